This design comes from an exercise in tuning for small area on the open sky130 flow, not from production work.
At most, simulation tests tie the RTL to the original design; equivalence was not proved.
Order is by start time. A run may have started before the one above it ended, and the first run may already hold edits.
The series may have gaps, and a smaller design here may also do less where the tests do not look.
Only the layout flow was run in run 4; the RTL was not checked for function there.
The clock cells of run 9 come from the design's own scripts or RTL, not from TritonCTS.
No driver is modelled on the clock port, so clock power and skew are understated where the tree is cut down; a real chip needs a root buffer or a tree.
No activity file was given, so power comes from the tool's default toggle rates.

**design/flow/config.mk**
```make
export PLATFORM = sky130hd
export DESIGN_NAME = top_led_controller
export DESIGN_NICKNAME = top_led_controller
export VERILOG_FILES = /design/flow/design.v
export SDC_FILE = /design/flow/constraint.sdc
export NUM_CORES = 4
export LEC_CHECK = 0
export CAP_MARGIN = 20
export CORE_MARGIN = 2
export CORE_UTILIZATION = 40
export SLEW_MARGIN = 20
```
**design/flow/constraint.sdc**
```tcl
create_clock -name core_clock -period 10.0 [get_ports {clk}]
set_input_delay 2.0000 -clock core_clock [delete_from_list [all_inputs] [get_ports {clk}]]
set_output_delay 2.0000 -clock core_clock [all_outputs]
set_load 0.01 [all_outputs]
```
**design/flow/design.v**
```verilog
module cnt_decimal_0_30 (
    input  wire        clk,
    input  wire        rst,          
    input  wire        key_s2,       
    output reg [7:0]   cnt_out       
);
parameter DIV_CNT_MAX = 22'd5_000_000;
reg [21:0] div_cnt;
reg        tick;      
always @(posedge clk or posedge rst) begin
    if (rst) begin
        div_cnt <= 22'd0;
        tick    <= 1'b0;
    end else begin
        if (div_cnt == DIV_CNT_MAX - 1'b1) begin
            div_cnt <= 22'd0;
            tick    <= 1'b1;
        end else begin
            div_cnt <= div_cnt + 1'b1;
            tick    <= 1'b0;
        end
    end
end
reg run_flag;       
reg prev_key_s2;
always @(posedge clk or posedge rst) begin
    if (rst) begin
        run_flag    <= 1'b1;
        prev_key_s2 <= 1'b0;
    end else begin
        prev_key_s2 <= key_s2;
        if (key_s2 & ~prev_key_s2) begin
            run_flag <= ~run_flag;
        end else begin
            run_flag <= run_flag;
        end
    end
end
always @(posedge clk or posedge rst) begin
    if (rst) begin
        cnt_out <= 8'h00;
    end else if (tick == 1'b1 && run_flag == 1'b1) begin
        if (cnt_out == 8'h30) begin
            cnt_out <= 8'h00;
        end else begin
            if (cnt_out[3:0] == 4'h9) begin
                cnt_out[3:0] <= 4'h0;
                cnt_out[7:4] <= cnt_out[7:4] + 1'b1;
            end else begin
                cnt_out[3:0] <= cnt_out[3:0] + 1'b1;
            end
        end
    end else begin
        cnt_out <= cnt_out;
    end
end
endmodule
module cnt_s3_no_debounce (
    input  wire        clk,
    input  wire        rst,          
    input  wire        key_s3,       
    output reg [7:0]   cnt_out       
);
reg prev_key_s3;
always @(posedge clk or posedge rst) begin
    if (rst) begin
        prev_key_s3 <= 1'b0;
    end else begin
        prev_key_s3 <= key_s3;
    end
end
wire key_s3_rise;
assign key_s3_rise = key_s3 & ~prev_key_s3;
always @(posedge clk or posedge rst) begin
    if (rst) begin
        cnt_out <= 8'h00;
    end else if (key_s3_rise == 1'b1) begin
        if (cnt_out[3:0] == 4'h9) begin
            cnt_out[3:0] <= 4'h0;
            if (cnt_out[7:4] == 4'h9) begin
                cnt_out[7:4] <= 4'h0;
            end else begin
                cnt_out[7:4] <= cnt_out[7:4] + 4'b1;
            end
        end else begin
            cnt_out[3:0] <= cnt_out[3:0] + 4'b1;
        end
    end else begin
        cnt_out <= cnt_out;
    end
end
endmodule
module cnt_s3_with_debounce (
    input  wire        clk,
    input  wire        rst,          
    input  wire        key_s3_rise,  
    output reg [7:0]   cnt_out       
);
always @(posedge clk or posedge rst) begin
    if (rst) begin
        cnt_out <= 8'h00;
    end else if (key_s3_rise == 1'b1) begin
        if (cnt_out[3:0] == 4'h9) begin
            cnt_out[3:0] <= 4'h0;
            if (cnt_out[7:4] == 4'h9) begin
                cnt_out[7:4] <= 4'h0;
            end else begin
                cnt_out[7:4] <= cnt_out[7:4] + 4'b1;
            end
        end else begin
            cnt_out[3:0] <= cnt_out[3:0] + 4'b1;
        end
    end else begin
        cnt_out <= cnt_out;
    end
end
endmodule
module key_debounce_15ms (
    input  wire        clk,
    input  wire        rst,          
    input  wire        key_in,       
    output reg         key_out,
    output reg         rise_pulse,
    output reg         fall_pulse
);
parameter DEBOUNCE_CNT_MAX = 21'd1_500_000;
reg [2:0]  sync_key;          
reg [20:0] debounce_cnt;
reg        prev_key_out;
always @(posedge clk or posedge rst) begin
    if (rst) begin
        sync_key[0] <= 1'b0;
        sync_key[1] <= 1'b0;
        sync_key[2] <= 1'b0;
    end else begin
        sync_key[0] <= key_in;
        sync_key[1] <= sync_key[0];
        sync_key[2] <= sync_key[1];
    end
end
always @(posedge clk or posedge rst) begin
    if (rst) begin
        debounce_cnt <= 21'd0;
    end else if (sync_key[2] != key_out) begin
        if (debounce_cnt < DEBOUNCE_CNT_MAX) begin
            debounce_cnt <= debounce_cnt + 1'b1;
        end else begin
            debounce_cnt <= debounce_cnt;
        end
    end else begin
        debounce_cnt <= 21'd0;
    end
end
always @(posedge clk or posedge rst) begin
    if (rst) begin
        key_out <= 1'b0;
    end else if (debounce_cnt == DEBOUNCE_CNT_MAX) begin
        key_out <= sync_key[2];
    end else begin
        key_out <= key_out;
    end
end
always @(posedge clk or posedge rst) begin
    if (rst) begin
        prev_key_out <= 1'b0;
        rise_pulse   <= 1'b0;
        fall_pulse   <= 1'b0;
    end else begin
        prev_key_out <= key_out;
        rise_pulse <= key_out & ~prev_key_out;
        fall_pulse <= ~key_out & prev_key_out;
    end
end
endmodule
module led_ctrl_unit (
    input  wire        clk,
    input  wire        rst,          
    input  wire        display_en,   
    input  wire [31:0] display,      
    output reg [7:0]   led_en,       
    output reg [7:0]   led_cx        
);
reg [16:0]  div_cnt;
reg         div_clk;
always @(posedge clk or posedge rst) begin
    if (rst) begin
        div_cnt <= 17'd0;
        div_clk <= 1'b0;
    end else if (div_cnt == 17'd99_999) begin
        div_cnt <= 17'd0;
        div_clk <= ~div_clk;
    end else begin
        div_cnt <= div_cnt + 1'b1;
        div_clk <= div_clk;
    end
end
reg [2:0]  bit_cnt;
wire       div_clk_rise = (div_cnt == 17'd99_999) & ~div_clk;
always @(posedge clk or posedge rst) begin
    if (rst) begin
        bit_cnt <= 3'd0;
    end else if (div_clk_rise) begin
        if (bit_cnt == 3'd7) begin
            bit_cnt <= 3'd0;
        end else begin
            bit_cnt <= bit_cnt + 3'd1;
        end
    end
end
function [7:0] seg_table;
    input [3:0] d;
    begin
        case (d)
            4'd0: seg_table = 8'h03;
            4'd1: seg_table = 8'h9F;
            4'd2: seg_table = 8'h25;
            4'd3: seg_table = 8'h0D;
            4'd4: seg_table = 8'h99;
            4'd5: seg_table = 8'h49;
            4'd6: seg_table = 8'h41;
            4'd7: seg_table = 8'h1F;
            4'd8: seg_table = 8'h01;
            4'd9: seg_table = 8'h09;
            default: seg_table = 8'hFF;
        endcase
    end
endfunction
always @(posedge clk or posedge rst) begin
    if (rst) begin
        led_en <= 8'h00;
        led_cx <= 8'hFD;
    end else if (display_en == 1'b0) begin
        led_en <= 8'hFF;
        led_cx <= 8'hFF;
    end else begin
        case (bit_cnt)
            3'd7: led_en <= 8'h7F;
            3'd6: led_en <= 8'hBF;
            3'd5: led_en <= 8'hDF;
            3'd4: led_en <= 8'hEF;
            3'd3: led_en <= 8'hF7;
            3'd2: led_en <= 8'hFB;
            3'd1: led_en <= 8'hFD;
            3'd0: led_en <= 8'hFE;
            default: led_en <= 8'hFF;
        endcase
        case (bit_cnt)
            3'd7: led_cx <= seg_table(display[31:28]);
            3'd6: led_cx <= seg_table(display[27:24]);
            3'd5: led_cx <= seg_table(display[23:20]);
            3'd4: led_cx <= seg_table(display[19:16]);
            3'd3: led_cx <= seg_table(display[15:12]);
            3'd2: led_cx <= seg_table(display[11:8]);
            3'd1: led_cx <= seg_table(display[7:4]);
            3'd0: led_cx <= seg_table(display[3:0]);
            default: led_cx <= 8'hFF;
        endcase
    end
end
endmodule
module top_led_controller (
    input  wire        clk,          
    input  wire        rst,          
    input  wire        key_s2,       
    input  wire        key_s3,       
    input  wire        sw0,          
    output wire [7:0]  led_en,       
    output wire [7:0]  led_cx        
);
parameter STUDENT_ID_TEN = 4'h5;
parameter STUDENT_ID_ONE = 4'h0;
wire [7:0]  cnt_s3_no_deb_out;
wire [7:0]  cnt_s3_deb_out;
wire [7:0]  cnt_dec_0_30_out;
wire        key_s3_deb_rise;
wire [31:0] display;
wire        key_s2_deb_out;
assign display = {
    STUDENT_ID_TEN,                                   
    STUDENT_ID_ONE,                                   
    cnt_s3_no_deb_out[7:4], cnt_s3_no_deb_out[3:0],   
    cnt_s3_deb_out[7:4], cnt_s3_deb_out[3:0],         
    cnt_dec_0_30_out[7:4], cnt_dec_0_30_out[3:0]      
};
led_ctrl_unit u_led_ctrl_unit (
    .clk(clk),
    .rst(rst),
    .display_en(sw0),
    .display(display),
    .led_en(led_en),
    .led_cx(led_cx)
);
key_debounce_15ms u_key_debounce_15ms_for_key_3 (
    .clk(clk),
    .rst(rst),
    .key_in(key_s3),
    .key_out(),
    .rise_pulse(key_s3_deb_rise),
    .fall_pulse()
);
key_debounce_15ms u_key_debounce_15ms_for_key_2 (
    .clk(clk),
    .rst(rst),
    .key_in(key_s2),
    .key_out(key_s2_deb_out),
    .rise_pulse(),
    .fall_pulse()
);
cnt_s3_no_debounce u_cnt_s3_no_debounce (
    .clk(clk),
    .rst(rst),
    .key_s3(key_s3),
    .cnt_out(cnt_s3_no_deb_out)
);
cnt_s3_with_debounce u_cnt_s3_with_debounce (
    .clk(clk),
    .rst(rst),
    .key_s3_rise(key_s3_deb_rise),
    .cnt_out(cnt_s3_deb_out)
);
cnt_decimal_0_30 u_cnt_decimal_0_30 (
    .clk(clk),
    .rst(rst),
    .key_s2(key_s2_deb_out),
    .cnt_out(cnt_dec_0_30_out)
);
endmodule
```
**design/flow/run.sh**
```bash
#!/bin/bash
# synth_recipe.tcl (not shown) runs the flow's synth.tcl, then flattens the netlist and writes it again
# the make line also repeats each setting of config.mk as NAME=value (left out here)
make -C /OpenROAD-flow-scripts/flow DESIGN_CONFIG=/design/flow/config.mk WORK_HOME=/design/flow/orfs CLKGATE_MAP_FILE= SYNTH_SCRIPT=/design/flow/synth_recipe.tcl finish
```
==> impl_results.md, run 1 <==
- Outcome: timing/DRC/antenna clean
- Switch share: a little over a quarter
- Hold path startpoint: u_key_debounce_15ms_for_key_2.sync_key[1]
- Critical path buffers and inverters: 1
- Final HPWL DP: ~11000 um
- Crit share post-route: between 30% and 40%
- Resize count post-CTS: 0
- Ys async rst share: 100%
- Vias in the first global route: around 5500
- Layout cells sized above 1: under 10%
- I/O Pins: 21
- Synth Area per Inst: around 9.3 um^2
- Cell variety after synth: 60
- Count of flip-flops with a built-in enable after synthesis: 0
- Final Hold Viols: 0
- Starting density of the core: around 40%
- Area Overhead vs Synth: 13.6%
- Drc violations: 0
- Crit path cell chain: clkdlybuf4s50_1
- Gpl congestion: about 0.83
- Diode count: 0
- Die Span Y: 144 um
- Die area: approximately 21000 um^2
- Non-Filler Instances: approximately 1100
- GR Util All Layers: approximately 17%
- Slew headroom: between 30 and 40%
- Skew final: roughly 0.010 ns
- Synth top area share: 41.6%
- Vias per cell: 5.25
- Top cells by count, synth: 130 x dfrtp_1, 84 x nor2_1, 73 x nand2_1, 54 x o21ai_0, 50 x a21oi_1
- Leading area contributor after synthesis: dfrtp_1
- PortBufs: 19
- Vias post-DR: roughly 5900
- Final Setup Violations: 0
- Leakage: 0.00374 uW
- Rows: 51
- CTS max path bufs: 2
- R2r worst-path depth: 5
- WHS Endpoint: u_key_debounce_15ms_for_key_2.sync_key[2]
- Overflow after GRT: 0
- Clock network power share: 46.3%
- Setup TNS: 0 ns
- CP endpoint kind: primary output
- Post-CTS Setup Bufs: 0
- P_int: 1040 uW
- Reg2Reg Launch Point: u_key_debounce_15ms_for_key_2.debounce_cnt[16]
- # clock sinks: 137
- CP Launch Type: register
- Drt pass-1 iters: 5
- Minimum clock period: approximately 3.5 ns
- Sequential-to-total area share from yosys stat: between 40% and 50%
- R2R Setup Slk: 7.66 ns
- CORE AREA: between 15000 and 20000 um^2
- Synthesized net count: roughly 890
- Max Cap Viol: 0
- Placed insts: approximately 1100
- Predominant post-synthesis flop cell: dfrtp_1
- Inserted Clock Buffers: 17
- Top delay family on crit path: flip-flops
- Reg clk slew, reported paths: 0.06 ns
- WL/cell: approximately 14 um
- CP max-delay cell: dfstp_2
- CP required: roughly 8 ns
- TritonCTS clock tree: built
- H-tree depth: 4
- Width of the die: approximately 140 um
- Worst-Margin Slew: slightly above 0.9 ns
- Setup CP Type: reg2out
- Final wirelength: 15800 um
- RSZ-0062 raised after global routing: no
- Combinational share of power: a little over a tenth
- Hold Buf Count CTS: 0
- Peak VDD IR: 0.120 mV
- Crit path max fanout: 1
- Largest cells by area after synthesis: dfrtp_1 42%, ha_1 7.8%, nor2_1 4.0%
- Initial antenna violation count: 0
- Hold Path Depth: 0
- First-pass GRT wire length: between 20000 and 30000 um
- Cell Area, Synth: 7820 um^2
- Clk root buf: clkbuf_16
- Arr. time, crit path: 1.48 ns
- Most common cell in the netlist: dfrtp_1
- Pwr dens: ~160 nW/um^2
- Ys Warns: 6
- Worst skew pair latency: around 0.42 ns
- Slew Limit Fails: 0
- Worst Hold Margin: roughly 0.37 ns
- ANT nets after route: 0
- Fill count: ~1900
- Largest net degree at the start of global routing: 71
- P_sw: 390 uW
- Fmax: approximately 290 MHz
- Crit Reg-Reg Endpoint: u_key_debounce_15ms_for_key_2.debounce_cnt[4]
- Nets@finish: 906
- DR iter-0 viols: around 410
- Worst hold path type: reg2reg
- Slowest stage delay, CP: roughly 0.53 ns
- Synthesized flop and latch total: around 140
- Cells after Synth: roughly 840
- Sequential power share: 43.1%
kinds of logic (layout without fill, tap and decap cells):
family          count (synthesis)  after routing  share of synthesized area (%)
simple gates                  335            335                           22.4
mux                            11             11                           1.52
other cells                     1              1                         0.0480
compound gates                174            174                           13.6
xor+xnor                       65             65                           7.28
buf+inv                        65             93                           3.30
flops                         137            137                           44.0
fa+ha+maj                      49             49                           7.84
worst max path at each step:
stage | start | end | slack, ns | depth (start not counted)
final | u_led_ctrl_unit.led_cx[6] | led_cx[6] | 6.52 | 1
after global routing | rst | u_led_ctrl_unit.div_cnt[13] | 6.33 | 3
after global placement | rst | u_led_ctrl_unit.div_cnt[11] | 6.06 | 3
after detailed placement | rst | u_led_ctrl_unit.div_cnt[12] | 6.05 | 3
after floorplan | rst | u_cnt_decimal_0_30.cnt_out[0] | 4.34 | 1
after CTS | u_led_ctrl_unit.led_cx[6] | led_cx[6] | 6.50 | 1
metal layers:
layer	part of all wire, %	routed length, um	GRT usage, %
met1	52	8240	24.6
met2	43	6790	24.0
met3	3.6	570	3.80
met4	1.4	218	4.75
met5	0	0	0
power groups by stage:
stage                     Combinational [uW]  Clock, uW  Sequential, uW
after global placement                   150          0             626
after global routing                     177        706             623
after CTS                                153        679             617
final                                    151        663             617
after floorplan                          130          0             605
after detailed placement                 152          0             626
sequential cells by signal (all words and copies together) (netlist names), 3 cells and up:
| signal | count |
|---|---|
| u_led_ctrl_unit.div_cnt | 17 |
| u_cnt_s3_no_debounce.cnt_out | 8 |
| u_cnt_decimal_0_30.cnt_out | 8 |
| u_key_debounce_15ms_for_key_3.debounce_cnt | 21 |
| u_led_ctrl_unit.bit_cnt | 3 |
| u_key_debounce_15ms_for_key_3.sync_key | 3 |
| u_led_ctrl_unit.led_en | 8 |
| u_led_ctrl_unit.led_cx | 7 |
| u_key_debounce_15ms_for_key_2.sync_key | 3 |
| u_key_debounce_15ms_for_key_2.debounce_cnt | 21 |
| u_cnt_decimal_0_30.div_cnt | 22 |
| u_cnt_s3_with_debounce.cnt_out | 8 |
stage by stage:
| stage | utilization, % | worst slack [ns] | cell area, um^2 | power (uW) |
|---|---|---|---|---|
| after floorplan | - | 4.34 | 7820 | 735 |
| after global placement | 42.7 | 6.06 | 8250 | 776 |
| after detailed placement | 42.7 | 6.05 | 8250 | 778 |
| after CTS | 45.9 | 6.50 | 8880 | 1450 |
| after global routing | 45.9 | 6.33 | 8880 | 1510 |
| final | 45.9 | 6.52 | 8880 | 1430 |
area by class of cell:
class | instances | area, um^2 | area share [%]
Multi-Input combinational cell | 635 | 4120 | 46.4
Inverter | 39 | 151 | 1.70
Clock inverter | 14 | 189 | 2.13
Timing Repair Buffer | 22 | 213 | 2.39
Clock buffer | 18 | 439 | 4.94
Tap cell | 265 | 332 | 3.73
Sequential cell | 137 | 3440 | 38.7
layout by cell type (no fill, tap or decap), types with 3 or more instances in the layout:
cell,count
dfrtp_1,130
nor2_1,84
nand2_1,73
o21ai_0,54
a21oi_1,50
ha_1,49
nand3_1,38
inv_1,38
xor2_1,33
xnor2_1,32
nand4_1,24
clkdlybuf4s50_1,19
clkbuf_16,17
nor3_1,14
and3_1,14
or3_1,12
o211ai_1,12
nor4_1,11
nand2b_1,10
nor2b_1,10
or4_1,9
and4_1,8
o221ai_1,8
mux2i_1,7
o31ai_1,7
a21o_1,7
dfstp_2,7
o21a_1,6
nand3b_1,6
a211oi_1,6
o2111ai_1,5
nor3b_1,5
inv_6,5
a31o_2,4
o22ai_1,4
clkinv_4,4
nor4b_2,3
mux2_2,3
bufinv_16,3
buf_4,3
==> run 2, diff against run 1 <==
==> design/flow/design.v (replaced) <==
module cnt_decimal_0_30 (
    input  wire        clk,
    input  wire        rst,          
    input  wire        key_s2,       
    output wire [7:0]  cnt_out       
);
localparam [19:0] TERM = 20'b01111000101011110100;
localparam [19:0] PRE2 = 20'b01111100010101111010;
reg [19:0] div;
wire       tick = (div == TERM);
always @(posedge clk or posedge rst) begin
    if (rst) div <= PRE2;
    else     div <= {div[18:0], div[19] ^ div[2] ^ tick};
end
reg run_flag;
reg prev_key_s2;
always @(posedge clk or posedge rst) begin
    if (rst)
        run_flag <= 1'b1;
    else if (key_s2 & ~prev_key_s2)
        run_flag <= ~run_flag;
end
always @(posedge clk) prev_key_s2 <= key_s2;
reg [1:0] tens;
reg [3:0] ones;
assign cnt_out = {2'b00, tens, ones};
function [4:0] bcd_inc;
    input [3:0] q;
    input       en;
    reg         e0;
    begin
        e0 = en & q[0];
        bcd_inc[0] = q[0] ^ en;
        bcd_inc[1] = q[1] ^ (e0 & ~q[3]);
        bcd_inc[2] = q[2] ^ (e0 & q[1]);
        bcd_inc[3] = q[3] ^ (e0 & (q[3] | (q[1] & q[2])));
        bcd_inc[4] = e0 & q[3];
    end
endfunction
wire       step   = tick & run_flag;
wire       wrap   = step & tens[1] & tens[0];
wire [4:0] ones_n = bcd_inc(ones, step & ~wrap);
always @(posedge clk or posedge rst) begin
    if (rst) begin
        tens <= 2'd0;
        ones <= 4'd0;
    end else begin
        tens <= {tens[1] ^ ((ones_n[4] & tens[0]) | wrap), tens[0] ^ (ones_n[4] | wrap)};
        ones <= ones_n[3:0];
    end
end
endmodule
module cnt_s3_no_debounce (
    input  wire        clk,
    input  wire        rst,          
    input  wire        inc,          
    output reg [7:0]   cnt_out       
);
function [4:0] bcd_inc;
    input [3:0] q;
    input       en;
    reg         e0;
    begin
        e0 = en & q[0];
        bcd_inc[0] = q[0] ^ en;
        bcd_inc[1] = q[1] ^ (e0 & ~q[3]);
        bcd_inc[2] = q[2] ^ (e0 & q[1]);
        bcd_inc[3] = q[3] ^ (e0 & (q[3] | (q[1] & q[2])));
        bcd_inc[4] = e0 & q[3];
    end
endfunction
wire [4:0] ones_n = bcd_inc(cnt_out[3:0], inc);
wire [4:0] tens_n = bcd_inc(cnt_out[7:4], ones_n[4]);
always @(posedge clk or posedge rst) begin
    if (rst) cnt_out <= 8'h00;
    else     cnt_out <= {tens_n[3:0], ones_n[3:0]};
end
endmodule
module cnt_s3_with_debounce (
    input  wire        clk,
    input  wire        rst,          
    input  wire        inc,          
    output reg [7:0]   cnt_out       
);
function [4:0] bcd_inc;
    input [3:0] q;
    input       en;
    reg         e0;
    begin
        e0 = en & q[0];
        bcd_inc[0] = q[0] ^ en;
        bcd_inc[1] = q[1] ^ (e0 & ~q[3]);
        bcd_inc[2] = q[2] ^ (e0 & q[1]);
        bcd_inc[3] = q[3] ^ (e0 & (q[3] | (q[1] & q[2])));
        bcd_inc[4] = e0 & q[3];
    end
endfunction
wire [4:0] ones_n = bcd_inc(cnt_out[3:0], inc);
wire [4:0] tens_n = bcd_inc(cnt_out[7:4], ones_n[4]);
always @(posedge clk or posedge rst) begin
    if (rst) cnt_out <= 8'h00;
    else     cnt_out <= {tens_n[3:0], ones_n[3:0]};
end
endmodule
module key_debounce_15ms (
    input  wire        clk,
    input  wire        rst,          
    input  wire        key_in,       
    output reg         key_out,
    output reg         rise_pulse,
    output wire        raw_rise
);
localparam [20:0] START = 21'b011000101000111001100;
reg [3:0]  sync_key;
localparam [20:0] MASK = 21'h155555;
reg [20:0] cnt_s;
wire [20:0] cnt = cnt_s ^ MASK;
reg        prev_key_out;
wire differ = sync_key[3] ^ key_out;
wire at_max = &cnt[20:1];
assign raw_rise = sync_key[0] & ~sync_key[1];
always @(posedge clk or posedge rst) begin
    if (rst) begin
        sync_key     <= 4'd0;
        key_out      <= 1'b0;
        rise_pulse   <= 1'b0;
    end else begin
        sync_key     <= {sync_key[2:0], key_in};
        if (at_max)
            key_out  <= sync_key[3];
        rise_pulse   <= key_out & ~prev_key_out;
    end
end
always @(posedge clk) begin
    cnt_s        <= (differ ? {cnt[19:0], (cnt[20] ^ cnt[1]) | at_max} : START) ^ MASK;
    prev_key_out <= key_out;
end
endmodule
module led_ctrl_unit (
    input  wire        clk,
    input  wire        rst,          
    input  wire        display_en,   
    input  wire [31:0] display,      
    output wire [7:0]  led_en,       
    output wire [7:0]  led_cx        
);
localparam [17:0] TERM = 18'b000010111111010001;
localparam [17:0] INIT = 18'b110000111000111001;
reg [17:0] div;
wire       step = (div == TERM);
always @(posedge clk or posedge rst) begin
    if (rst) div <= INIT;
    else     div <= {div[16:0], div[17] ^ div[6] ^ step};
end
reg [2:0] bit_cnt;
always @(posedge clk or posedge rst) begin
    if (rst)       bit_cnt <= 3'd0;
    else         bit_cnt <= bit_cnt ^ {step & bit_cnt[1] & bit_cnt[0], step & bit_cnt[0], step};
end
reg rst_q;
reg en_q;
always @(posedge clk or posedge rst) begin
    if (rst) rst_q <= 1'b1;
    else     rst_q <= 1'b0;
end
always @(posedge clk) en_q <= display_en;
function [7:0] seg_table;
    input [3:0] d;
    begin
        case (d)
            4'd0: seg_table = 8'h03;
            4'd1: seg_table = 8'h9F;
            4'd2: seg_table = 8'h25;
            4'd3: seg_table = 8'h0D;
            4'd4: seg_table = 8'h99;
            4'd5: seg_table = 8'h49;
            4'd6: seg_table = 8'h41;
            4'd7: seg_table = 8'h1F;
            4'd8: seg_table = 8'h01;
            4'd9: seg_table = 8'h09;
            default: seg_table = 8'hFF;
        endcase
    end
endfunction
wire [7:0] sel = 8'h01 << bit_cnt;
reg  [3:0] digit;
integer i;
always @(*) begin
    digit = 4'd0;
    for (i = 0; i < 8; i = i + 1)
        digit = digit | ({4{sel[i]}} & display[4*i +: 4]);
end
assign led_en = rst_q ? 8'h00 : (en_q ? ~sel : 8'hFF);
assign led_cx = rst_q ? 8'hFD : (en_q ? seg_table(digit) : 8'hFF);
endmodule
module top_led_controller (
    input  wire        clk,          
    input  wire        rst,          
    input  wire        key_s2,       
    input  wire        key_s3,       
    input  wire        sw0,          
    output wire [7:0]  led_en,       
    output wire [7:0]  led_cx        
);
parameter STUDENT_ID_TEN = 4'h5;
parameter STUDENT_ID_ONE = 4'h0;
wire [7:0]  cnt_s3_no_deb_out;
wire [7:0]  cnt_s3_deb_out;
wire [7:0]  cnt_dec_0_30_out;
wire        key_s3_deb_rise;
wire        key_s3_raw_rise;
wire        key_s2_deb_out;
wire [31:0] display = {
    STUDENT_ID_TEN, STUDENT_ID_ONE,
    cnt_s3_no_deb_out, cnt_s3_deb_out, cnt_dec_0_30_out
};
led_ctrl_unit u_led_ctrl_unit (
    .clk(clk), .rst(rst), .display_en(sw0), .display(display),
    .led_en(led_en), .led_cx(led_cx)
);
key_debounce_15ms u_key_debounce_15ms_for_key_3 (
    .clk(clk), .rst(rst), .key_in(key_s3),
    .key_out(), .rise_pulse(key_s3_deb_rise), .raw_rise(key_s3_raw_rise)
);
key_debounce_15ms u_key_debounce_15ms_for_key_2 (
    .clk(clk), .rst(rst), .key_in(key_s2),
    .key_out(key_s2_deb_out), .rise_pulse(), .raw_rise()
);
cnt_s3_no_debounce u_cnt_s3_no_debounce (
    .clk(clk), .rst(rst), .inc(key_s3_raw_rise), .cnt_out(cnt_s3_no_deb_out)
);
cnt_s3_with_debounce u_cnt_s3_with_debounce (
    .clk(clk), .rst(rst), .inc(key_s3_deb_rise), .cnt_out(cnt_s3_deb_out)
);
cnt_decimal_0_30 u_cnt_decimal_0_30 (
    .clk(clk), .rst(rst), .key_s2(key_s2_deb_out), .cnt_out(cnt_dec_0_30_out)
);
endmodule
==> design/flow/flow/run.sh (new file) <==
#!/bin/bash
set -euo pipefail
bash standard.sh \
  "BUFFER_PORTS_ARGS=-buffer_cell sky130_fd_sc_hd__buf_1" \
  "CTS_ARGS=-sink_clustering_enable -repair_clock_nets -buf_list sky130_fd_sc_hd__clkbuf_4 -dont_use_dummy_load" \
  finish > standard.log 2>&1
==> design/flow/standard.sh (new file) <==
#!/bin/bash
# synth_recipe.tcl (not shown) runs the flow's synth.tcl, then flattens the netlist and writes it again
# the make line also repeats each setting of config.mk as NAME=value (left out here)
make -C /OpenROAD-flow-scripts/flow DESIGN_CONFIG=/design/flow/config.mk WORK_HOME=/design/flow/orfs CLKGATE_MAP_FILE= SYNTH_SCRIPT=/design/flow/synth_recipe.tcl "${@:-finish}"
--- a/design/flow/config.mk
+++ b/design/flow/config.mk
@@ -7,5 +7,5 @@
 export LEC_CHECK = 0
 export CAP_MARGIN = 20
 export CORE_MARGIN = 2
-export CORE_UTILIZATION = 40
+export CORE_UTILIZATION = 60
 export SLEW_MARGIN = 20
removed: design/flow/run.sh
==> impl_results.md, run 2 <==
- Drt pass-1 iters: 4 (-1)
- Worst skew pair latency: 0.49 ns (+0.07 ns)
- Setup TNS: 0 ns (unchanged)
- CORE AREA: 6870 um^2 (-64%)
- Reg2Reg Launch Point: u_cnt_decimal_0_30.div[13]
- Ys async rst share: 62.8% (-37 points)
- Most common cell in the netlist: dfrtp_1
- Post-CTS Setup Bufs: 0 (unchanged)
- Largest net degree at the start of global routing: 77 (+8.5%)
- Commonest cells after routing, fill and taps aside: 53 x dfrtp_1, 45 x dfxtp_1, 34 x nor2_1
- Gpl congestion: 0.789 (-4.5%)
- CP endpoint kind: primary output
- Starting density of the core: 62.6% (+22 points)
- Synth Area per Inst: 12.7 um^2 (+36%)
- Crit path cell chain: mux4_2, mux2i_1, ha_1, inv_1, a21boi_0, o21ai_0, buf_1
- Inserted Clock Buffers: 17 (unchanged)
- Synthesized flop and latch total: 121 (-12%)
- Top delay family on crit path: multiplexers
- Resize count post-CTS: 0 (unchanged)
- Skew final: 0.0482 ns (+0.0378 ns)
- Final HPWL DP: 4110 um (-62%)
- Initial antenna violation count: 0 (unchanged)
- Slew headroom: 32.8% (-4.8 points)
- Crit Reg-Reg Endpoint: u_cnt_decimal_0_30.tens[1]
- Count of flip-flops with a built-in enable after synthesis: 0 (unchanged)
- Max Cap Viol: 0 (unchanged)
- Hold path startpoint: u_key_debounce_15ms_for_key_2.cnt_s[9]
- Vias in the first global route: 2331 (-58%)
- Die area: 7860 um^2 (-62%)
- Synthesized net count: 354 (-60%)
- PortBufs: 19 (unchanged)
- Hold Path Depth: 1 (+1)
- Cell variety after synth: 54 (-10%)
- ANT nets after route: 0 (unchanged)
- Sequential-to-total area share from yosys stat: 65.8% (+22 points)
- CTS max path bufs: 2 (unchanged)
- Overflow after GRT: 0 (unchanged)
- Worst hold path type: reg2reg
- I/O Pins: 21 (unchanged)
- First-pass GRT wire length: 10600 um (-62%)
- CP required: 8.00 ns (about the same)
- Minimum clock period: 4.89 ns (+1.41 ns)
- Hold Buf Count CTS: 0 (unchanged)
- Clk root buf: clkbuf_4
- Layout cells sized above 1: 15.6% (+8.3 points)
- Die Span Y: 88.7 um (-38%)
- TritonCTS clock tree: built
- Crit path max fanout: 16 (+15)
- Critical path buffers and inverters: 2 (+1)
- Cell area after placement: 4440 um^2 (-46%)
- Top cells by count, synth: 53 x dfrtp_1, 45 x dfxtp_1, 34 x nor2_1, 26 x nand2_1, 23 x dfstp_2
- Fmax: 205 MHz (-29%)
- Leakage: 0.00192 uW (-49%)
- Cell Area, Synth: 4300 um^2 (-45%)
- Slowest stage delay, CP: 0.72 ns (+0.19 ns)
- Rows: 30 (-41%)
- R2r worst-path depth: 8 (+3)
- Setup CP Type: reg2out
- Final instance area: 4570 um^2 (-49%)
- Synth top area share: 30.8% (-11 points)
- Most common cell after layout, fill and taps aside: dfrtp_1
- WL/cell: 13.2 um (-5.9%)
- Area Overhead vs Synth: 6.14%
- Drc violations: 0 (unchanged)
- Nets@finish: 384 (-58%)
- Largest cells by area after synthesis: dfrtp_1 31%, dfxtp_1 21%, dfstp_2 14%
- Vias post-DR: 2376 (-60%)
- DR iter-0 viols: 70 (-83%)
- Reg clk slew, reported paths: 0.12 ns (+0.06 ns)
- Leading area contributor after synthesis: dfrtp_1
- Predominant post-synthesis flop cell: dfrtp_1
- Diode count: 0 (unchanged)
- GR Util All Layers: 18.1% (+1.5 points)
- WHS Endpoint: u_key_debounce_15ms_for_key_2.cnt_s[10]
- R2R Setup Slk: 7.75 ns (+0.09 ns)
- Width of the die: 88.7 um (-38%)
- Peak VDD IR: 0.126 mV (+5.1%)
- Final Setup Violations: 0 (unchanged)
- Final Hold Viols: 0 (unchanged)
- Ys Warns: 5 (-1)
- Vias per cell: 5.14 (-2.1%)
- H-tree depth: 4 (unchanged)
- Outcome: timing/DRC/antenna clean
- Slew Limit Fails: 0 (unchanged)
- Crit share post-route: 48.9% (+14 points)
- Pwr dens: 173 nW/um^2 (+7.2%)
- Worst-Margin Slew: 1.00 ns (+0.0732 ns)
- Arr. time, crit path: 2.89 ns (+1.41 ns)
- Cells after Synth: 338 (-60%)
- Top flop regs: u_key_debounce_15ms_for_key_2.cnt_s (21), u_key_debounce_15ms_for_key_3.cnt_s (21), u_cnt_decimal_0_30.div (20)
- CP Launch Type: register
- # clock sinks: 121 (-12%)
- Final wirelength: 6090 um (-62%)
- CP max-delay cell: dfrtp_1
- RSZ-0062 raised after global routing: no
run 2: how the worst max path moves through the flow:
stage | from | endpoint | slack [ns] | cells after the start
after floorplan | u_led_ctrl_unit.bit_cnt[0] | led_cx[6] | 5.96 | 8
after global placement | u_led_ctrl_unit.bit_cnt[0] | led_cx[6] | 5.67 | 7
after detailed placement | u_led_ctrl_unit.bit_cnt[0] | led_cx[6] | 5.56 | 7
after CTS | u_led_ctrl_unit.bit_cnt[0] | led_cx[6] | 5.05 | 7
after global routing | u_led_ctrl_unit.bit_cnt[0] | led_cx[6] | 4.85 | 7
final | u_led_ctrl_unit.bit_cnt[0] | led_cx[6] | 5.11 | 7
run 2: area by class of cell:
| type | instances | area (um^2) |
|---|---|---|
| clock buffers | 17 | 128 |
| fillers | 549 | 2300 |
| inverters | 7 | 27.5 |
| multi-input cells | 201 | 1380 |
| flip-flops and latches | 121 | 2830 |
| well taps | 96 | 120 |
| repair buffers | 20 | 78.8 |
run 2: kinds of logic after synthesis:
family                     share of synthesized area (%)
xor gates and xnor gates                            4.28
buffers and inverters                               2.09
DFF                                                 65.8
and+or+nand+nor                                     14.7
muxes                                               4.65
AOI/OAI and AO/OA                                   5.06
other                                              0.175
adders and majority gates                           3.20
run 2: layer usage:
metal  track usage (%)  vias to the layer above  routed length (um)
met5                 0                        -                   0
met4              7.85                        0                  91
met3              6.16                        9                 193
met2              26.5                       30                2710
met1              24.7                     1139                3100
li1                  -                     1198                   -
run 2: where the power goes:
part           total [uW]  leakage (uW)  switching (uW)  internal, uW
sequential            531       0.00132            19.2           512
combinational        42.4      0.000514            20.7          21.8
clock                 215     0.0000782             137          77.8
total                 788       0.00192             177           612
run 2: through the flow:
stage,utilization [%],setup WS [ns],hold WS (ns),instances,total power [uW]
2_1_floorplan,-,5.96,0.331,338,571
3_3_place_gp,64.6,5.67,0.332,445,584
3_5_place_dp,64.6,5.56,0.336,445,585
4_1_cts,66.5,5.05,0.331,462,799
5_1_grt,66.5,4.85,0.351,462,833
6_report,66.5,5.11,0.331,462,788
==> run 3, diff against run 2 <==
--- a/design/flow/config.mk
+++ b/design/flow/config.mk
@@ -7,5 +7,6 @@
 export LEC_CHECK = 0
 export CAP_MARGIN = 20
 export CORE_MARGIN = 2
-export CORE_UTILIZATION = 60
+export CORE_UTILIZATION = 75
+export PLACE_DENSITY = 0.85
 export SLEW_MARGIN = 20
==> impl_results.md, run 3 <==
- Outcome: timing/DRC/antenna clean
- Top flop regs: u_key_debounce_15ms_for_key_2.cnt_s (21), u_key_debounce_15ms_for_key_3.cnt_s (21), u_cnt_decimal_0_30.div (20)
- Non-Filler Instances: 438 (-5.2%)
- Slew Limit Fails: 0 (unchanged)
- PortBufs: 19 (unchanged)
- P_int: 612 uW (about the same)
- CP max-delay cell: dfrtp_1
- Placed insts: 421 (-5.4%)
- Max Cap Viol: 0 (unchanged)
- Top delay family on crit path: flip-flops
- Resize count post-CTS: 0 (unchanged)
- Cells after Synth: 338 (unchanged)
- CP Launch Type: register
- Worst skew pair latency: 0.49 ns (about the same)
- Inserted Clock Buffers: 17 (unchanged)
- Gpl congestion: 0.715 (-9.3%)
- Synth top area share: 30.8% (unchanged)
- Switch share: 22.6% (+0.22 points)
- Worst hold path type: reg2reg
- P_sw: 179 uW (+1.3%)
- Cell area after placement: 4410 um^2 (-0.68%)
- Predominant post-synthesis flop cell: dfrtp_1
- Layout cells sized above 1: 15.8% (+0.27 points)
- DR iter-0 viols: 157 (+120%)
- Width of the die: 79.7 um (-10%)
- Synthesized flop and latch total: 121 (unchanged)
- Commonest cells after routing, fill and taps aside: 53 x dfrtp_1, 45 x dfxtp_1, 34 x nor2_1
- Starting density of the core: 78.1% (+15 points)
- Count of flip-flops with a built-in enable after synthesis: 0 (unchanged)
- Clock network power share: 27.1% (about the same)
- Crit path cell chain: mux4_2, inv_2, o21ai_2, clkinv_2, ha_1, or2_2, a31oi_1, buf_1
- Drt pass-1 iters: 5 (+1)
- GR Util All Layers: 24.0% (+5.9 points)
- Cell variety after synth: 54 (unchanged)
- Ys Warns: 5 (unchanged)
- Slew headroom: 33.6% (+0.78 points)
- Overflow after GRT: 0 (unchanged)
- WL/cell: 15.1 um (+15%)
- Diode count: 0 (unchanged)
- R2R Setup Slk: 7.68 ns (-0.07 ns)
- Sequential power share: 67.3% (about the same)
- Largest cells by area after synthesis: dfrtp_1 31%, dfxtp_1 21%, dfstp_2 14%
- Skew final: 0.0427 ns (-0.00542 ns)
- Nets@finish: 384 (unchanged)
- Vias post-DR: 2536 (+6.7%)
- CP required: 8.00 ns (about the same)
- Clk root buf: clkbuf_4
- Pwr dens: 174 nW/um^2 (+0.81%)
- Crit share post-route: 49.0% (+0.12 points)
- Die Span Y: 79.7 um (-10%)
- Sequential-to-total area share from yosys stat: 65.8% (unchanged)
- Final wirelength: 6630 um (+9.0%)
- Rows: 27 (-10%)
- Vias per cell: 5.79 (+13%)
- RSZ-0062 raised after global routing: no
- Reg clk slew, reported paths: 0.09 ns (-0.03 ns)
- Largest net degree at the start of global routing: 77 (unchanged)
- Final HPWL DP: 4350 um (+5.9%)
- Peak VDD IR: 0.137 mV (+8.5%)
- H-tree depth: 4 (unchanged)
- # clock sinks: 121 (unchanged)
- Drc violations: 0 (unchanged)
- Most common cell after layout, fill and taps aside: dfrtp_1
- Combinational share of power: 5.6% (+0.2 points)
- Setup CP Type: reg2out
- TritonCTS clock tree: built
- CTS max path bufs: 2 (unchanged)
- CP endpoint kind: primary output
- CORE AREA: 5510 um^2 (-20%)
- Top cells by count, synth: 53 x dfrtp_1, 45 x dfxtp_1, 34 x nor2_1, 26 x nand2_1, 23 x dfstp_2
- Critical path buffers and inverters: 3 (+1)
- Leading area contributor after synthesis: dfrtp_1
- Initial antenna violation count: 0 (unchanged)
- Ys async rst share: 62.8% (unchanged)
- Setup TNS: 0 ns (unchanged)
- ANT nets after route: 0 (unchanged)
- Cell Area, Synth: 4300 um^2 (unchanged)
- Final Setup Violations: 0 (unchanged)
- Slowest stage delay, CP: 0.72 ns (about the same)
- Vias in the first global route: 2457 (+5.4%)
- Area Overhead vs Synth: 5.61%
- Fmax: 204 MHz (-0.25%)
- Synth Area per Inst: 12.7 um^2 (unchanged)
- Post-CTS Setup Bufs: 0 (unchanged)
- Die area: 6360 um^2 (-19%)
- Hold Buf Count CTS: 0 (unchanged)
- I/O Pins: 21 (unchanged)
- Most common cell in the netlist: dfrtp_1
- Final Hold Viols: 0 (unchanged)
- Worst Hold Margin: 0.354 ns (+0.0224 ns)
- Final core occ: 82.5% (+16 points)
- Arr. time, crit path: 2.90 ns (about the same)
- Minimum clock period: 4.90 ns (+0.0124 ns)
- Crit path max fanout: 16 (unchanged)
- Final instance area: 4540 um^2 (-0.49%)
- First-pass GRT wire length: 11300 um (+6.7%)
- Worst-Margin Slew: 0.989 ns (-0.0116 ns)
- Synthesized net count: 354 (unchanged)
- Leakage: 0.00192 uW (+0.23%)
-- run 3: cell types whose count changed in the layout (fill, tap and decap cells not counted) --
cell     delta
xnor2_2     +1
xnor2_1     -1
-- run 3: worst paths after layout --
check / to / from / depth (start not counted)
max reg2reg: u_cnt_decimal_0_30.tens[1] / u_cnt_decimal_0_30.div[13] / 8
min in group asynchronous: u_cnt_decimal_0_30.div[0] / rst / 3
max in group asynchronous: u_cnt_decimal_0_30.tens[0] / rst / 3
max: led_cx[2] / u_led_ctrl_unit.bit_cnt[0] / 8
min: u_key_debounce_15ms_for_key_3.sync_key[3] / u_key_debounce_15ms_for_key_3.sync_key[2] / 0
min reg2reg: u_key_debounce_15ms_for_key_3.sync_key[3] / u_key_debounce_15ms_for_key_3.sync_key[2] / 0
-- run 3: per-layer routing --
metal / track usage (%) / vias to the layer above / part of all wire, %
met2: 35.6 / 64 / 47
met3: 6.79 / 11 / 4.4
met5: 0 / - / 0
met4: 12.5 / 0 / 1.5
li1: - / 1213 / -
met1: 32.5 / 1248 / 47
-- run 3: logic make-up (layout without fill, tap and decap cells) --
family	after synthesis	in the layout	synth area share, %
other	2	2	0.175
XOR/XNOR	21	21	4.28
AND/OR/NAND/NOR	118	118	14.7
AO/OA/AOI/OAI	33	33	5.06
flip-flops	121	121	65.8
multiplexers	16	16	4.65
buffers and inverters	16	44	2.09
adder cells (fa/ha/maj)	11	11	3.20
-- run 3: metrics by stage --
step                      setup slack, ns  power, uW
after floorplan                      5.96        571
after global placement               5.67        582
after detailed placement             5.59        586
after CTS                            5.07        799
after global routing                 4.89        823
final                                5.10        791
-- run 3: power groups by stage --
stage               clock network [uW]  registers [uW]  logic (uW)
floorplan                            0             535        36.5
global placement                     0             540        42.0
detailed placement                   0             541        44.9
CTS                                222             532        45.3
global route                       238             535        49.6
finish                             214             532        44.2
-- run 3: final cells by class --
class	instances	area, um^2
fillers	327	963
multi-input cells	201	1390
inverters	7	27.5
flip-flops and latches	121	2830
clock buffers	17	128
repair buffers	20	78.8
well taps	72	90.1
-- run 3: worst reg2reg max path, delay by kind of cell, from the launching register on --
kind                       cells  cell delay (ns)
and+or+nand+nor                4             1.14
DFF                            1             0.39
AOI/OAI and AO/OA              2             0.33
adders and majority gates      1             0.24
muxes                          1             0.09
==> run 4, diff against run 3 <==
--- a/design/flow/design.v
+++ b/design/flow/design.v
@@ -1,17 +1,18 @@
 module cnt_decimal_0_30 (
     input  wire        clk,
     input  wire        rst,          
+    input  wire        init,         
     input  wire        key_s2,       
     output wire [7:0]  cnt_out       
 );
 localparam [19:0] TERM = 20'b01111000101011110100;
-localparam [19:0] PRE2 = 20'b01111100010101111010;
-reg [19:0] div;
-wire       tick = (div == TERM);
-always @(posedge clk or posedge rst) begin
-    if (rst) div <= PRE2;
-    else     div <= {div[18:0], div[19] ^ div[2] ^ tick};
-end
+localparam [19:0] PRE1 = 20'b11111000101011110100;
+localparam [19:0] MASK = 20'haaaaa;
+reg  [19:0] div_s;
+wire [19:0] div  = div_s ^ MASK;
+wire        tick = (div == TERM) & ~init;
+always @(posedge clk)
+    div_s <= (init ? PRE1 : {div[18:0], div[19] ^ div[2] ^ tick}) ^ MASK;
 reg run_flag;
 reg prev_key_s2;
 always @(posedge clk or posedge rst) begin
@@ -141,23 +142,25 @@
     input  wire        rst,          
     input  wire        display_en,   
     input  wire [31:0] display,      
+    output wire        init,         
     output wire [7:0]  led_en,       
     output wire [7:0]  led_cx        
 );
 localparam [17:0] TERM = 18'b000010111111010001;
-localparam [17:0] INIT = 18'b110000111000111001;
-reg [17:0] div;
-wire       step = (div == TERM);
-always @(posedge clk or posedge rst) begin
-    if (rst) div <= INIT;
-    else     div <= {div[16:0], div[17] ^ div[6] ^ step};
-end
+reg rst_q;
+assign init = rst_q;
+localparam [17:0] LOAD = 18'b100001110001110011;
+localparam [17:0] MASK = 18'h2aaaa;
+reg  [17:0] div_s;
+wire [17:0] div  = div_s ^ MASK;
+wire        step = (div == TERM) & ~rst_q;
+always @(posedge clk)
+    div_s <= (rst_q ? LOAD : {div[16:0], div[17] ^ div[6] ^ step}) ^ MASK;
 reg [2:0] bit_cnt;
 always @(posedge clk or posedge rst) begin
     if (rst)       bit_cnt <= 3'd0;
     else         bit_cnt <= bit_cnt ^ {step & bit_cnt[1] & bit_cnt[0], step & bit_cnt[0], step};
 end
-reg rst_q;
 reg en_q;
 always @(posedge clk or posedge rst) begin
     if (rst) rst_q <= 1'b1;
@@ -210,12 +213,13 @@
 wire        key_s3_deb_rise;
 wire        key_s3_raw_rise;
 wire        key_s2_deb_out;
+wire        init;
 wire [31:0] display = {
     STUDENT_ID_TEN, STUDENT_ID_ONE,
     cnt_s3_no_deb_out, cnt_s3_deb_out, cnt_dec_0_30_out
 };
 led_ctrl_unit u_led_ctrl_unit (
-    .clk(clk), .rst(rst), .display_en(sw0), .display(display),
+    .clk(clk), .rst(rst), .display_en(sw0), .display(display), .init(init),
     .led_en(led_en), .led_cx(led_cx)
 );
 key_debounce_15ms u_key_debounce_15ms_for_key_3 (
@@ -233,6 +237,6 @@
     .clk(clk), .rst(rst), .inc(key_s3_deb_rise), .cnt_out(cnt_s3_deb_out)
 );
 cnt_decimal_0_30 u_cnt_decimal_0_30 (
-    .clk(clk), .rst(rst), .key_s2(key_s2_deb_out), .cnt_out(cnt_dec_0_30_out)
-);
-endmodule
+    .clk(clk), .rst(rst), .init(init), .key_s2(key_s2_deb_out), .cnt_out(cnt_dec_0_30_out)
+);
+endmodule
==> impl_results.md, run 4 <==
- Fill count: 349 (+6.7%)
- Clk root buf: clkbuf_4
- Critical path buffers and inverters: 3 (unchanged)
- Synth Area in Adders: 3.43% (+0.23 points)
- Complex-gate fraction of the synthesized area: 6.54% (+1.5 points)
- Rows: 27 (unchanged)
- Cell Area, Synth: 4380 um^2 (+1.9%)
- Top delay family on crit path: flip-flops
- Largest net degree at the start of global routing: 49 (-36%)
- Skew final: 0.0332 ns (-0.00957 ns)
- Simple-gate share of the synthesized area: 19.2% (+4.4 points)
- I/O Pins: 21 (unchanged)
- Crit share post-route: 50.1% (+1.1 points)
- Initial antenna violation count: 0 (unchanged)
- H-tree depth: 4 (unchanged)
- Predominant post-synthesis flop cell: dfxtp_1
- Overflow after GRT: 0 (unchanged)
- Post-CTS Setup Bufs: 0 (unchanged)
- Arr. time, crit path: 3.01 ns (+0.11 ns)
- Resize count post-CTS: 0 (unchanged)
- Peak VDD IR: 0.132 mV (-3.8%)
- Vias in the first global route: 2648 (+7.8%)
- Crit path max fanout: 18 (+2)
- Hold Buf Count CTS: 0 (unchanged)
- Cells after Synth: 393 (+16%)
- Placed insts: 470 (+12%)
- Die area: 6470 um^2 (+1.8%)
- Power Total: 810 uW (+2.4%)
- CORE AREA: 5570 um^2 (+1.2%)
- Layout cells sized above 1: 8.43% (-7.4 points)
- Slew Limit Fails: 0 (unchanged)
- ANT nets after route: 0 (unchanged)
- Reg clk slew, reported paths: 0.08 ns (about the same)
- Synthesized flop and latch total: 121 (unchanged)
- Top flop regs: u_key_debounce_15ms_for_key_2.cnt_s (21), u_key_debounce_15ms_for_key_3.cnt_s (21), u_cnt_decimal_0_30.div_s (20)
- Setup TNS: 0 ns (unchanged)
- Synth Area per Inst: 11.2 um^2 (-12%)
- WL/cell: 14.3 um (-5.9%)
- Inserted Clock Buffers: 17 (unchanged)
- DR iter-0 viols: 118 (-25%)
- TritonCTS clock tree: built
- Final wirelength: 6940 um (+4.7%)
- GR Util All Layers: 24.1% (+0.15 points)
- Pwr dens: 178 nW/um^2 (+2.4%)
- Outcome: timing/DRC/antenna clean
- PortBufs: 19 (unchanged)
- Gpl congestion: 0.745 (+4.2%)
- Synth top area share: 37.9% (+7.1 points)
- CP endpoint kind: primary output
- Ys async rst share: 31.4% (-31 points)
- Largest family of logic cells by synthesized area: simple AND/OR/NAND/NOR gates
- Drt pass-1 iters: 4 (-1)
- Starting density of the core: 78.6% (+0.51 points)
- Area Overhead vs Synth: 3.71%
- Top cells by count, synth: 83 x dfxtp_1, 50 x nor2_1, 36 x dfrtp_1, 35 x nand2_1, 30 x nand2b_1
- Most common cell after layout, fill and taps aside: dfxtp_1
- Most common cell in the netlist: dfxtp_1
- CP Launch Type: register
- Largest cells by area after synthesis: dfxtp_1 38%, dfrtp_1 21%, nand2b_1 4.3%
- Leading area contributor after synthesis: dfxtp_1
- Crit path cell chain: mux4_1, inv_1, o21ai_0, inv_1, ha_1, or2_2, a31oi_1, buf_1
- Drc violations: 0 (unchanged)
- Final HPWL DP: 4780 um (+9.9%)
- Minimum clock period: 5.01 ns (+0.114 ns)
- RSZ-0062 raised after global routing: no
- Count of flip-flops with a built-in enable after synthesis: 0 (unchanged)
- Sequential-to-total area share from yosys stat: 59.7% (-6.2 points)
- Worst skew pair latency: 0.49 ns (about the same)
- Die Span Y: 80.4 um (+0.89%)
- Cell variety after synth: 60 (+11%)
- Crit-path most repeated cell: inv_1
- Setup CP Type: reg2out
- CTS max path bufs: 2 (unchanged)
- Width of the die: 80.4 um (+0.89%)
- Worst hold path type: reg2reg
- Leakage: 0.00193 uW (+0.34%)
- Worst-Margin Slew: 1.04 ns (+0.0479 ns)
- Vias post-DR: 2705 (+6.7%)
- Ys Warns: 5 (unchanged)
- Commonest cells after routing, fill and taps aside: 83 x dfxtp_1, 50 x nor2_1, 36 x dfrtp_1
- Max Cap Viol: 0 (unchanged)
- Final Setup Violations: 0 (unchanged)
- Nets@finish: 434 (+13%)
- Mux contribution to synthesized area: 3.20% (-1.5 points)
- Slowest stage delay, CP: 0.71 ns (about the same)
- Post-synthesis xor/xnor area fraction: 4.00% (-0.28 points)
- Final Hold Viols: 0 (unchanged)
- First-pass GRT wire length: 11600 um (+3.1%)
- Fmax: 200 MHz (-2.3%)
- Diode count: 0 (unchanged)
- Vias per cell: 5.55 (-4.1%)
- Non-Filler Instances: 487 (+11%)
- Slew headroom: 30.4% (-3.2 points)
- # clock sinks: 121 (unchanged)
- Synthesized net count: 410 (+16%)
- CP required: 8.00 ns (about the same)
- CP max-delay cell: dfrtp_1
-- run 4: cell types whose count changed in the layout (fill, tap and decap cells not counted), moves of 3 or more --
cell / change
and2b_2: +3
dfrtp_1: -17
dfstp_2: -21
dfxtp_1: +38
inv_1: +4
mux2i_1: -3
nand2_1: +9
nand2b_1: +19
nand3_1: -6
nand4b_1: -3
nor2_1: +16
-- run 4: final timing paths --
kind | startpoint | to | slack (ns) | cells after the start
setup / recovery | u_led_ctrl_unit.bit_cnt[0] | led_cx[2] | 4.99 | 8
hold / removal | u_key_debounce_15ms_for_key_2.sync_key[0] | u_key_debounce_15ms_for_key_2.sync_key[1] | 0.35 | 0
setup reg to reg | u_led_ctrl_unit.rst_q | u_cnt_decimal_0_30.tens[0] | 7.69 | 10
hold reg to reg | u_key_debounce_15ms_for_key_2.sync_key[0] | u_key_debounce_15ms_for_key_2.sync_key[1] | 0.35 | 0
max in group asynchronous | rst | u_cnt_decimal_0_30.run_flag | 8.05 | 3
min in group asynchronous | rst | u_key_debounce_15ms_for_key_3.sync_key[2] | 1.59 | 3
-- run 4: power by group --
| group | leakage (uW) | switching (uW) | internal (uW) |
|---|---|---|---|
| sequential | 0.00119 | 26.4 | 517 |
| clock | 0.0000782 | 138 | 77.6 |
| combinational | 0.000663 | 23.4 | 26.9 |
-- run 4: cells by family after synthesis --
kind of cell,Yosys count
and+or+nand+nor,162
muxes,11
adders and majority gates,12
AOI/OAI and AO/OA,41
DFF,121
other,2
buffers and inverters,24
xor gates and xnor gates,20
-- run 4: layout make-up --
| type | instances | area [um^2] | share of cell area (%) |
|---|---|---|---|
| Sequential cell | 121 | 2620 | 57.5 |
| Multi-Input combinational cell | 248 | 1600 | 35.2 |
| Clock buffer | 17 | 128 | 2.81 |
| Tap cell | 72 | 90.1 | 1.98 |
| Timing Repair Buffer | 20 | 78.8 | 1.73 |
| Inverter | 9 | 35.0 | 0.771 |
-- run 4: routing by layer --
layer | vias up | track usage [%] | share of wire [%]
li1 | 1357 | - | -
met1 | 1304 | 30.7 | 48
met2 | 34 | 37.6 | 48
met3 | 10 | 7.53 | 3.0
met4 | 0 | 11.5 | 1.3
met5 | - | 0 | 0
-- run 4: per-stage QoR --
stage / worst slack [ns] / utilization [%] / hold slack, ns / area, um^2
CTS: 4.95 / 81.5 / 0.352 / 4550
global route: 4.62 / 81.5 / 0.358 / 4550
finish: 4.99 / 81.5 / 0.348 / 4550
detailed placement: 5.48 / 79.3 / 0.336 / 4420
floorplan: 5.81 / - / 0.331 / 4380
global placement: 5.61 / 79.3 / 0.335 / 4420
-- run 4: worst reg2reg max path: stages, from the launching register on --
cell and delay, ns:
dfstp_2 1.01, nor2_1 0.18, nand4_1 0.16, nor3_1 0.08
nand2_1 0.08, a21oi_1 0.04, ha_1 0.22, nand2_1 0.13
nand2_1 0.07, a31oi_1 0.14, o21bai_1 0.13
==> run 5, diff against run 4 <==
--- a/design/flow/design.v
+++ b/design/flow/design.v
@@ -1,18 +1,17 @@
 module cnt_decimal_0_30 (
     input  wire        clk,
     input  wire        rst,          
-    input  wire        init,         
     input  wire        key_s2,       
     output wire [7:0]  cnt_out       
 );
 localparam [19:0] TERM = 20'b01111000101011110100;
-localparam [19:0] PRE1 = 20'b11111000101011110100;
-localparam [19:0] MASK = 20'haaaaa;
-reg  [19:0] div_s;
-wire [19:0] div  = div_s ^ MASK;
-wire        tick = (div == TERM) & ~init;
-always @(posedge clk)
-    div_s <= (init ? PRE1 : {div[18:0], div[19] ^ div[2] ^ tick}) ^ MASK;
+localparam [19:0] PRE2 = 20'b01111100010101111010;
+reg [19:0] div;
+wire       tick = (div == TERM);
+always @(posedge clk or posedge rst) begin
+    if (rst) div <= PRE2;
+    else     div <= {div[18:0], div[19] ^ div[2] ^ tick};
+end
 reg run_flag;
 reg prev_key_s2;
 always @(posedge clk or posedge rst) begin
@@ -142,59 +141,43 @@
     input  wire        rst,          
     input  wire        display_en,   
     input  wire [31:0] display,      
-    output wire        init,         
     output wire [7:0]  led_en,       
     output wire [7:0]  led_cx        
 );
 localparam [17:0] TERM = 18'b000010111111010001;
-reg rst_q;
-assign init = rst_q;
-localparam [17:0] LOAD = 18'b100001110001110011;
-localparam [17:0] MASK = 18'h2aaaa;
-reg  [17:0] div_s;
-wire [17:0] div  = div_s ^ MASK;
-wire        step = (div == TERM) & ~rst_q;
-always @(posedge clk)
-    div_s <= (rst_q ? LOAD : {div[16:0], div[17] ^ div[6] ^ step}) ^ MASK;
+localparam [17:0] INIT = 18'b110000111000111001;
+reg [17:0] div;
+wire       step = (div == TERM);
+always @(posedge clk or posedge rst) begin
+    if (rst) div <= INIT;
+    else     div <= {div[16:0], div[17] ^ div[6] ^ step};
+end
 reg [2:0] bit_cnt;
 always @(posedge clk or posedge rst) begin
     if (rst)       bit_cnt <= 3'd0;
     else         bit_cnt <= bit_cnt ^ {step & bit_cnt[1] & bit_cnt[0], step & bit_cnt[0], step};
 end
+reg rst_q;
 reg en_q;
 always @(posedge clk or posedge rst) begin
     if (rst) rst_q <= 1'b1;
     else     rst_q <= 1'b0;
 end
 always @(posedge clk) en_q <= display_en;
-function [7:0] seg_table;
-    input [3:0] d;
-    begin
-        case (d)
-            4'd0: seg_table = 8'h03;
-            4'd1: seg_table = 8'h9F;
-            4'd2: seg_table = 8'h25;
-            4'd3: seg_table = 8'h0D;
-            4'd4: seg_table = 8'h99;
-            4'd5: seg_table = 8'h49;
-            4'd6: seg_table = 8'h41;
-            4'd7: seg_table = 8'h1F;
-            4'd8: seg_table = 8'h01;
-            4'd9: seg_table = 8'h09;
-            default: seg_table = 8'hFF;
-        endcase
-    end
-endfunction
+wire [3:0] digit;
+wire [7:0] seg;
+assign seg[0] = 1'b1;
+assign seg[1] = (~digit[3] & ~digit[2] & ~digit[1]) | (digit[2] & digit[1] & digit[0]);
+assign seg[2] = (~digit[2] & digit[1]) | (digit[1] & digit[0]) | (~digit[3] & ~digit[2] & digit[0]);
+assign seg[3] = (digit[2] & ~digit[1]) | (digit[0]);
+assign seg[4] = (digit[2] & ~digit[1] & ~digit[0]) | (digit[2] & digit[1] & digit[0]) | (~digit[3] & ~digit[2] & ~digit[1] & digit[0]);
+assign seg[5] = (~digit[2] & digit[1] & ~digit[0]);
+assign seg[6] = (digit[2] & digit[1] & ~digit[0]) | (digit[2] & ~digit[1] & digit[0]);
+assign seg[7] = (digit[2] & ~digit[1] & ~digit[0]) | (~digit[3] & ~digit[2] & ~digit[1] & digit[0]);
 wire [7:0] sel = 8'h01 << bit_cnt;
-reg  [3:0] digit;
-integer i;
-always @(*) begin
-    digit = 4'd0;
-    for (i = 0; i < 8; i = i + 1)
-        digit = digit | ({4{sel[i]}} & display[4*i +: 4]);
-end
+assign digit = display[{bit_cnt, 2'b00} +: 4];
 assign led_en = rst_q ? 8'h00 : (en_q ? ~sel : 8'hFF);
-assign led_cx = rst_q ? 8'hFD : (en_q ? seg_table(digit) : 8'hFF);
+assign led_cx = rst_q ? 8'hFD : (en_q ? seg : 8'hFF);
 endmodule
 module top_led_controller (
     input  wire        clk,          
@@ -213,13 +196,12 @@
 wire        key_s3_deb_rise;
 wire        key_s3_raw_rise;
 wire        key_s2_deb_out;
-wire        init;
 wire [31:0] display = {
     STUDENT_ID_TEN, STUDENT_ID_ONE,
     cnt_s3_no_deb_out, cnt_s3_deb_out, cnt_dec_0_30_out
 };
 led_ctrl_unit u_led_ctrl_unit (
-    .clk(clk), .rst(rst), .display_en(sw0), .display(display), .init(init),
+    .clk(clk), .rst(rst), .display_en(sw0), .display(display),
     .led_en(led_en), .led_cx(led_cx)
 );
 key_debounce_15ms u_key_debounce_15ms_for_key_3 (
@@ -237,6 +219,6 @@
     .clk(clk), .rst(rst), .inc(key_s3_deb_rise), .cnt_out(cnt_s3_deb_out)
 );
 cnt_decimal_0_30 u_cnt_decimal_0_30 (
-    .clk(clk), .rst(rst), .init(init), .key_s2(key_s2_deb_out), .cnt_out(cnt_dec_0_30_out)
-);
-endmodule
+    .clk(clk), .rst(rst), .key_s2(key_s2_deb_out), .cnt_out(cnt_dec_0_30_out)
+);
+endmodule
==> impl_results.md, run 5 <==
- Outcome: timing/DRC/antenna clean
- Area Overhead vs Synth: 5.93%
- Fmax: 216 MHz (+8.3%)
- Placed insts: 410 (-13%)
- Predominant post-synthesis flop cell: dfrtp_1
- Gpl congestion: 0.806 (+8.1%)
- First-pass GRT wire length: 11800 um (+1.4%)
- Synth top area share: 31.9% (-6.0 points)
- Skew final: 0.0433 ns (+0.0101 ns)
- Final HPWL DP: 4460 um (-6.6%)
- DR iter-0 viols: 144 (+22%)
- Diode count: 0 (unchanged)
- Slew Limit Fails: 0 (unchanged)
- Final Hold Viols: 0 (unchanged)
- Synthesized net count: 337 (-18%)
- Cell Area, Synth: 4160 um^2 (-5.2%)
- TritonCTS clock tree: built
- Rows: 27 (unchanged)
- Die area: 6150 um^2 (-4.9%)
- Final worst setup slack: 5.37 ns (+0.385 ns)
- Leakage: 0.00187 uW (-2.8%)
- Hold Buf Count CTS: 0 (unchanged)
- Synth Area per Inst: 12.7 um^2 (+14%)
- Cells after Synth: 326 (-17%)
- PortBufs: 19 (unchanged)
- GR Util All Layers: 25.6% (+1.5 points)
- Starting density of the core: 76.4% (-2.2 points)
- Overflow after GRT: 0 (unchanged)
- Final wirelength: 6660 um (-4.1%)
- I/O Pins: 21 (unchanged)
- Top flop regs: u_key_debounce_15ms_for_key_2.cnt_s (21), u_key_debounce_15ms_for_key_3.cnt_s (21), u_cnt_decimal_0_30.div (20)
- Most common cell in the netlist: dfrtp_1
- Drc violations: 0 (unchanged)
- Reg clk slew, reported paths: 0.09 ns (about the same)
- Inserted Clock Buffers: 17 (unchanged)
- Slew headroom: 32.7% (+2.3 points)
- CP endpoint kind: primary output
- Layout cells sized above 1: 14.6% (+6.2 points)
- Initial antenna violation count: 0 (unchanged)
- Ys Warns: 5 (unchanged)
- Die Span Y: 78.4 um (-2.5%)
- Crit share post-route: 46.3% (-3.9 points)
- Drt pass-1 iters: 4 (unchanged)
- Largest cells by area after synthesis: dfrtp_1 32%, dfxtp_1 22%, dfstp_2 15%
- Vias per cell: 5.80 (+4.4%)
- Vias in the first global route: 2521 (-4.8%)
- CP required: 8.00 ns (about the same)
- Nets@finish: 368 (-15%)
- RSZ-0062 raised after global routing: no
- Width of the die: 78.4 um (-2.5%)
- Minimum clock period: 4.63 ns (-0.385 ns)
- Pre-CTS setup slack: 5.89 ns (+0.412 ns)
- Most common cell after layout, fill and taps aside: dfrtp_1
- ANT nets after route: 0 (unchanged)
- Pwr dens: 179 nW/um^2 (+0.20%)
- Max Cap Viol: 0 (unchanged)
- Vias post-DR: 2475 (-8.5%)
- Post-CTS Setup Bufs: 0 (unchanged)
- Crit path max fanout: 17 (-1)
- Final core occ: 81.0% (-0.60 points)
- Worst hold path type: reg2reg
- Setup CP Type: reg2out
- Commonest cells after routing, fill and taps aside: 53 x dfrtp_1, 45 x dfxtp_1, 32 x nor2_1
- Arr. time, crit path: 2.63 ns (-0.38 ns)
- Power Total: 786 uW (-2.9%)
- CP Launch Type: register
- CORE AREA: 5440 um^2 (-2.4%)
- Final Setup Violations: 0 (unchanged)
- CTS max path bufs: 2 (unchanged)
- Largest net degree at the start of global routing: 77 (+57%)
- Cell variety after synth: 54 (-10%)
- Resize count post-CTS: 0 (unchanged)
- Top cells by count, synth: 53 x dfrtp_1, 45 x dfxtp_1, 32 x nor2_1, 30 x nand2_1, 23 x dfstp_2
- Worst skew pair latency: 0.50 ns (about the same)
- Count of flip-flops with a built-in enable after synthesis: 0 (unchanged)
- WL/cell: 15.6 um (+9.3%)
- Setup TNS: 0 ns (unchanged)
- Worst-Margin Slew: 1.00 ns (-0.0345 ns)
- Clk root buf: clkbuf_4
- Sequential-to-total area share from yosys stat: 68.1% (+8.5 points)
- Ys async rst share: 62.8% (+31 points)
- Non-Filler Instances: 427 (-12%)
- Synthesized flop and latch total: 121 (unchanged)
- H-tree depth: 4 (unchanged)
- Peak VDD IR: 0.126 mV (-4.6%)
- Leading area contributor after synthesis: dfrtp_1
- # clock sinks: 121 (unchanged)
==> run 5: cell count changes after synthesis, moves of 4 or more <==
cell	delta
dfxtp_1	-38
buf_6	-4
nand2b_1	-18
nand2_1	-5
dfrtp_1	+17
dfstp_2	+21
nor2_1	-18
inv_1	-5
ha_1	-6
==> run 5: through the flow <==
step / cell area (um^2) / hold slack (ns)
floorplan: 4160 / 0.331
global placement: 4270 / 0.332
detailed placement: 4270 / 0.345
CTS: 4400 / 0.346
global route: 4400 / 0.345
finish: 4400 / 0.345
==> run 5: final timing paths <==
kind                                            startpoint                                       end  slack, ns  cells past startpoint
worst max-delay path            u_led_ctrl_unit.bit_cnt[0]                                 led_cx[4]       5.37                      5
worst min-delay path               u_led_ctrl_unit.div[16]                   u_led_ctrl_unit.div[17]       0.35                      0
worst max register to register  u_cnt_decimal_0_30.div[17]                u_cnt_decimal_0_30.ones[3]       8.02                      7
worst min register to register     u_led_ctrl_unit.div[16]                   u_led_ctrl_unit.div[17]       0.35                      0
max in group asynchronous                              rst         u_cnt_s3_with_debounce.cnt_out[7]       7.63                      3
min in group asynchronous                              rst  u_key_debounce_15ms_for_key_3.rise_pulse       1.77                      3
==> run 5: final cells by class <==
class	count	area, um^2
Fill cell	314	1040
Timing Repair Buffer	20	78.8
Multi-Input combinational cell	193	1260
Clock buffer	17	128
Inverter	4	15.0
Sequential cell	121	2830
Tap cell	72	90.1
==> run 5: per-layer routing <==
layer / global-route usage (%) / up-vias / part of all wire, %
met1: 34.2 / 1220 / 47
met5: 0 / - / 0
met4: 11.8 / 0 / 1.2
met2: 38.8 / 73 / 47
li1: - / 1174 / -
met3: 8.28 / 8 / 4.6
==> run 5: critical path, cell delays in order (launching register included) <==
cell and delay [ns]:
dfrtp_1 0.76, mux4_2 0.62, a21oi_4 0.26, xnor2_1 0.14
o211ai_1 0.20, buf_1 0.17
==> run 5: logic make-up after synthesis <==
family,Yosys count,synth area share [%]
xor+xnor,22,4.64
buf+inv,12,1.75
simple gates,116,14.5
mux,10,2.80
flops,121,68.1
other cells,2,0.181
fa+ha+maj,6,1.81
compound gates,37,6.17
==> run 5: where the power goes <==
part | total (uW) | internal [uW] | switching (uW)
registers | 534 | 512 | 21.8
logic | 39.9 | 17.8 | 22.2
clock network | 212 | 77.6 | 135
total | 786 | 607 | 179
==> run 6, diff against run 5 <==
==> design/flow/flow/run.sh (replaced) <==
#!/bin/bash
set -euo pipefail
bash standard.sh \
  "BUFFER_PORTS_ARGS=-buffer_cell sky130_fd_sc_hd__buf_1" \
  "CTS_ARGS=-sink_clustering_enable -repair_clock_nets -buf_list sky130_fd_sc_hd__clkbuf_4 -dont_use_dummy_load" \
  "RECOVER_POWER=100" \
  finish > standard.log 2>&1
==> impl_results.md, run 6 <==
- Hold path startpoint: u_led_ctrl_unit.div[16]
- Crit path launch: rst
- Simple-gate share of the synthesized area: 14.5% (unchanged)
- CP max-delay cell: clkbuf_1
- Most common cell after layout, fill and taps aside: dfrtp_1
- Hold Buf Count CTS: 0 (unchanged)
- Post-synthesis xor/xnor area fraction: 4.64% (unchanged)
- Hold Path Depth: 0 (unchanged)
- CP Launch Type: primary input
- Layout cells sized above 1: 9.58% (-5.1 points)
- Final HPWL DP: 4460 um (unchanged)
- Die Span Y: 78.4 um (unchanged)
- ANT nets after route: 0 (unchanged)
- TritonCTS clock tree: built
- R2R Setup Slk: 7.98 ns (-0.04 ns)
- Largest net degree at the start of global routing: 77 (unchanged)
- Sequential-to-total area share from yosys stat: 68.1% (unchanged)
- Most common cell in the netlist: dfrtp_1
- Resize count post-CTS: 0 (unchanged)
- CP endpoint kind: asynchronous set/reset pin
- Critical path buffers and inverters: 3 (+2)
- Vias per cell: 5.86 (+1.1%)
- Synth top area share: 31.9% (unchanged)
- Vias in the first global route: 2521 (unchanged)
- I/O Pins: 21 (unchanged)
- Top flop regs: u_key_debounce_15ms_for_key_2.cnt_s (21), u_key_debounce_15ms_for_key_3.cnt_s (21), u_cnt_decimal_0_30.div (20)
- CP required: 9.69 ns (+1.69 ns)
- Top cells by count, synth: 53 x dfrtp_1, 45 x dfxtp_1, 32 x nor2_1, 30 x nand2_1, 23 x dfstp_2
- Slew Limit Fails: 77 (+77)
- Pwr dens: 180 nW/um^2 (+0.58%)
- Ys async rst share: 62.8% (unchanged)
- Synthesized net count: 337 (unchanged)
- Setup CP Type: in2async
- Initial antenna violation count: 0 (unchanged)
- Post-CTS Setup Bufs: 0 (unchanged)
- Arr. time, crit path: 4.82 ns (+2.19 ns)
- Predominant post-synthesis flop cell: dfrtp_1
- Crit share post-route: 51.3% (+5.0 points)
- Cell variety after synth: 54 (unchanged)
- Largest cells by area after synthesis: dfrtp_1 32%, dfxtp_1 22%, dfstp_2 15%
- Cells after Synth: 326 (unchanged)
- Final Setup Violations: 0 (unchanged)
- Area Overhead vs Synth: 5.21%
- Final wirelength: 6680 um (+0.36%)
- Starting density of the core: 76.4% (unchanged)
- Final instance area: 4370 um^2 (-0.68%)
- GR Util All Layers: 25.6% (unchanged)
- R2r worst-path depth: 7 (unchanged)
- # clock sinks: 121 (unchanged)
- Final worst setup slack: 4.87 ns (-0.504 ns)
- Top delay family on crit path: buffers and inverters
- Cell area after placement: 4270 um^2 (unchanged)
- RSZ-0062 raised after global routing: no
- Complex-gate fraction of the synthesized area: 6.17% (unchanged)
- Slowest stage delay, CP: 2.68 ns (+1.92 ns)
- DR iter-0 viols: 124 (-14%)
- Count of flip-flops with a built-in enable after synthesis: 0 (unchanged)
- Crit Reg-Reg Endpoint: u_cnt_decimal_0_30.ones[3]
- Worst-Margin Slew: 3.82 ns (+2.82 ns)
- Max Cap Viol: 1 (+1)
- Worst hold path type: reg2reg
- Drc violations: 0 (unchanged)
- Fmax: 195 MHz (-9.8%)
- Final Hold Viols: 0 (unchanged)
- Failing Checks: max-capacitance violations, max-slew violations
- First-pass GRT wire length: 11800 um (unchanged)
- Vias post-DR: 2502 (+1.1%)
- WHS Endpoint: u_led_ctrl_unit.div[17]
- Die area: 6150 um^2 (unchanged)
- Peak VDD IR: 0.126 mV (+0.35%)
- Setup TNS: 0 ns (unchanged)
- Synth Area per Inst: 12.7 um^2 (unchanged)
- Fill count: 322 (+2.5%)
- Ys Warns: 5 (unchanged)
- Synthesized flop and latch total: 121 (unchanged)
- Width of the die: 78.4 um (unchanged)
- Largest family of logic cells by synthesized area: simple AND/OR/NAND/NOR gates
- Multi-input gate area: 1230 um^2 (-2.1%)
- CTS max path bufs: 2 (unchanged)
- Reg clk slew, reported paths: 0.09 ns (about the same)
- Clk root buf: clkbuf_4
- Diode count: 0 (unchanged)
- CORE AREA: 5440 um^2 (unchanged)
- FF/Latch Area: 2830 um^2 (unchanged)
- Crit path cell chain: buf_1, clkinv_1, clkbuf_1
- Slew headroom: -155% (-190 points)
- Pre-CTS setup slack: 5.89 ns (unchanged)
- Leakage: 0.00186 uW (-0.68%)
- Synth Area in Adders: 1.81% (unchanged)
- Gpl congestion: 0.806 (unchanged)
- Overflow after GRT: 0 (unchanged)
- Commonest cells after routing, fill and taps aside: 53 x dfrtp_1, 45 x dfxtp_1, 33 x nor2_1
- Leading area contributor after synthesis: dfrtp_1
- Mux contribution to synthesized area: 2.80% (unchanged)
- Crit path max fanout: 76 (+59)
- H-tree depth: 4 (unchanged)
- Inserted Clock Buffers: 17 (unchanged)
- Outcome: finished with violations
- Rows: 27 (unchanged)
- Worst skew pair latency: 0.50 ns (about the same)
- Nets@finish: 368 (unchanged)
- Reg2Reg Launch Point: u_cnt_decimal_0_30.div[17]
- Skew final: 0.0426 ns (-0.000756 ns)
- PortBufs: 19 (unchanged)
- Drt pass-1 iters: 5 (+1)
- Minimum clock period: 5.13 ns (+0.504 ns)
- Final core occ: 80.4% (-0.55 points)
- WL/cell: 15.6 um (+0.36%)
- Cell Area, Synth: 4160 um^2 (unchanged)
==> run 6: cell counts after synthesis <==
No cell type changed its count.
==> run 6: cell families (layout without fill, tap and decap cells) <==
family | after synthesis | after routing
multiplexers | 10 | 10
buffers and inverters | 12 | 41
flip-flops | 121 | 121
AO/OA/AOI/OAI | 37 | 37
adder cells (fa/ha/maj) | 6 | 6
AND/OR/NAND/NOR | 116 | 116
other | 2 | 2
XOR/XNOR | 22 | 22
==> run 6: worst max path at each step <==
stage | endpoint | depth (start not counted)
after floorplan | u_cnt_decimal_0_30.div[0] | 1
after global placement | led_cx[2] | 5
after detailed placement | led_cx[4] | 5
after CTS | led_cx[4] | 5
after global routing | u_cnt_s3_with_debounce.cnt_out[5] | 3
final | u_cnt_s3_with_debounce.cnt_out[5] | 3
==> run 6: routing by layer <==
metal / global-route usage [%] / vias to the layer above / routed length [um] / part of all wire [%]
li1: - / 1171 / - / -
met1: 34.2 / 1241 / 3150 / 47
met2: 38.8 / 77 / 3130 / 47
met3: 8.28 / 13 / 307 / 4.6
met4: 11.8 / 0 / 101 / 1.5
met5: 0 / - / 0 / 0
==> run 6: final cells by class <==
cell class / instances / share of cell area [%]
repair buffers: 20 / 1.72
clock buffers: 17 / 2.92
multi-input cells: 193 / 28.2
flip-flops and latches: 121 / 64.7
inverters: 4 / 0.343
well taps: 72 / 2.06
==> run 6: per-stage QoR <==
step	total power (uW)	instances	hold slack, ns
floorplan	567	326	0.331
global placement	579	410	0.332
detailed placement	583	410	0.345
CTS	794	427	0.346
global route	820	427	0.345
finish	785	427	0.350
==> run 6: power breakdown <==
group          switching [uW]  internal, uW  total, uW
sequential               21.7           512        533
clock                     135          77.5        212
combinational            22.1          17.5       39.6
==> run 7, diff against run 6 <==
==> design/flow/flow/run.sh (replaced) <==
#!/bin/bash
# The standard layout with these changes:
#  - after the standard synthesis, its combinational logic is remapped for
#    area (remap.tcl); flip-flops keep the standard synthesis's names and cells
#  - port buffers are the smallest buffer (buf_1)
#  - clock tree synthesis uses clkbuf_4 and no dummy loads
# Each tool's output goes to a log file of its own in this folder (and ORFS's
# per-step logs under orfs/logs).
set -euo pipefail
FLOW_DIR="$(cd "$(dirname "${BASH_SOURCE[0]}")" && pwd)"
KNOBS=(
  "BUFFER_PORTS_ARGS=-buffer_cell sky130_fd_sc_hd__buf_1"
  "CTS_ARGS=-sink_clustering_enable -repair_clock_nets -buf_list sky130_fd_sc_hd__clkbuf_4 -dont_use_dummy_load"
)
RESULTS="orfs/results/${FLOW_PLATFORM:-sky130hd}/top_led_controller/base"

bash standard.sh "${KNOBS[@]}" synth > synth.log 2>&1

cp "$RESULTS/1_2_yosys.v" "$RESULTS/1_2_yosys_standard.v"
REMAP_LIB="$FLOW_HOME/platforms/sky130hd/lib/sky130_fd_sc_hd__tt_025C_1v80.lib" \
REMAP_DIR="$FLOW_DIR" \
REMAP_IN="$RESULTS/1_2_yosys_standard.v" \
REMAP_OUT="$RESULTS/1_2_yosys.v" \
REMAP_TOP="${FLOW_TOP:-top_led_controller}" \
  yosys -c "$FLOW_DIR/remap.tcl" > remap.log 2>&1
# make rebuilds the synthesis database from the remapped netlist
rm -f "$RESULTS/1_synth.odb" "$RESULTS/1_synth.sdc"

bash standard.sh "${KNOBS[@]}" finish > standard.log 2>&1
==> design/flow/flow/dont_use.txt (new file) <==
sky130_fd_sc_hd__lpflow_bleeder_1
sky130_fd_sc_hd__lpflow_clkbufkapwr_1
sky130_fd_sc_hd__lpflow_clkbufkapwr_16
sky130_fd_sc_hd__lpflow_clkbufkapwr_2
sky130_fd_sc_hd__lpflow_clkbufkapwr_4
sky130_fd_sc_hd__lpflow_clkbufkapwr_8
sky130_fd_sc_hd__lpflow_clkinvkapwr_1
sky130_fd_sc_hd__lpflow_clkinvkapwr_16
sky130_fd_sc_hd__lpflow_clkinvkapwr_2
sky130_fd_sc_hd__lpflow_clkinvkapwr_4
sky130_fd_sc_hd__lpflow_clkinvkapwr_8
sky130_fd_sc_hd__lpflow_decapkapwr_12
sky130_fd_sc_hd__lpflow_decapkapwr_3
sky130_fd_sc_hd__lpflow_decapkapwr_4
sky130_fd_sc_hd__lpflow_decapkapwr_6
sky130_fd_sc_hd__lpflow_decapkapwr_8
sky130_fd_sc_hd__lpflow_inputiso0n_1
sky130_fd_sc_hd__lpflow_inputiso0p_1
sky130_fd_sc_hd__lpflow_inputiso1n_1
sky130_fd_sc_hd__lpflow_inputiso1p_1
sky130_fd_sc_hd__lpflow_inputisolatch_1
sky130_fd_sc_hd__lpflow_isobufsrc_1
sky130_fd_sc_hd__lpflow_isobufsrc_16
sky130_fd_sc_hd__lpflow_isobufsrc_2
sky130_fd_sc_hd__lpflow_isobufsrc_4
sky130_fd_sc_hd__lpflow_isobufsrc_8
sky130_fd_sc_hd__lpflow_isobufsrckapwr_16
sky130_fd_sc_hd__lpflow_lsbuf_lh_hl_isowell_tap_1
sky130_fd_sc_hd__lpflow_lsbuf_lh_hl_isowell_tap_2
sky130_fd_sc_hd__lpflow_lsbuf_lh_hl_isowell_tap_4
sky130_fd_sc_hd__lpflow_lsbuf_lh_isowell_4
sky130_fd_sc_hd__lpflow_lsbuf_lh_isowell_tap_1
sky130_fd_sc_hd__lpflow_lsbuf_lh_isowell_tap_2
sky130_fd_sc_hd__lpflow_lsbuf_lh_isowell_tap_4
sky130_fd_sc_hd__probe_p_8
sky130_fd_sc_hd__probec_p_8
==> design/flow/flow/remap.abc (new file) <==
strash
&get -n
&deepsyn -T 20
&st
&dch -f
&nf -R 1000 -p
&put
==> design/flow/flow/remap.tcl (new file) <==
# Remap the combinational logic of the standard synthesis netlist for area.
# Every flip-flop (and tie cell) instance is kept exactly as the standard
# synthesis made it: same name, same cell. Only the combinational cells are
# dissolved into logic and mapped again with ABC (remap.abc: deepsyn, choices,
# area-oriented mapping), then tie cells and pass-through buffers are added as
# ORFS's synthesis does.
yosys -import
set lib $::env(REMAP_LIB)
set dont_use {}
foreach c [split [string trim [exec cat $::env(REMAP_DIR)/dont_use.txt]] "\n"] {
  lappend dont_use -dont_use $c
}
read_liberty -ignore_miss_func $lib
blackbox sky130_fd_sc_hd__df* sky130_fd_sc_hd__conb_1
read_verilog $::env(REMAP_IN)
hierarchy -top $::env(REMAP_TOP)
flatten
opt_clean -purge
abc -liberty $lib {*}$dont_use -script $::env(REMAP_DIR)/remap.abc
splitnets
opt_clean -purge
hilomap -singleton -hicell sky130_fd_sc_hd__conb_1 HI -locell sky130_fd_sc_hd__conb_1 LO
insbuf -buf sky130_fd_sc_hd__buf_4 A X
read_liberty -lib $lib
check -assert -mapped
stat -liberty $lib
write_verilog -noattr -nohex -nodec $::env(REMAP_OUT)
==> impl_results.md, run 7 <==
- Outcome: timing/DRC/antenna clean
- Crit path max fanout: 16 (-79%)
- Cell Area, Synth: 3980 um^2 (-4.2%)
- Rows: 26 (-3.7%)
- Starting density of the core: 78.0% (+1.5 points)
- Vias post-DR: 2499 (-0.12%)
- Commonest cells after routing, fill and taps aside: 53 x dfrtp_1, 45 x nor2_1, 45 x dfxtp_1
- Leakage: 0.00182 uW (-2.1%)
- Top flop regs: u_key_debounce_15ms_for_key_2.cnt_s (21), u_key_debounce_15ms_for_key_3.cnt_s (21), u_cnt_decimal_0_30.div (20)
- Slowest stage delay, CP: 0.62 ns (-2.06 ns)
- Die Span Y: 76.9 um (-2.0%)
- TritonCTS clock tree: built
- Combinational share of power: 4.9% (about the same)
- Slew headroom: 32.6% (+190 points)
- Final Setup Violations: 0 (unchanged)
- First-pass GRT wire length: 12200 um (+3.0%)
- ANT nets after route: 0 (unchanged)
- Drt pass-1 iters: 8 (+3)
- Vias in the first global route: 2606 (+3.4%)
- DR iter-0 viols: 150 (+21%)
- Nets@finish: 367 (-0.27%)
- Reg clk slew, reported paths: 0.09 ns (about the same)
- # clock sinks: 121 (unchanged)
- Hold Buf Count CTS: 0 (unchanged)
- Inserted Clock Buffers: 17 (unchanged)
- Vias per cell: 5.81 (-0.82%)
- Width of the die: 76.9 um (-2.0%)
- CTS max path bufs: 2 (unchanged)
- Synth Area per Inst: 12.3 um^2 (-3.3%)
- Power Total: 791 uW (+0.76%)
- Fmax: 193 MHz (-1.0%)
- Layout cells sized above 1: 11.9% (+2.4 points)
- Pwr dens: 185 nW/um^2 (+3.1%)
- Die area: 5910 um^2 (-4.0%)
- PortBufs: 19 (unchanged)
- P_int: 607 uW (about the same)
- Minimum clock period: 5.18 ns (+0.0516 ns)
- Diode count: 0 (unchanged)
- Post-CTS Setup Bufs: 0 (unchanged)
- Final Hold Viols: 0 (unchanged)
- Fill count: 289 (-10%)
- Overflow after GRT: 0 (unchanged)
- Final core occ: 83.7% (+3.3 points)
- Skew final: 0.0308 ns (-0.0117 ns)
- Slew Limit Fails: 0 (-100%)
- Drc violations: 0 (unchanged)
- Crit share post-route: 51.8% (+0.52 points)
- Largest net degree at the start of global routing: 77 (unchanged)
- Final wirelength: 6900 um (+3.3%)
- CP max-delay cell: dfrtp_1
- Synthesized net count: 328 (-2.7%)
- CORE AREA: 5110 um^2 (-6.1%)
- Max Cap Viol: 0 (-1)
- Initial antenna violation count: 0 (unchanged)
- CP endpoint kind: primary output
- Clock network power share: 27.2% (+0.2 points)
- Worst skew pair latency: 0.51 ns (about the same)
- Worst hold path type: reg2reg
- GR Util All Layers: 27.5% (+1.9 points)
- H-tree depth: 4 (unchanged)
- Cells after Synth: 323 (-0.92%)
- Crit path cell chain: nor3b_1, a222oi_1, and3_1, xor2_1, nand2b_1, nand2b_1, and2_0, nand2b_1, nand2_1, a21oi_1, buf_1
- Final HPWL DP: 4760 um (+6.6%)
- Arr. time, crit path: 3.18 ns (-1.64 ns)
- Setup CP Type: reg2out
- Resize count post-CTS: 0 (unchanged)
- CP Launch Type: register
- Area Overhead vs Synth: 7.39%
- Crit-path most repeated cell: nand2b_1
- CP required: 8.00 ns (-1.69 ns)
- Setup TNS: 0 ns (unchanged)
- I/O Pins: 21 (unchanged)
- P_sw: 185 uW (+3.4%)
- Switch share: 23.3% (+0.59 points)
- WL/cell: 16.0 um (+2.6%)
- RSZ-0062 raised after global routing: no
- Ys Warns: 5 (unchanged)
- Worst-Margin Slew: 1.00 ns (-2.81 ns)
- Sequential power share: 67.9% (about the same)
- Peak VDD IR: 0.138 mV (+9.0%)
- Most common cell after layout, fill and taps aside: dfrtp_1
- Clk root buf: clkbuf_4
- Gpl congestion: 0.914 (+13%)
[run 7: final timing paths]
| check | slack [ns] | cells past startpoint | startpoint | endpoint |
|---|---|---|---|---|
| hold reg to reg | 0.32 | 0 | u_key_debounce_15ms_for_key_2.sync_key[0] | u_key_debounce_15ms_for_key_2.sync_key[1] |
| hold / removal | 0.32 | 0 | u_key_debounce_15ms_for_key_2.sync_key[0] | u_key_debounce_15ms_for_key_2.sync_key[1] |
| setup / recovery | 4.82 | 11 | u_led_ctrl_unit.bit_cnt[2] | led_cx[1] |
| min in group asynchronous | 1.74 | 3 | rst | u_cnt_decimal_0_30.div[12] |
| max in group asynchronous | 7.65 | 3 | rst | u_key_debounce_15ms_for_key_2.sync_key[0] |
| setup reg to reg | 7.84 | 7 | u_cnt_decimal_0_30.div[19] | u_cnt_decimal_0_30.ones[2] |
[run 7: routing by layer]
metal,wire length (um),GRT usage (%)
met2,3520,44.5
met3,396,9.06
met4,106,12.2
met5,0,0
met1,2880,34.0
[run 7: worst max-delay path: cells and delay by family, from the launching register on]
family	cells	cell delay, ns
xor+xnor	1	0.17
simple gates	7	1.40
buf+inv	1	0.16
compound gates	2	0.32
flops	1	0.62
[run 7: area by class of cell]
| class | instances | area [um^2] | share of cell area, % |
|---|---|---|---|
| multi-input combinational | 198 | 1130 | 26.5 |
| tap | 70 | 87.6 | 2.05 |
| sequential | 121 | 2830 | 66.2 |
| timing repair buffer | 21 | 86.3 | 2.02 |
| inverter | 3 | 11.3 | 0.263 |
| clock buffer | 17 | 128 | 2.99 |
[run 7: stage by stage]
stage / worst slack [ns] / hold WS [ns] / cells / instance area, um^2
after global placement: 5.63 / 0.334 / 413 / 4150
after global routing: 4.62 / 0.325 / 430 / 4280
after floorplan: 5.58 / 0.331 / 323 / 3980
after CTS: 4.87 / 0.319 / 430 / 4280
after detailed placement: 5.43 / 0.336 / 413 / 4150
final: 4.82 / 0.324 / 430 / 4280
[run 7: power by group through the flow]
stage / Sequential, uW / Combinational, uW / Clock (uW)
6_report: 537 / 38.8 / 216
4_1_cts: 536 / 39.5 / 220
5_1_grt: 541 / 45.5 / 238
3_3_place_gp: 544 / 37.3 / 0
3_5_place_dp: 546 / 39.3 / 0
2_1_floorplan: 537 / 30.9 / 0
==> run 8, diff against run 7 <==
--- a/design/flow/flow/run.sh
+++ b/design/flow/flow/run.sh
@@ -13,6 +13,7 @@
   "CTS_ARGS=-sink_clustering_enable -repair_clock_nets -buf_list sky130_fd_sc_hd__clkbuf_4 -dont_use_dummy_load"
 )
 RESULTS="orfs/results/${FLOW_PLATFORM:-sky130hd}/top_led_controller/base"
+YOSYS="$(command -v yosys || echo "$FLOW_HOME/../tools/install/yosys/bin/yosys")"
 
 bash standard.sh "${KNOBS[@]}" synth > synth.log 2>&1
 
@@ -22,7 +23,7 @@
 REMAP_IN="$RESULTS/1_2_yosys_standard.v" \
 REMAP_OUT="$RESULTS/1_2_yosys.v" \
 REMAP_TOP="${FLOW_TOP:-top_led_controller}" \
-  yosys -c "$FLOW_DIR/remap.tcl" > remap.log 2>&1
+  "$YOSYS" -c "$FLOW_DIR/remap.tcl" > remap.log 2>&1
 # make rebuilds the synthesis database from the remapped netlist
 rm -f "$RESULTS/1_synth.odb" "$RESULTS/1_synth.sdc"
 
==> impl_results.md, run 8 <==
- Crit path cell chain: nor3b_1, a222oi_1, and3_1, xor2_1, nand2b_1, nand2b_1, and2_0, nand2b_1, nand2_1, a21oi_1, buf_1
- Placed insts: 413 (unchanged)
- Vias in the first global route: 2606 (unchanged)
- Initial antenna violation count: 0 (unchanged)
- CP endpoint kind: primary output
- Crit-path most repeated cell: nand2b_1
- Pwr dens: 185 nW/um^2 (unchanged)
- Area Overhead vs Synth: 7.39% (unchanged)
- Final wirelength: 6900 um (unchanged)
- Max Cap Viol: 0 (unchanged)
- Overflow after GRT: 0 (unchanged)
- CORE AREA: 5110 um^2 (unchanged)
- H-tree depth: 4 (unchanged)
- Setup TNS: 0 ns (unchanged)
- Setup CP Type: reg2out
- Clock network power share: 27.2% (about the same)
- Hold Buf Count CTS: 0 (unchanged)
- First-pass GRT wire length: 12200 um (unchanged)
- Critical path buffers and inverters: 1 (unchanged)
- Inserted Clock Buffers: 17 (unchanged)
- Starting density of the core: 78.0% (unchanged)
- Crit share post-route: 51.8% (unchanged)
- Width of the die: 76.9 um (unchanged)
- CTS max path bufs: 2 (unchanged)
- Most common cell after layout, fill and taps aside: dfrtp_1
- Slew headroom: 32.6% (unchanged)
- Ys Warns: 5 (unchanged)
- I/O Pins: 21 (unchanged)
- Drc violations: 0 (unchanged)
- Top flop regs: u_key_debounce_15ms_for_key_2.cnt_s (21), u_key_debounce_15ms_for_key_3.cnt_s (21), u_cnt_decimal_0_30.div (20)
- Fmax: 193 MHz (unchanged)
- Combinational share of power: 4.9% (about the same)
- Top delay family on crit path: simple AND/OR/NAND/NOR gates
- Fill count: 289 (unchanged)
- RSZ-0062 raised after global routing: no
- Layout cells sized above 1: 11.9% (unchanged)
- Peak VDD IR: 0.138 mV (unchanged)
- Post-CTS Setup Bufs: 0 (unchanged)
- Reg clk slew, reported paths: 0.09 ns (about the same)
- Arr. time, crit path: 3.18 ns (about the same)
- GR Util All Layers: 27.5% (unchanged)
- CP max-delay cell: dfrtp_1
- Outcome: timing/DRC/antenna clean
- Gpl congestion: 0.914 (unchanged)
- Slowest stage delay, CP: 0.62 ns (about the same)
- Nets@finish: 367 (unchanged)
- Minimum clock period: 5.18 ns (unchanged)
- Die Span Y: 76.9 um (unchanged)
- Leakage: 0.00182 uW (unchanged)
- Synthesized net count: 328 (unchanged)
- Skew final: 0.0308 ns (unchanged)
- Worst-Margin Slew: 1.00 ns (unchanged)
- Rows: 26 (unchanged)
- Worst skew pair latency: 0.51 ns (about the same)
- P_int: 607 uW (unchanged)
- Clk root buf: clkbuf_4
- Non-Filler Instances: 430 (unchanged)
- ANT nets after route: 0 (unchanged)
- Diode count: 0 (unchanged)
- Switch share: 23.3% (unchanged)
- P_sw: 185 uW (unchanged)
- CP required: 8.00 ns (about the same)
- TritonCTS clock tree: built
- PortBufs: 19 (unchanged)
- Final HPWL DP: 4760 um (unchanged)
- CP Launch Type: register
- Final Setup Violations: 0 (unchanged)
- Worst hold path type: reg2reg
- Cells after Synth: 323 (unchanged)
- Cell Area, Synth: 3980 um^2 (unchanged)
- Crit path max fanout: 16 (unchanged)
- WL/cell: 16.0 um (unchanged)
- Sequential power share: 67.9% (about the same)
- Synth Area per Inst: 12.3 um^2 (unchanged)
- Die area: 5910 um^2 (unchanged)
- Vias per cell: 5.81 (unchanged)
- Drt pass-1 iters: 8 (unchanged)
- Vias post-DR: 2499 (unchanged)
- DR iter-0 viols: 150 (unchanged)
- # clock sinks: 121 (unchanged)
- Largest net degree at the start of global routing: 77 (unchanged)
- Commonest cells after routing, fill and taps aside: 53 x dfrtp_1, 45 x nor2_1, 45 x dfxtp_1
- Final Hold Viols: 0 (unchanged)
- Slew Limit Fails: 0 (unchanged)
- Resize count post-CTS: 0 (unchanged)
[run 8: per-stage QoR]
step	util (%)	hold slack, ns	setup slack [ns]	instance area, um^2	power [uW]
after floorplan	-	0.331	5.58	3980	568
after global placement	81.2	0.334	5.63	4150	582
after detailed placement	81.2	0.336	5.43	4150	585
after CTS	83.7	0.319	4.87	4280	796
after global routing	83.7	0.325	4.62	4280	824
final	83.7	0.324	4.82	4280	791
[run 8: final cells by class]
| cell class | instances | area, um^2 | area share, % |
|---|---|---|---|
| multi-input combinational | 198 | 1130 | 26.5 |
| timing repair buffer | 21 | 86.3 | 2.02 |
| sequential | 121 | 2830 | 66.2 |
| tap | 70 | 87.6 | 2.05 |
| clock buffer | 17 | 128 | 2.99 |
| inverter | 3 | 11.3 | 0.263 |
[run 8: per-layer routing]
metal | global-route usage [%] | vias to the layer above | part of all wire, % | wire (um)
li1 | - | 1178 | - | -
met1 | 34.0 | 1228 | 42 | 2880
met2 | 44.5 | 81 | 51 | 3520
met3 | 9.06 | 12 | 5.7 | 396
met4 | 12.2 | 0 | 1.5 | 106
met5 | 0 | - | 0 | 0
[run 8: worst paths after layout]
kind	from	to	slack, ns	cells past startpoint
setup reg to reg	u_cnt_decimal_0_30.div[19]	u_cnt_decimal_0_30.ones[2]	7.84	7
hold / removal	u_key_debounce_15ms_for_key_2.sync_key[0]	u_key_debounce_15ms_for_key_2.sync_key[1]	0.32	0
hold reg to reg	u_key_debounce_15ms_for_key_2.sync_key[0]	u_key_debounce_15ms_for_key_2.sync_key[1]	0.32	0
max in group asynchronous	rst	u_key_debounce_15ms_for_key_2.sync_key[0]	7.65	3
setup / recovery	u_led_ctrl_unit.bit_cnt[2]	led_cx[1]	4.82	11
min in group asynchronous	rst	u_cnt_decimal_0_30.div[12]	1.74	3
[run 8: power by group through the flow]
| stage | logic [uW] | clock network, uW | registers [uW] |
|---|---|---|---|
| 6_report | 38.8 | 216 | 537 |
| 5_1_grt | 45.5 | 238 | 541 |
| 4_1_cts | 39.5 | 220 | 536 |
| 3_5_place_dp | 39.3 | 0 | 546 |
| 3_3_place_gp | 37.3 | 0 | 544 |
| 2_1_floorplan | 30.9 | 0 | 537 |
==> run 9, diff against run 8 <==
--- a/design/flow/flow/run.sh
+++ b/design/flow/flow/run.sh
@@ -3,7 +3,8 @@
 #  - after the standard synthesis, its combinational logic is remapped for
 #    area (remap.tcl); flip-flops keep the standard synthesis's names and cells
 #  - port buffers are the smallest buffer (buf_1)
-#  - clock tree synthesis uses clkbuf_4 and no dummy loads
+#  - clock tree synthesis uses clkbuf_4 and no dummy loads, and its H-tree is
+#    then replaced by a flat two-level tree with fewer buffers (clock_tree.tcl)
 # Each tool's output goes to a log file of its own in this folder (and ORFS's
 # per-step logs under orfs/logs).
 set -euo pipefail
@@ -11,6 +12,7 @@
 KNOBS=(
   "BUFFER_PORTS_ARGS=-buffer_cell sky130_fd_sc_hd__buf_1"
   "CTS_ARGS=-sink_clustering_enable -repair_clock_nets -buf_list sky130_fd_sc_hd__clkbuf_4 -dont_use_dummy_load"
+  "POST_CTS_TCL=$FLOW_DIR/clock_tree.tcl"
 )
 RESULTS="orfs/results/${FLOW_PLATFORM:-sky130hd}/top_led_controller/base"
 YOSYS="$(command -v yosys || echo "$FLOW_HOME/../tools/install/yosys/bin/yosys")"
==> design/flow/flow/clock_tree.tcl (new file) <==
# POST_CTS_TCL hook: replace the H-tree that CTS built with a flat two-level
# tree. The flip-flops are split into a CLK_COLS x CLK_ROWS grid of groups with
# balanced counts; each group gets one clkbuf_4 at its centre, and one clkbuf_4
# root, fed by the clock port, drives the group buffers. With ~121 sinks this
# needs 13 buffers where the H-tree used 17.
set cols 3
set rows 4
set db [ord::get_db]
set block [ord::get_db_block]
set leaf_m [$db findMaster sky130_fd_sc_hd__clkbuf_4]
set root_m [$db findMaster sky130_fd_sc_hd__clkbuf_4]
set clk_net [[$block findBTerm clk] getNet]

# 1. find the tree's buffers and its sinks
set sinks {}
set tree_insts {}
set tree_nets {}
set work [list $clk_net]
while {[llength $work]} {
  set net [lindex $work 0]
  set work [lrange $work 1 end]
  foreach it [$net getITerms] {
    if {[$it getIoType] != "INPUT"} { continue }
    set inst [$it getInst]
    if {[string match "*clkbuf*" [[$inst getMaster] getName]]} {
      lappend tree_insts $inst
      foreach o [$inst getITerms] {
        if {[$o getIoType] == "OUTPUT" && [$o getNet] != "NULL"} {
          lappend work [$o getNet]
          lappend tree_nets [$o getNet]
        }
      }
    } else {
      lappend sinks $it
    }
  }
}
foreach it $sinks { $it disconnect }
foreach inst $tree_insts { odb::dbInst_destroy $inst }
foreach net $tree_nets { odb::dbNet_destroy $net }
puts "clock_tree: removed [llength $tree_insts] buffers; [llength $sinks] sinks"

# 2. group the sinks: columns by x, then rows by y within each column
proc sink_xy {it} {
  set b [[$it getInst] getBBox]
  list [expr {([$b xMin] + [$b xMax]) / 2}] [expr {([$b yMin] + [$b yMax]) / 2}]
}
proc split_sorted {items idx parts} {
  set s [lsort -integer -index $idx $items]
  set n [llength $s]
  set out {}
  for {set p 0} {$p < $parts} {incr p} {
    lappend out [lrange $s [expr {$p * $n / $parts}] [expr {($p + 1) * $n / $parts - 1}]]
  }
  return $out
}
set items {}
foreach it $sinks { lappend items [concat [sink_xy $it] [list $it]] }
set groups {}
foreach c [split_sorted $items 0 $cols] {
  foreach g [split_sorted $c 1 $rows] { lappend groups $g }
}

# 3. root and group buffers
set root [odb::dbInst_create $block $root_m clkbuf_flat_root]
set root_net [odb::dbNet_create $block clknet_flat_root]
$root_net setSigType CLOCK
[$root findITerm A] connect $clk_net
[$root findITerm X] connect $root_net
set i 0
set ax 0
set ay 0
foreach g $groups {
  if {![llength $g]} { continue }
  set sx 0
  set sy 0
  foreach e $g { incr sx [lindex $e 0]; incr sy [lindex $e 1] }
  set cx [expr {$sx / [llength $g]}]
  set cy [expr {$sy / [llength $g]}]
  incr ax $cx
  incr ay $cy
  set inst [odb::dbInst_create $block $leaf_m clkbuf_flat_$i]
  set net [odb::dbNet_create $block clknet_flat_$i]
  $net setSigType CLOCK
  [$inst findITerm A] connect $root_net
  [$inst findITerm X] connect $net
  $inst setLocation $cx $cy
  $inst setPlacementStatus PLACED
  foreach e $g { [lindex $e 2] connect $net }
  puts "clock_tree: buffer $i drives [llength $g] sinks"
  incr i
}
$root setLocation [expr {$ax / $i}] [expr {$ay / $i}]
$root setPlacementStatus PLACED

detailed_placement
check_placement -verbose
estimate_parasitics -placement
report_worst_slack -min
report_worst_slack -max
==> impl_results.md, run 9 <==
- Top flop regs: u_key_debounce_15ms_for_key_2.cnt_s (21), u_key_debounce_15ms_for_key_3.cnt_s (21), u_cnt_decimal_0_30.div (20)
- Vias post-DR: 2485 (-0.56%)
- Die Span Y: 76.9 um (unchanged)
- Final Hold Viols: 0 (unchanged)
- Pre-CTS setup slack: 5.43 ns (unchanged)
- WL/cell: 16.1 um (+0.62%)
- Starting density of the core: 78.0% (unchanged)
- Synthesized net count: 328 (unchanged)
- CP endpoint kind: primary output
- Vias in the first global route: 2608 (+0.077%)
- CP Launch Type: register
- Overflow after GRT: 0 (unchanged)
- I/O Pins: 21 (unchanged)
- Drc violations: 0 (unchanged)
- Worst skew pair latency: 0.47 ns (-0.04 ns)
- Worst-Margin Slew: 0.987 ns (-0.0160 ns)
- Rows: 26 (unchanged)
- Width of the die: 76.9 um (unchanged)
- Power Total: 767 uW (-3.1%)
- Commonest cells after routing, fill and taps aside: 53 x dfrtp_1, 45 x nor2_1, 45 x dfxtp_1
- Minimum clock period: 5.15 ns (-0.0359 ns)
- Cell Area, Synth: 3980 um^2 (unchanged)
- Worst Hold Margin: 0.357 ns (+0.0331 ns)
- Fill count: 287 (-0.69%)
- Cells after Synth: 323 (unchanged)
- Reg clk slew, reported paths: 0.10 ns (about the same)
- Largest net degree at the start of global routing: 77 (unchanged)
- Multi-input gate area: 1130 um^2 (unchanged)
- CORE AREA: 5110 um^2 (unchanged)
- Diode count: 0 (unchanged)
- Pwr dens: 181 nW/um^2 (-2.4%)
- Arr. time, crit path: 3.15 ns (-0.03 ns)
- Nets@finish: 363 (-1.1%)
- Top delay family on crit path: simple AND/OR/NAND/NOR gates
- Ys Warns: 5 (unchanged)
- GR Util All Layers: 25.8% (-1.6 points)
- Final worst setup slack: 4.85 ns (+0.0359 ns)
- First-pass GRT wire length: 12100 um (-0.45%)
- Critical path buffers and inverters: 1 (unchanged)
- ANT nets after route: 0 (unchanged)
- Peak VDD IR: 0.143 mV (+4.0%)
- Setup TNS: 0 ns (unchanged)
- PortBufs: 19 (unchanged)
- # clock sinks: 121 (unchanged)
- Leakage: 0.00180 uW (-1.0%)
- CP max-delay cell: dfrtp_1
- Vias per cell: 5.83 (+0.37%)
- Outcome: timing/DRC/antenna clean
- DR iter-0 viols: 97 (-35%)
- Most common cell after layout, fill and taps aside: dfrtp_1
- Initial antenna violation count: 0 (unchanged)
- Area Overhead vs Synth: 6.63%
- Drt pass-1 iters: 4 (-4)
- Layout cells sized above 1: 11.0% (-0.99 points)
- Crit path max fanout: 16 (unchanged)
- Skew final: 0.00999 ns (-0.0208 ns)
- Final wirelength: 6880 um (-0.32%)
- Final Setup Violations: 0 (unchanged)
- Crit path cell chain: nor3b_1, a222oi_1, and3_1, xor2_1, nand2b_1, nand2b_1, and2_0, nand2b_1, nand2_1, a21oi_1, buf_1
- RSZ-0062 raised after global routing: no
- Slew headroom: 33.7% (+1.1 points)
- Slowest stage delay, CP: 0.63 ns (about the same)
- Max Cap Viol: 0 (unchanged)
- CP required: 8.00 ns (about the same)
- Die area: 5910 um^2 (unchanged)
- Final HPWL DP: 4760 um (unchanged)
- FF/Latch Area: 2830 um^2 (unchanged)
- Setup CP Type: reg2out
- Slew Limit Fails: 0 (unchanged)
- Crit-path most repeated cell: nand2b_1
- Gpl congestion: 0.914 (unchanged)
- Synth Area per Inst: 12.3 um^2 (unchanged)
- Crit share post-route: 51.5% (-0.36 points)
- Worst hold path type: reg2reg
- Fmax: 194 MHz (+0.70%)
[run 9: per-layer routing]
layer	up-vias	wire length (um)	global-route usage, %
met2	70	3460	43.9
met3	22	326	4.47
met1	1214	2910	34.2
met4	0	189	8.36
met5	-	0	0
li1	1179	-	-
[run 9: per-stage QoR]
stage,area (um^2),util [%],std cells
finish,4250,83.1,426
detailed placement,4150,81.2,413
floorplan,3980,-,323
global placement,4150,81.2,413
global route,4250,83.1,426
[run 9: final cells by class]
class                           count  area share [%]
Inverter                            3           0.265
Buffer                             13            2.30
Tap cell                           70            2.06
Sequential cell                   121            66.7
Multi-Input combinational cell    198            26.6
Timing Repair Buffer               21            2.03
[run 9: worst register-to-register path, stage by stage (launching register included)]
cell     delay, ns
dfrtp_1       0.42
nor4b_1       0.33
nand4_1       0.14
nor4_1        0.47
and2_0        0.26
and3_1        0.22
a31oi_1       0.09
a21oi_1       0.14
[run 9: path summary, 6_finish.rpt]
path	cells past startpoint	from	endpoint	slack (ns)
worst min-delay path	0	u_key_debounce_15ms_for_key_2.sync_key[0]	u_key_debounce_15ms_for_key_2.sync_key[1]	0.36
worst max-delay path	11	u_led_ctrl_unit.bit_cnt[2]	led_cx[1]	4.85
max in group asynchronous	3	rst	u_key_debounce_15ms_for_key_3.rise_pulse	7.64
min in group asynchronous	3	rst	u_cnt_decimal_0_30.div[2]	1.77
worst max register to register	7	u_cnt_decimal_0_30.div[19]	u_cnt_decimal_0_30.ones[3]	7.84
worst min register to register	0	u_key_debounce_15ms_for_key_2.sync_key[0]	u_key_debounce_15ms_for_key_2.sync_key[1]	0.36
[run 9: power by group]
| group | switching, uW | internal [uW] | total [uW] |
|---|---|---|---|
| Clock | 131 | 59.9 | 191 |
| Sequential | 24.8 | 512 | 537 |
| Combinational | 22.0 | 17.0 | 39.0 |
| Total | 178 | 589 | 767 |

## what the ideal ports hide
The results above use ideal ports. As a check the final layouts listed here were re-extracted and re-timed, cells and wires unchanged.
Step 1 assumes that a clkbuf_16 drives the clock port and a buf_2 every other input.
Step 2 also shifts input and output timing later by t, the mid clock arrival at the registers, as if the neighbouring blocks saw the same clock.
Slacks: ideal ports / drivers / drivers and shift; pairs: ideal ports / drivers.
run	t, ns	slack for setup (ns)	slew at the worst register clock pin (ns)	pins driven straight from the clock port
run 1	0.462	6.524 / 6.475 / 6.203	0.07 / 0.07	1
run 2	0.488	5.114 / 5.085 / 5.573	0.12 / 0.12	1
run 3	0.498	5.101 / 5.072 / 5.570	0.10 / 0.10	1
run 4	0.508	4.988 / 4.958 / 5.467	0.11 / 0.11	1
run 5	0.504	5.373 / 5.346 / 5.850	0.11 / 0.11	1
run 6	0.509	4.869 / 4.872 / 4.363	0.11 / 0.11	1
run 7	0.514	4.817 / 4.787 / 5.301	0.11 / 0.11	1
run 8	0.514	4.817 / 4.787 / 5.301	0.11 / 0.11	1
run 9	0.494	4.853 / 4.821 / 5.315	0.10 / 0.10	1
The setup slack of run 6, which loses most, moves by +0.003 ns with the drivers and by -0.506 ns with both steps. The worst setup slack also covers recovery checks on asynchronous resets.
